This is an optimization exercise on Yosys and OpenROAD, whose aim is small area, a short achievable clock period and few clock cycles, not a production implementation. RTL that was checked went through simulation tests only; none was proved equivalent to the original. Runs are listed by start time; runs that overlapped did not see each other's results, and the first one shown may already differ from the original design. Some runs may be left out. An edit can pass the tests and still lose a function that they never use. The RTL of runs 2 and 6 was laid out without a check of its function.

[flow/design.v]
`timescale 1ns / 1ps
module queens(
	input clk,
	input reset,
	input [4:0] n,
	output reg [31:0] result,
	input [4:0] row_query,
	output [4:0] row_result
    );
	parameter N = 31;
	parameter N2 = 63;
	parameter logN = 4;
	parameter logN2 = 5;
	reg [logN:0] column;  
	reg [logN:0] row [N:0];  
	reg [N:0] Rused;  
	reg [N2:0] D1used;  
	reg [N2:0] D2used;  
	reg finished;
	reg [logN:0] first_solution [N:0];  
	reg first_solution_found;
	wire [logN:0] currow = row[column];
	wire backward_needed = (currow == n) || (column == n);  
	wire [logN2:0] D1_check = currow + column;
	wire [logN2:0] D2_check = n+column-currow;
	wire forward_possible = (~(Rused[currow] || D1used[D1_check] || D2used[D2_check])) && ~backward_needed;
	wire solution_found = (column == n);
	wire [31:0] next_result = solution_found ? result+1 : result;
	wire [logN:0] next_currow = (currow == n) ? 0 : currow + 1;
	wire [logN:0] next_column = forward_possible ? column+1 : (backward_needed ? column-1 : column);
	wire next_finished = backward_needed && (column == 0);  
	wire edit_needed = forward_possible || backward_needed;
	wire [logN:0] edit_column = forward_possible ? column : next_column;  
	wire [logN:0] edit_row = forward_possible ? currow : row[next_column]-1;  
	wire edit_value = forward_possible ? 1 : 0;
	wire [logN:0] R_index = edit_needed ? edit_row : n;  
	wire [logN2:0] D1_index = edit_needed ? (edit_row + edit_column) : N2;  
	wire [logN2:0] D2_index = edit_needed ? (n + edit_column - edit_row) : N2;  
	always @ (posedge clk, posedge reset)
	begin
		if(reset)
		begin
			result <= 0;
			Rused <= 0;
			D1used <= 0;
			D2used <= 0;
			row[0] <= 0; row[1] <= 0; row[2] <= 0; row[3] <= 0; row[4] <= 0; row[5] <= 0; row[6] <= 0; row[7] <= 0;
			row[8] <= 0; row[9] <= 0; row[10] <= 0; row[11] <= 0; row[12] <= 0; row[13] <= 0; row[14] <= 0; row[15] <= 0;
			row[16] <= 0; row[17] <= 0; row[18] <= 0; row[19] <= 0; row[20] <= 0; row[21] <= 0; row[22] <= 0; row[23] <= 0;
			row[24] <= 0; row[25] <= 0; row[26] <= 0; row[27] <= 0; row[28] <= 0; row[29] <= 0; row[30] <= 0; row[31] <= 0;
			first_solution[0] <= 0; first_solution[1] <= 0; first_solution[2] <= 0; first_solution[3] <= 0; first_solution[4] <= 0; first_solution[5] <= 0; first_solution[6] <= 0; first_solution[7] <= 0;
			first_solution[8] <= 0; first_solution[9] <= 0; first_solution[10] <= 0; first_solution[11] <= 0; first_solution[12] <= 0; first_solution[13] <= 0; first_solution[14] <= 0; first_solution[15] <= 0;
			first_solution[16] <= 0; first_solution[17] <= 0; first_solution[18] <= 0; first_solution[19] <= 0; first_solution[20] <= 0; first_solution[21] <= 0; first_solution[22] <= 0; first_solution[23] <= 0;
			first_solution[24] <= 0; first_solution[25] <= 0; first_solution[26] <= 0; first_solution[27] <= 0; first_solution[28] <= 0; first_solution[29] <= 0; first_solution[30] <= 0; first_solution[31] <= 0;
			first_solution_found <= 0;
			column <= 0;
			finished <= 0;
		end
		else
		begin
			if(~finished)
			begin
				result <= next_result;
				row[column] <= next_currow;
				column <= next_column;
				Rused[R_index] <= edit_value;
				D1used[D1_index] <= edit_value;
				D2used[D2_index] <= edit_value;
				finished <= next_finished;
				if(solution_found && ~first_solution_found)
				begin
					first_solution[0] <= row[0]; first_solution[1] <= row[1]; first_solution[2] <= row[2]; first_solution[3] <= row[3];
					first_solution[4] <= row[4]; first_solution[5] <= row[5]; first_solution[6] <= row[6]; first_solution[7] <= row[7];
					first_solution[8] <= row[8]; first_solution[9] <= row[9]; first_solution[10] <= row[10]; first_solution[11] <= row[11];
					first_solution[12] <= row[12]; first_solution[13] <= row[13]; first_solution[14] <= row[14]; first_solution[15] <= row[15];
					first_solution[16] <= row[16]; first_solution[17] <= row[17]; first_solution[18] <= row[18]; first_solution[19] <= row[19];
					first_solution[20] <= row[20]; first_solution[21] <= row[21]; first_solution[22] <= row[22]; first_solution[23] <= row[23];
					first_solution[24] <= row[24]; first_solution[25] <= row[25]; first_solution[26] <= row[26]; first_solution[27] <= row[27];
					first_solution[28] <= row[28]; first_solution[29] <= row[29]; first_solution[30] <= row[30]; first_solution[31] <= row[31];
					first_solution_found <= 1;
				end
			end
		end
	end
	assign row_result = finished ? first_solution[row_query] : row[row_query];
endmodule
`timescale 1ns / 1ps
module queenController(
    input [4:0] n,
    input [1:0] outSel,
    input reset,
    output [7:0] outNum,
    input sysClk,
	 output [31:0] result,
	 input [4:0] row_query,
	 output [4:0] row_result
    );
	wire calcClk = sysClk;
	queens queenSolver(.clk(calcClk), .reset(reset), .n(n), .result(result), .row_query(row_query), .row_result(row_result));
	assign outNum = outSel[1] ? (outSel[0] ? result[31:24] : result[23:16]) : (outSel[0] ? result[15:8] : result[7:0]);
endmodule
[flow/constraint.sdc]
create_clock -name core_clock -period 12.0 [get_ports {sysClk}]
set_input_delay 2.4000 -clock core_clock [delete_from_list [all_inputs] [get_ports {sysClk}]]
set_output_delay 2.4000 -clock core_clock [all_outputs]
set_load 0.01 [all_outputs]
[flow/run.sh]
#!/bin/bash
# synth_recipe.tcl (not shown) runs the flow's synth.tcl, then flattens the netlist and writes it again
# the make line also repeats each setting of config.mk as NAME=value (left out here)
make -C /OpenROAD-flow-scripts/flow DESIGN_CONFIG=/design/flow/config.mk WORK_HOME=/design/flow/orfs CLKGATE_MAP_FILE= SYNTH_SCRIPT=/design/flow/synth_recipe.tcl finish
[flow/config.mk]
export PLATFORM = sky130hd
export DESIGN_NAME = queenController
export DESIGN_NICKNAME = queenController
export VERILOG_FILES = /design/flow/design.v
export SDC_FILE = /design/flow/constraint.sdc
export NUM_CORES = 4
export LEC_CHECK = 0
export CAP_MARGIN = 20
export CORE_MARGIN = 2
export CORE_UTILIZATION = 40
export SLEW_MARGIN = 20
==> metrics.csv, run 1 <==
stage,metric,value,unit
worst_setup_path,CP Class,flip-flop to flip-flop,
worst_setup_path,Arrival @ worst endpoint,12.22,ns
worst_setup_path,R2R Path End,queenSolver.D2used[1]$_DFFE_PP0N_,
sta,Sum Neg Setup Slack,0,ns
global_route,global-route wire length before repair,191,mm
worst_setup_path,"CP delay by family, top",simple AND/OR/NAND/NOR gates,
clocking,root buffer cell,clkbuf_16,
worst_setup_path,Startpoint Class,flip-flop,
global_route,vias in the first global route,26900,
placed_design,Post-DP Area,0.0333,mm2
routing,first-pass detailed-route iteration total,6,
routing,DR vias,27500,
logic_synthesis,register area share after synthesis,43.6,%
routing,aggregate routed wire length,132,mm
hold_path,Min-Delay Endpoint,queenSolver.D2used[27]$_DFFE_PP0N_,
worst_setup_path,Worst EP required,12.50,ns
routing,WL/cell,31.0,um
placed_design,Port Buffers,58,
hold_path,worst hold path cell count,2,
logic_synthesis,commonest cells in the netlist,"519 x dfrtp_1, 516 x nand2_1, 286 x o21ai_0, 206 x mux2_2, 130 x clkbuf_1",
placed_design,post-DP HPWL,93.5,mm
floorplanning,Core Box Area,0.0741,mm2
worst_setup_path,R2R Path Start,queenSolver.column[0]$_DFFE_PP0N_,
logic_synthesis,ranking of synthesized cells by area,"dfrtp_1 44%, mux2_2 7.8%, nand2_1 6.5%, o21ai_0 4.8%, mux4_2 4.3%",
sta,final setup vio count,0,
cells_and_area,area delta synth->final,18.8,%
global_route,M2 GR Usage,49.2,%
cells_and_area,final instance area,0.0354,mm2
cells_and_area,Post-Route Utilization,47.8,%
logic_synthesis,top cell type by total area after synthesis,dfrtp_1,
floorplanning,die width,277,um
logic_synthesis,Synth top area share,43.6,%
logic_synthesis,most common cell in the netlist,dfrtp_1,
logic_synthesis,synthesized area,0.0298,mm2
placed_design,DP Cell Count,4143,
routing,DR DRC count,0,
logic_synthesis,ys async rst share,100,%
sta,RSZ-0062 raised after global routing,no,
cells_and_area,Nets,3310,
cells_and_area,Fill cells,6870,
clocking,"Clk Latency, worst-skew pair",0.63,ns
worst_setup_path,Crit path largest cell delay,0.63,ns
clocking,clock tree sinks,519,
hold_path,hold wc startpoint,queenSolver.D2used[27]$_DFFE_PP0N_,
sta,final hold viol count,0,
clocking,htree depth,2,
routing,vias per inst,6.46,
worst_setup_path,CP max FO,9,
routing,Initial DRC Count,3545,
logic_synthesis,syn_area_per_cell,9.89,um2
worst_setup_path,critical path endpoint category,flip-flop,
logic_synthesis,Synth Register Bits,519,
global_route,grt met1 use,46.6,%
routing,Antenna Violating Nets Remaining,0,
floorplanning,starting density of the core,40.2,%
sta,Peak Freq,85.3,MHz
clocking,CTS Hold Bufs,0,
cells_and_area,non-filler instance count after layout,4257,
worst_setup_path,CP bufs+invs,8,
sta,Final min period,11.72,ns
floorplanning,Die Height,277,um
global_route,global-route usage over all layers,33.9,%
sta,"Slew Viols, Final",0,
cells_and_area,FF+latch area,0.0130,mm2
sta,Worst-Margin Slew,1.34,ns
cells_and_area,Multi-input gate area,0.0159,mm2
hold_path,worst hold path type,flip-flop to flip-flop,
logic_synthesis,ys flop type,dfrtp_1,
logic_synthesis,YS warnings,3,
clocking,Num CTS Buffers,59,
floorplanning,die area,0.0767,mm2
logic_synthesis,"Distinct cells, synth",101,
sta,Slew headroom,11.0,%
global_route,grt peak-use layer,met2,
global_route,initial antenna violation count,6,
worst_setup_path,"setup slack, reg-to-reg",0.28,ns
outcome,status,"complete, no violations",
floorplanning,Boundary Pins,59,
clocking,TritonCTS clock tree,done,
global_route,GR Overflow Total,0,
global_route,pin count of the biggest net entering global routing,161,
cells_and_area,share of layout cells above drive strength 1,23.1,%
logic_synthesis,Post-synth EDFFs,0,
flow_run,Max Cap Violations,0,
worst_setup_path,R2R cell count,45,
global_route,met3 Use GR,10.1,%
logic_synthesis,Synth Instances,3010,
worst_setup_path,"most used cell, CP",ha_1,
worst_setup_path,CP max-delay cell,or4_4,
sta,Final Skew,0.0368,ns
sta,crit share post-route,97.7,%
clocking,CTS Buffer Depth,3,
placed_design,gpl congestion,1.09,
clocking,Clock transition at path regs,0.07,ns
floorplanning,row count,100,
==> logic make-up (layout without fill, tap and decap cells) <==
logic type / count (synthesis) / in the layout / share of synthesized area, %
and+or+nand+nor: 1008 / 1008 / 15.9
AOI/OAI and AO/OA: 759 / 759 / 17.5
DFF: 519 / 519 / 43.6
muxes: 324 / 324 / 14.2
buffers and inverters: 267 / 544 / 3.79
xor gates and xnor gates: 77 / 77 / 2.29
adders and majority gates: 56 / 56 / 2.66
other: 0 / 1 / 0
==> stage by stage <==
| step | setup WS (ns) | hold WS [ns] |
|---|---|---|
| detailed placement | 0.0149 | 0.467 |
| global placement | 0.154 | 0.456 |
| CTS | 0.102 | 0.481 |
| finish | 0.276 | 0.476 |
| global route | 0.000528 | 0.501 |
| floorplan | 0.00107 | 0.441 |
==> worst max path at each step <==
stage | startpoint | endpoint | slack, ns | depth (start not counted)
after floorplan | queenSolver.column[2]$_DFFE_PP0N_ | queenSolver.D2used[38]$_DFFE_PP0N_ | 0.001 | 56
after global placement | queenSolver.column[1]$_DFFE_PP0N_ | queenSolver.D2used[50]$_DFFE_PP0N_ | 0.15 | 50
after detailed placement | n[1] | queenSolver.D2used[50]$_DFFE_PP0N_ | 0.01 | 38
after CTS | queenSolver.column[0]$_DFFE_PP0N_ | queenSolver.D2used[50]$_DFFE_PP0N_ | 0.10 | 47
after global routing | queenSolver.column[0]$_DFFE_PP0N_ | queenSolver.D2used[1]$_DFFE_PP0N_ | 0.0005 | 48
final | queenSolver.column[0]$_DFFE_PP0N_ | queenSolver.D2used[1]$_DFFE_PP0N_ | 0.28 | 45
==> final cells by class <==
type                            instances  area share, %
Multi-Input combinational cell       2224           44.9
Timing Repair Buffer                  358           8.44
Clock inverter                         35           1.13
Antenna cell                            1        0.00707
Tap cell                              969           3.43
Clock buffer                           73           4.55
Inverter                               78          0.848
Sequential cell                       519           36.7
==> cells in the final DEF, fill, tap and decap left out, types with 35 or more instances in the layout <==
cell / instances
mux4_2: 57
xnor2_1: 58
a21oi_1: 57
inv_1: 75
clkdlybuf4s50_1: 58
ha_1: 39
nand4_1: 65
a221oi_1: 77
clkbuf_16: 59
a22o_1: 80
nand2_1: 515
o21ai_0: 285
mux2i_1: 52
dfrtp_1: 515
nor2_1: 88
and2_1: 35
a22oi_1: 49
nor3_1: 40
mux2_2: 205
nand3_1: 68
buf_4: 287
==> metal layers <==
| metal | part of all wire [%] | wire length (um) |
|---|---|---|
| met3 | 12 | 15300 |
| met5 | 0.0099 | 13 |
| met1 | 41 | 54200 |
| met4 | 5.4 | 7120 |
| met2 | 42 | 55100 |
==> timing repair <==
item / 4_1_cts / 5_1_grt
setup endpoints to repair: 0 / 127
gates resized for setup: 0 / 21
buffers inserted: 0 / 5
==> worst min-delay path, delay by kind of cell (launching register included) <==
family	cells	cell delay [ns]
compound gates	1	0.05
simple gates	1	0.04
flops	1	0.34
==> flip-flops by register name (all words and copies together), names as in the netlist <==
register,flops
queenSolver.first_solution,160
queenSolver.D1used,64
queenSolver.first_solution_found,1
queenSolver.row,160
queenSolver.column,5
queenSolver.result,32
queenSolver.Rused,32
queenSolver.finished,1
queenSolver.D2used,64
Testbench counts, summed over its fixed seeds: cycles 3,905,824.
Power of run 1 is left out: the tool's default activity adds up to more than one toggle a clock period on the data nets, which glitch-free logic cannot reach.
==> run 2, diff against run 1 <==
==> flow/design.v (replaced) <==
`timescale 1ns / 1ps
module queens(
	input clk,
	input reset,
	input [4:0] n,
	output reg [31:0] result,
	input [4:0] row_query,
	output [4:0] row_result
    );
	reg [4:0] column;
	reg [4:0] cur;
	reg [4:0] rn;
	reg [4:0] Q [0:30];
	reg [4:0] FS [0:30];
	reg [30:0] Rused;    
	reg [60:0] D1used;   
	reg [61:0] D2used;   
	reg finished;
	reg found;
	integer i;
	wire [4:0] cm1 = column - 5'd1;
	wire [4:0] qa [0:31];
	wire [4:0] fa [0:31];
	genvar g;
	generate for (g = 0; g < 31; g = g + 1) begin : rd
		assign qa[g] = Q[g];
		assign fa[g] = FS[g];
	end endgenerate
	assign qa[31] = 5'd0;
	assign fa[31] = 5'd0;
	wire [4:0] prev = qa[cm1];
	wire sol = (column == n);
	wire exh = (cur == n);
	wire back = sol | exh;
	wire [4:0] er = back ? prev - 5'd1 : cur;
	wire [4:0] ec = back ? cm1 : column;
	wire [5:0] e1 = er + ec;
	wire [5:0] e2 = n + ec - er;
	wire [31:0] r_vec = {1'b0, Rused};
	wire [63:0] d1_vec = {3'b0, D1used};
	wire [63:0] d2_vec = {2'b0, D2used[61:1], 1'b0};
	wire r_bit = r_vec[er];
	wire d1_bit = d1_vec[e1];
	wire d2_bit = d2_vec[e2];
	wire blocked = r_bit | d1_bit | d2_bit;
	wire fwd = ~back & ~blocked;
	wire edit = back | ~blocked;
	always @(posedge clk, posedge reset)
	begin
		if (reset) begin
			result <= 0;
			Rused <= 0;
			D1used <= 0;
			D2used <= 0;
			column <= 0;
			cur <= 0;
			rn <= 0;
			finished <= 0;
			found <= 0;
		end else if (~finished) begin
			if (sol) begin
				result <= result + 1;
				rn <= (rn == n) ? 5'd0 : rn + 5'd1;
				found <= 1'b1;
			end
			if (fwd) begin
				column <= column + 5'd1;
				cur <= 5'd0;
			end else if (back) begin
				column <= cm1;
				cur <= prev;
			end else
				cur <= cur + 5'd1;
			finished <= back & (column == 0);
			for (i = 0; i < 31; i = i + 1) if (edit && er == i) Rused[i] <= ~back;
			for (i = 0; i < 61; i = i + 1) if (edit && e1 == i) D1used[i] <= ~back;
			for (i = 1; i < 62; i = i + 1) if (edit && e2 == i) D2used[i] <= ~back;
		end
	end
	always @(posedge clk)
	begin
		if (~finished) begin
			for (i = 0; i < 31; i = i + 1) begin
				if (fwd && column == i) Q[i] <= cur + 5'd1;
				if (sol && ~found) FS[i] <= Q[i];
			end
		end
	end
	wire [4:0] q_rd = qa[row_query];
	wire [4:0] fs_rd = fa[row_query];
	wire [4:0] live = (row_query < column) ? q_rd :
	                  (row_query == column && ~sol) ? cur :
	                  (row_query == n) ? rn : 5'd0;
	wire [4:0] done = (found && row_query < n) ? fs_rd : 5'd0;
	assign row_result = finished ? done : live;
endmodule
`timescale 1ns / 1ps
module queenController(
    input [4:0] n,
    input [1:0] outSel,
    input reset,
    output [7:0] outNum,
    input sysClk,
    output [31:0] result,
    input [4:0] row_query,
    output [4:0] row_result
    );
	queens queenSolver(.clk(sysClk), .reset(reset), .n(n), .result(result), .row_query(row_query), .row_result(row_result));
	assign outNum = outSel[1] ? (outSel[0] ? result[31:24] : result[23:16]) : (outSel[0] ? result[15:8] : result[7:0]);
endmodule
==> run 2 against run 1 <==
  * Sequential cell count is 7 lower
  * Final cell count down 26%
  * Routed wire length is 27% lower
  * Non-clock buffer count down 235
  * Largest cell class is now sequential cells
==> metrics.csv, run 2 <==
stage,metric,value,unit,change
sta,Worst-Margin Slew,1.05,ns,-0.282 ns
floorplanning,Die Height,258,um,-6.7%
placed_design,post-DP HPWL,67.3,mm,-28%
logic_synthesis,Synth Instances,2220,,-26%
floorplanning,Core Box Area,0.0642,mm2,-13%
logic_synthesis,syn_area_per_cell,11.6,um2,+18%
worst_setup_path,"setup slack, reg-to-reg",1.38,ns,+1.10 ns
cells_and_area,area delta synth->final,13.9,%,
placed_design,gpl congestion,0.981,,-9.5%
logic_synthesis,Synth top area share,36.0,%,-7.6 points
logic_synthesis,synthesized area,0.0259,mm2,-13%
clocking,Clock transition at path regs,0.07,ns,about the same
routing,M1 WL,37.8,mm,-30%
global_route,vias in the first global route,20200,,-25%
sta,final hold viol count,0,,unchanged
clocking,Resized cells post-CTS,0,,unchanged
flow_run,Max Cap Violations,0,,unchanged
worst_setup_path,"most used cell, CP",inv_1,,
placed_design,Port Buffers,58,,unchanged
worst_setup_path,CP bufs+invs,6,,-2
routing,WL/cell,30.6,um,-1.1%
routing,metal3 WL,9.81,mm,-36%
logic_synthesis,Compound-Gate Fraction of Synth Area,19.4,%,+1.9 points
cells_and_area,n_diodes,0,,-1
global_route,global-route usage over all layers,28.6,%,-5.3 points
hold_path,Min-Delay Endpoint,queenSolver.FS[0][4]$_DFFE_PP_,,
global_route,initial antenna violation count,2,,-4
clocking,root buffer cell,clkbuf_16,,
sta,final setup vio count,0,,unchanged
cells_and_area,share of layout cells above drive strength 1,11.8,%,-11 points
global_route,GR Overflow Total,0,,unchanged
sta,"Slew Viols, Final",0,,unchanged
worst_setup_path,CP max FO,30,,+21
routing,Antenna Violating Nets Remaining,0,,unchanged
logic_synthesis,ys flop type,edfxtp_1,,
logic_synthesis,adder-cell share of the synthesized area,1.98,%,-0.68 points
routing,aggregate routed wire length,96.7,mm,-27%
clocking,CTS Buffer Depth,3,,unchanged
sta,Slew headroom,29.7,%,+19 points
logic_synthesis,top cell type by total area after synthesis,edfxtp_1,,
routing,highest routed layer,met5,,
cells_and_area,most frequent cells in the layout,"310 x edfxtp_1, 202 x a31oi_1, 201 x dfrtp_1",,
logic_synthesis,ys async rst share,39.5,%,-61 points
worst_setup_path,CP max-delay cell,fa_1,,
clocking,TritonCTS clock tree,done,,
worst_setup_path,critical path endpoint category,flip-flop,,
logic_synthesis,Post-Synth Simple-Gate Area,10.9,%,-5.0 points
clocking,clock tree sinks,512,,-1.3%
worst_setup_path,Startpoint Class,flip-flop,,
floorplanning,row count,93,,-7.0%
worst_setup_path,Crit path largest cell delay,1.22,ns,+0.59 ns
cells_and_area,Largest regs,"queenSolver.FS x155, queenSolver.Q x155",,
logic_synthesis,"Distinct cells, synth",99,,-2.0%
logic_synthesis,register area share after synthesis,55.5,%,+12 points
logic_synthesis,ranking of synthesized cells by area,"edfxtp_1 36%, dfrtp_1 20%, a31oi_1 4.9%, mux4_2 3.7%, a21oi_1 2.9%",,
clocking,"Clk Latency, worst-skew pair",0.63,ns,about the same
routing,DR vias,21200,,-23%
worst_setup_path,Worst EP required,12.25,ns,-0.25 ns
cells_and_area,Nets,2305,,-30%
sta,Sum Neg Setup Slack,0,ns,unchanged
logic_synthesis,commonest cells in the netlist,"310 x edfxtp_1, 202 x a31oi_1, 202 x dfrtp_1, 152 x nor2_1, 149 x a21oi_1",,
hold_path,worst hold path cell count,0,,-2
logic_synthesis,XOR/XNOR Fraction of Synth Area,2.39,%,+0.10 points
worst_setup_path,R2R Path Start,queenSolver.column[1]$_DFFE_PP0N_,,
worst_setup_path,CP Class,flip-flop to flip-flop,,
floorplanning,starting density of the core,40.3,%,+0.053 points
hold_path,worst hold path type,flip-flop to flip-flop,,
global_route,pin count of the biggest net entering global routing,164,,+1.9%
routing,DR DRC count,0,,unchanged
clocking,Num CTS Buffers,56,,-5.1%
floorplanning,Boundary Pins,59,,unchanged
worst_setup_path,R2R cell count,28,,-38%
routing,vias per inst,6.73,,+4.2%
clocking,htree depth,2,,unchanged
global_route,global-route wire length before repair,141,mm,-26%
hold_path,hold wc startpoint,queenSolver.Q[0][4]$_DFFE_PP_,,
logic_synthesis,post-synthesis mux area share,6.36,%,-7.8 points
sta,RSZ-0062 raised after global routing,no,,
logic_synthesis,Post-synth EDFFs,310,,+310
outcome,status,"complete, no violations",,
worst_setup_path,Arrival @ worst endpoint,10.87,ns,-1.35 ns
sta,Final Skew,0.0360,ns,-0.000819 ns
logic_synthesis,YS warnings,3,,unchanged
sta,Peak Freq,94.1,MHz,+10%
sta,crit share post-route,88.5,%,-9.2 points
routing,Initial DRC Count,3010,,-15%
worst_setup_path,R2R Path End,queenSolver.Q[25][3]$_DFFE_PP_,,
logic_synthesis,Synth Register Bits,512,,-1.3%
sta,Final min period,10.62,ns,-1.10 ns
cells_and_area,"most common cell after layout, fill and taps aside",edfxtp_1,,
worst_setup_path,"CP delay by family, top",adder cells,,
routing,wire length on met2,43.9,mm,-20%
logic_synthesis,most common cell in the netlist,edfxtp_1,,
floorplanning,die width,258,um,-6.7%
clocking,post-CTS setup buffers,0,,unchanged
routing,first-pass detailed-route iteration total,8,,+2
logic_synthesis,largest family of logic cells by synthesized area,compound AO/OA/AOI/OAI gates,,
floorplanning,die area,0.0667,mm2,-13%
clocking,CTS Hold Bufs,0,,unchanged
## run 2: area by class of cell
type                            instances  area (um2)
Clock buffer                           71        1580
Clock inverter                         34         403
Fill cell                            5855       34800
Inverter                               49         191
Multi-Input combinational cell       1512       10800
Sequential cell                       512       14400
Tap cell                              855        1070
Timing Repair Buffer                  123        1090
## run 2: worst max path at each step
stage                                      start                             end  slack (ns)  cells after the start
5_1_grt        queenSolver.column[1]$_DFFE_PP0N_  queenSolver.Q[25][3]$_DFFE_PP_        0.72                     31
3_3_place_gp   queenSolver.column[0]$_DFFE_PP0N_  queenSolver.Q[25][3]$_DFFE_PP_        1.75                     27
2_1_floorplan                               n[3]  queenSolver.FS[0][0]$_DFFE_PP_        2.30                      5
3_5_place_dp   queenSolver.column[1]$_DFFE_PP0N_  queenSolver.Q[25][3]$_DFFE_PP_        1.52                     27
6_report       queenSolver.column[1]$_DFFE_PP0N_  queenSolver.Q[25][3]$_DFFE_PP_        1.38                     28
4_1_cts        queenSolver.column[0]$_DFFE_PP0N_  queenSolver.Q[25][3]$_DFFE_PP_        1.53                     27
## run 2: per-stage QoR
stage / utilization (%) / instance area, um2 / setup WS, ns / hold WS [ns] / std cells
after floorplan: - / 25900 / 2.30 / 0.441 / 2220
after global placement: 42.7 / 27400 / 1.75 / 0.494 / 3051
after detailed placement: 42.7 / 27500 / 1.52 / 0.501 / 3051
after CTS: 45.8 / 29400 / 1.53 / 0.517 / 3156
after global routing: 45.9 / 29500 / 0.716 / 0.524 / 3156
final: 45.9 / 29500 / 1.38 / 0.505 / 3156
## run 2: layer usage
metal,up-vias,GRT usage [%]
met2,1403,44.7
met4,2,13.2
met3,273,5.07
li1,8921,-
met5,-,0
met1,10600,38.9
## run 2: cell families (layout without fill, tap and decap cells)
| family | count (synthesis) | count (layout) |
|---|---|---|
| and+or+nand+nor | 573 | 573 |
| AOI/OAI and AO/OA | 723 | 723 |
| muxes | 109 | 109 |
| DFF | 512 | 512 |
| xor gates and xnor gates | 69 | 69 |
| adders and majority gates | 38 | 38 |
| buffers and inverters | 196 | 277 |
Power of run 2 is not shown: the default activity estimate is doubtful for this run.
==> run 3, diff against run 2 <==
--- a/flow/design.v
+++ b/flow/design.v
@@ -13,7 +13,7 @@
 	reg [4:0] Q [0:30];
 	reg [4:0] FS [0:30];
-	reg [30:0] Rused;    
-	reg [60:0] D1used;   
-	reg [61:0] D2used;   
+	reg [30:0] Rused;
+	reg [60:0] A;
+	reg [60:0] B;
 	reg finished;
 	reg found;
@@ -33,17 +33,16 @@
 	wire exh = (cur == n);
 	wire back = sol | exh;
-	wire [4:0] er = back ? prev - 5'd1 : cur;
-	wire [4:0] ec = back ? cm1 : column;
-	wire [5:0] e1 = er + ec;
-	wire [5:0] e2 = n + ec - er;
-	wire [31:0] r_vec = {1'b0, Rused};
-	wire [63:0] d1_vec = {3'b0, D1used};
-	wire [63:0] d2_vec = {2'b0, D2used[61:1], 1'b0};
-	wire r_bit = r_vec[er];
-	wire d1_bit = d1_vec[e1];
-	wire d2_bit = d2_vec[e2];
-	wire blocked = r_bit | d1_bit | d2_bit;
+	wire [30:0] occ = Rused | {1'b0, A[60:31]} | {B[29:0], 1'b0};
+	wire [31:0] occ_vec = {1'b0, occ};
+	wire [4:0] pr = prev - 5'd1;
+	reg [30:0] S, C;
+	always @* begin
+		for (i = 0; i < 31; i = i + 1) begin
+			S[i] = (cur == i);
+			C[i] = (pr == i);
+		end
+	end
+	wire blocked = occ_vec[cur];
 	wire fwd = ~back & ~blocked;
-	wire edit = back | ~blocked;
 	always @(posedge clk, posedge reset)
 	begin
@@ -51,6 +50,6 @@
 			result <= 0;
 			Rused <= 0;
-			D1used <= 0;
-			D2used <= 0;
+			A <= 0;
+			B <= 0;
 			column <= 0;
 			cur <= 0;
@@ -73,7 +72,13 @@
 				cur <= cur + 5'd1;
 			finished <= back & (column == 0);
-			for (i = 0; i < 31; i = i + 1) if (edit && er == i) Rused[i] <= ~back;
-			for (i = 0; i < 61; i = i + 1) if (edit && e1 == i) D1used[i] <= ~back;
-			for (i = 1; i < 62; i = i + 1) if (edit && e2 == i) D2used[i] <= ~back;
+			if (fwd) begin
+				Rused <= Rused | S;
+				A <= {1'b0, A[60:1]} | {S, 30'd0};
+				B <= {B[59:0], 1'b0} | {30'd0, S};
+			end else if (back) begin
+				Rused <= Rused & ~C;
+				A <= {A[59:0], 1'b0} & ~{C[29:0], 31'd0};
+				B <= {1'b0, B[60:1]} & ~{31'd0, C[30:1]};
+			end
 		end
 	end
--- a/flow/config.mk
+++ b/flow/config.mk
@@ -9,3 +9,4 @@
 export CORE_MARGIN = 2
 export CORE_UTILIZATION = 40
+export SETUP_SLACK_MARGIN = 5
 export SLEW_MARGIN = 20
==> run 3 against run 2 <==
  * Critical path depth down 17
  * Maximum frequency up 51%
  * First-iteration DRC count down 20%
  * Final cell count down 7.4%
  * Worst setup slack better by 3.6 ns
==> metrics.csv, run 3 <==
stage,metric,value,unit,change
outcome,status,"complete, no violations",,
cells_and_area,"most common cell after layout, fill and taps aside",edfxtp_1,,
logic_synthesis,commonest cells in the netlist,"310 x edfxtp_1, 202 x dfrtp_1, 166 x nand2_1, 142 x a22oi_1, 138 x nor2_1",,
logic_synthesis,ys flop type,edfxtp_1,,
clocking,root buffer cell,clkbuf_16,,
clocking,clock tree sinks,512,,unchanged
logic_synthesis,most common cell in the netlist,edfxtp_1,,
global_route,global-route wire length before repair,130,mm,-8.1%
hold_path,worst hold path cell count,0,,unchanged
clocking,Clock transition at path regs,0.06,ns,about the same
clocking,htree depth,2,,unchanged
sta,hold slack,0.455,ns,-0.0498 ns
routing,WL/cell,30.6,um,-0.17%
worst_setup_path,CP Class,input pin to output port,,
placed_design,Port Buffers,58,,unchanged
cells_and_area,n_diodes,0,,unchanged
logic_synthesis,ys async rst share,39.5,%,unchanged
routing,first-pass detailed-route iteration total,8,,unchanged
worst_setup_path,"CP delay by family, top",simple AND/OR/NAND/NOR gates,,
logic_synthesis,XOR/XNOR Fraction of Synth Area,2.10,%,-0.29 points
worst_setup_path,"setup slack, reg-to-reg",6.18,ns,+4.80 ns
worst_setup_path,Worst EP required,9.60,ns,-2.65 ns
floorplanning,starting density of the core,40.4,%,+0.17 points
worst_setup_path,CP max FO,6,,-80%
floorplanning,die width,248,um,-4.0%
logic_synthesis,Synth Instances,2016,,-9.2%
logic_synthesis,YS warnings,3,,unchanged
cells_and_area,Largest regs,"queenSolver.FS x155, queenSolver.Q x155",,
sta,Slew headroom,29.3,%,-0.44 points
logic_synthesis,synthesized area,0.0238,mm2,-7.9%
worst_setup_path,CP Cell Sequence,"clkbuf_4, inv_2, or3_4, nor2_1, buf_6, buf_4, a222oi_1, nand3_1, nor4_4, o22ai_4, buf_2",,
placed_design,gpl congestion,0.973,,-0.87%
worst_setup_path,Crit path largest cell delay,0.53,ns,-0.69 ns
routing,Antenna Violating Nets Remaining,0,,unchanged
sta,final setup vio count,0,,unchanged
floorplanning,die area,0.0615,mm2,-7.8%
logic_synthesis,post-synthesis mux area share,2.46,%,-3.9 points
worst_setup_path,critical path endpoint category,output port,,
worst_setup_path,CP bufs+invs,5,,-1
global_route,pin count of the biggest net entering global routing,161,,-1.8%
hold_path,hold wc startpoint,queenSolver.Q[8][4]$_DFFE_PP_,,
sta,crit share post-route,58.6,%,-30 points
logic_synthesis,Post-Synth Simple-Gate Area,10.9,%,-0.045 points
worst_setup_path,R2R cell count,13,,-54%
sta,RSZ-0062 raised after global routing,yes,,
logic_synthesis,Synth top area share,39.1,%,+3.1 points
routing,Initial DRC Count,2423,,-20%
sta,Sum Neg Setup Slack,0,ns,unchanged
floorplanning,Boundary Pins,59,,unchanged
logic_synthesis,adder-cell share of the synthesized area,1.26,%,-0.72 points
routing,DR DRC count,0,,unchanged
global_route,global-route usage over all layers,29.1,%,+0.55 points
placed_design,Post-DP Area,0.0255,mm2,-7.3%
logic_synthesis,Synth Register Bits,512,,unchanged
worst_setup_path,CP max-delay cell,nor4_4,,
cells_and_area,final instance area,0.0278,mm2,-5.6%
hold_path,Min-Delay Endpoint,queenSolver.FS[8][4]$_DFFE_PP_,,
global_route,initial antenna violation count,1,,-1
worst_setup_path,Arrival @ worst endpoint,4.63,ns,-6.24 ns
clocking,CTS Hold Bufs,0,,unchanged
sta,Peak Freq,142,MHz,+51%
worst_setup_path,R2R Path End,queenSolver.Rused[18]$_DFFE_PP0P_,,
cells_and_area,area delta synth->final,16.8,%,
hold_path,worst hold path type,flip-flop to flip-flop,,
worst_setup_path,Startpoint Class,input pin,,
logic_synthesis,"Distinct cells, synth",83,,-16%
routing,DR vias,19200,,-9.8%
floorplanning,Core Box Area,0.0589,mm2,-8.3%
logic_synthesis,Post-synth EDFFs,310,,unchanged
floorplanning,Die Height,248,um,-4.0%
cells_and_area,share of layout cells above drive strength 1,14.1,%,+2.3 points
cells_and_area,most frequent cells in the layout,"310 x edfxtp_1, 201 x dfrtp_1, 165 x nand2_1",,
cells_and_area,Post-Route Utilization,47.2,%,+1.3 points
global_route,GR Overflow Total,0,,unchanged
flow_run,Max Cap Violations,0,,unchanged
routing,aggregate routed wire length,89.3,mm,-7.6%
logic_synthesis,largest family of logic cells by synthesized area,compound AO/OA/AOI/OAI gates,,
logic_synthesis,top cell type by total area after synthesis,edfxtp_1,,
clocking,CTS Buffer Depth,3,,unchanged
clocking,Num CTS Buffers,57,,+1.8%
cells_and_area,Nets,2138,,-7.2%
sta,Final Skew,0.0408,ns,+0.00483 ns
clocking,"Clk Latency, worst-skew pair",0.63,ns,about the same
sta,final hold viol count,0,,unchanged
logic_synthesis,ranking of synthesized cells by area,"edfxtp_1 39%, dfrtp_1 21%, a22oi_1 4.5%, o21ai_0 2.8%, nand2_1 2.6%",,
logic_synthesis,syn_area_per_cell,11.8,um2,+1.4%
worst_setup_path,R2R Path Start,queenSolver.column[1]$_DFFE_PP0P_,,
routing,vias per inst,6.56,,-2.5%
sta,Worst-Margin Slew,1.06,ns,+0.00389 ns
clocking,TritonCTS clock tree,done,,
logic_synthesis,register area share after synthesis,60.3,%,+4.8 points
floorplanning,row count,89,,-4.3%
placed_design,post-DP HPWL,60.8,mm,-9.6%
global_route,vias in the first global route,18500,,-8.7%
sta,Final min period,7.03,ns,-3.59 ns
logic_synthesis,Compound-Gate Fraction of Synth Area,20.6,%,+1.2 points
sta,"Slew Viols, Final",0,,unchanged
run 3: cell types whose count changed in the layout (fill, tap and decap cells not counted), moves of 32 or more:
cell	before	now
a221o_1	3	37
mux4_2	43	11
nand2_1	105	165
o21ai_0	39	133
a21oi_1	149	117
a31oi_1	202	22
a22oi_1	77	142
mux2i_1	54	19
run 3: area by class of cell:
class                   count  area [um2]
inverters                  28         109
fillers                  5278       31100
clock inverters            31         263
well taps                 773         967
repair buffers            139        1250
multi-input cells        1362        9250
flip-flops and latches    512       14400
clock buffers              76        1610
run 3: kinds of logic (layout without fill, tap and decap cells):
group	Yosys count	after routing
adders and majority gates	24	24
DFF	512	512
muxes	43	43
xor gates and xnor gates	55	55
buffers and inverters	142	274
AOI/OAI and AO/OA	691	691
and+or+nand+nor	549	549
run 3: how the worst max path moves through the flow:
stage          cells past startpoint          from       endpoint
2_1_floorplan                     10  row_query[1]  row_result[3]
3_3_place_gp                      10  row_query[1]  row_result[0]
3_5_place_dp                       9  row_query[3]  row_result[1]
4_1_cts                           12  row_query[3]  row_result[0]
5_1_grt                           10          n[2]  row_result[1]
6_report                          11  row_query[0]  row_result[4]
run 3: stage by stage:
step | std cells | setup WS [ns]
after floorplan | 2016 | 5.36
after global placement | 2795 | 3.85
after detailed placement | 2795 | 3.78
after CTS | 2918 | 5.03
after global routing | 2921 | 4.95
final | 2921 | 4.97
run 3: worst reg2reg max path: stages, from the launching register on:
cell,delay (ns)
dfrtp_1,0.60
inv_1,0.27
ha_1,0.18
buf_4,0.34
or3b_1,0.57
xnor2_4,0.18
buf_4,0.33
a32oi_1,0.43
o2111ai_2,0.26
nor3_1,0.90
a2111o_1,0.50
nor3_2,0.20
nor3_1,0.69
a31oi_1,0.19
run 3: per-layer routing:
metal  share of wire [%]  track usage, %  up-vias
li1                    -               -     8106
met1                  42            41.1     9775
met2                  45            44.2     1092
met3                 9.7            6.25      190
met4                 4.1            10.5        0
met5                   0               0        -
run 3: timing repair:
action	4_1_cts	5_1_grt
gates resized for setup	115	17
buffers inserted	15	3
pin swaps	18	17
setup endpoints to repair	5	5
hold endpoints to repair	0	0
cloned	1	0
Testbench counts for the RTL of run 3, summed over its fixed seeds: cycles 3,905,824.
Power of run 3 is not shown: the default activity estimate is doubtful for this run.
==> run 4, diff against run 3 <==
--- a/flow/config.mk
+++ b/flow/config.mk
@@ -9,4 +9,6 @@
 export CORE_MARGIN = 2
 export CORE_UTILIZATION = 40
+export CTS_CLUSTER_DIAMETER = 80
+export CTS_CLUSTER_SIZE = 35
 export SETUP_SLACK_MARGIN = 5
 export SLEW_MARGIN = 20
==> run 4 against run 3 <==
  * Register-to-register slack better by 0.08 ns
  * Sequential cell count unchanged
  * Utilization down 1.0 points
  * Count of clock-buffer cells in the layout down 39
  * Area after synthesis unchanged
  * Maximum frequency up 0.85%
  * Still clean on timing, DRC and antenna
  * Routed wire length down 0.59%
  * First-iteration DRC count up 6.7%
  * Hold slack better by 0.024 ns
  * Non-clock buffer count unchanged
==> metrics.csv, run 4 <==
stage,metric,value,unit,change
logic_synthesis,adder-cell share of the synthesized area,1.26,%,unchanged
hold_path,worst hold path cell count,0,,unchanged
clocking,Clock transition at path regs,0.10,ns,+0.04 ns
sta,RSZ-0062 raised after global routing,yes,,
logic_synthesis,XOR/XNOR Fraction of Synth Area,2.10,%,unchanged
cells_and_area,"most common cell after layout, fill and taps aside",edfxtp_1,,
worst_setup_path,R2R Path End,queenSolver.Rused[18]$_DFFE_PP0P_,,
worst_setup_path,CP Class,input pin to output port,,
worst_setup_path,"setup slack, reg-to-reg",6.26,ns,+0.08 ns
logic_synthesis,post-synthesis mux area share,2.46,%,unchanged
worst_setup_path,critical path endpoint category,output port,,
global_route,initial antenna violation count,2,,+1
floorplanning,Die Height,248,um,unchanged
clocking,Num CTS Buffers,34,,-40%
worst_setup_path,CP max FO,6,,unchanged
routing,aggregate routed wire length,88.8,mm,-0.59%
sta,fin worst setup slack,5.02,ns,+0.0592 ns
logic_synthesis,Synth top area share,39.1,%,unchanged
cells_and_area,share of layout cells above drive strength 1,12.9,%,-1.2 points
routing,DR vias,19000,,-0.96%
sta,Peak Freq,143,MHz,+0.85%
flow_run,Max Cap Violations,0,,unchanged
logic_synthesis,commonest cells in the netlist,"310 x edfxtp_1, 202 x dfrtp_1, 166 x nand2_1, 142 x a22oi_1, 138 x nor2_1",,
sta,final hold viol count,0,,unchanged
clocking,clock tree sinks,512,,unchanged
logic_synthesis,Post-synth EDFFs,310,,unchanged
placed_design,gpl congestion,0.973,,unchanged
logic_synthesis,ys async rst share,39.5,%,unchanged
cells_and_area,most frequent cells in the layout,"310 x edfxtp_1, 201 x dfrtp_1, 165 x nand2_1",,
logic_synthesis,ranking of synthesized cells by area,"edfxtp_1 39%, dfrtp_1 21%, a22oi_1 4.5%, o21ai_0 2.8%, nand2_1 2.6%",,
placed_design,Port Buffers,58,,unchanged
worst_setup_path,Startpoint Class,input pin,,
logic_synthesis,register area share after synthesis,60.3,%,unchanged
routing,Initial DRC Count,2585,,+6.7%
logic_synthesis,Compound-Gate Fraction of Synth Area,20.6,%,unchanged
outcome,status,"complete, no violations",,
clocking,htree depth,2,,unchanged
sta,Slew headroom,30.8,%,+1.5 points
routing,first-pass detailed-route iteration total,6,,-2
sta,Sum Neg Setup Slack,0,ns,unchanged
clocking,"Clk Latency, worst-skew pair",0.62,ns,about the same
worst_setup_path,Worst EP required,9.60,ns,about the same
worst_setup_path,R2R cell count,13,,unchanged
global_route,GR Overflow Total,0,,unchanged
global_route,vias in the first global route,18300,,-1.2%
hold_path,hold wc startpoint,queenSolver.Q[8][4]$_DFFE_PP_,,
sta,"Slew Viols, Final",0,,unchanged
sta,final setup vio count,0,,unchanged
clocking,CTS Buffer Depth,3,,unchanged
cells_and_area,area delta synth->final,14.3,%,
logic_synthesis,Synth Register Bits,512,,unchanged
worst_setup_path,Arrival @ worst endpoint,4.58,ns,-0.05 ns
global_route,global-route wire length before repair,129,mm,-0.62%
sta,Final min period,6.98,ns,-0.0592 ns
logic_synthesis,YS warnings,3,,unchanged
floorplanning,die width,248,um,unchanged
routing,WL/cell,30.9,um,+0.97%
logic_synthesis,ys flop type,edfxtp_1,,
logic_synthesis,largest family of logic cells by synthesized area,compound AO/OA/AOI/OAI gates,,
global_route,pin count of the biggest net entering global routing,161,,unchanged
clocking,TritonCTS clock tree,done,,
cells_and_area,n_diodes,0,,unchanged
routing,Antenna Violating Nets Remaining,0,,unchanged
sta,Worst-Margin Slew,1.03,ns,-0.0232 ns
cells_and_area,Largest regs,"queenSolver.FS x155, queenSolver.Q x155",,
logic_synthesis,syn_area_per_cell,11.8,um2,unchanged
hold_path,worst hold path type,flip-flop to flip-flop,,
floorplanning,row count,89,,unchanged
routing,DR DRC count,0,,unchanged
clocking,root buffer cell,clkbuf_16,,
floorplanning,Boundary Pins,59,,unchanged
hold_path,Min-Delay Endpoint,queenSolver.FS[8][4]$_DFFE_PP_,,
floorplanning,starting density of the core,40.4,%,unchanged
routing,vias per inst,6.60,,+0.59%
floorplanning,Core Box Area,0.0589,mm2,unchanged
placed_design,dpl ws,3.78,ns,unchanged
logic_synthesis,"Distinct cells, synth",83,,unchanged
worst_setup_path,R2R Path Start,queenSolver.column[1]$_DFFE_PP0P_,,
global_route,global-route usage over all layers,29.0,%,-0.16 points
sta,Final Skew,0.0659,ns,+0.0251 ns
logic_synthesis,most common cell in the netlist,edfxtp_1,,
cells_and_area,Nets,2115,,-1.1%
floorplanning,die area,0.0615,mm2,unchanged
logic_synthesis,Post-Synth Simple-Gate Area,10.9,%,unchanged
placed_design,post-DP HPWL,60.8,mm,unchanged
logic_synthesis,top cell type by total area after synthesis,edfxtp_1,,
sta,crit share post-route,58.1,%,-0.49 points
logic_synthesis,Synth Instances,2016,,unchanged
logic_synthesis,synthesized area,0.0238,mm2,unchanged
run 4: kinds of logic after synthesis:
group / after synthesis
simple gates: 549
mux: 43
flops: 512
compound gates: 691
buf+inv: 142
fa+ha+maj: 24
xor+xnor: 55
run 4: repair_timing:
item                                    CTS  global route
setup buffers                             9             9
resized for setup                       114            24
endpoints found under the hold margin     0             0
endpoints found under the setup margin    5             5
pin swaps                                16            19
gates cloned                              1             0
hold buffers                              0             0
run 4: final cells by class:
| class | count | area [um2] |
|---|---|---|
| tap | 773 | 967 |
| fill | 5308 | 31700 |
| inverter | 28 | 111 |
| multi-input combinational | 1362 | 9260 |
| clock buffer | 37 | 893 |
| timing repair buffer | 139 | 1250 |
| clock inverter | 25 | 373 |
| sequential | 512 | 14400 |
run 4: per-stage QoR:
step	hold slack (ns)	util (%)	instances	instance area [um2]
floorplan	0.442	-	2016	23800
detailed placement	0.474	43.2	2795	25500
global placement	0.472	43.2	2795	25500
finish	0.479	46.2	2876	27200
CTS	0.478	45.9	2867	27000
global route	0.487	46.2	2876	27200
run 4: worst max path at each step:
| stage | cells after the start | startpoint | endpoint |
|---|---|---|---|
| 6_report | 12 | row_query[0] | row_result[1] |
| 3_5_place_dp | 9 | row_query[3] | row_result[1] |
| 3_3_place_gp | 10 | row_query[1] | row_result[0] |
| 2_1_floorplan | 10 | row_query[1] | row_result[3] |
| 4_1_cts | 10 | n[2] | row_result[1] |
| 5_1_grt | 12 | row_query[2] | row_result[4] |
run 4: per-layer routing:
metal / wire (um) / global-route usage [%] / share of wire (%)
met2: 40000 / 44.3 / 45
met1: 36900 / 41.1 / 42
met5: 9 / 0 / 0.010
met4: 3150 / 9.67 / 3.5
met3: 8670 / 5.90 / 9.8
run 4: worst max-delay path, stage by stage:
cell,delay [ns]
buf_4,0.13
inv_4,0.06
or3_4,0.42
nor2_4,0.17
buf_6,0.19
a22o_1,0.17
a221oi_2,0.05
nand4_1,0.17
nor3_4,0.07
o31a_1,0.32
o22ai_4,0.22
buf_2,0.19
Power of run 4 is not shown: the default activity estimate is doubtful for this run.
==> run 5, diff against run 4 <==
--- a/flow/design.v
+++ b/flow/design.v
@@ -19,29 +19,26 @@
 	reg found;
 	integer i;
+	genvar g;
+	wire [154:0] q_flat, fs_flat;
+	generate for (g = 0; g < 31; g = g + 1) begin : fl
+		assign q_flat[5*g +: 5] = Q[g];
+		assign fs_flat[5*g +: 5] = FS[g];
+	end endgenerate
+	wire [31:0] col_oh, cur_oh, rq_oh, prev_oh;
+	queens_dec dec_col(.s(column), .oh(col_oh));
+	queens_dec dec_cur(.s(cur), .oh(cur_oh));
+	queens_dec dec_rq(.s(row_query), .oh(rq_oh));
 	wire [4:0] cm1 = column - 5'd1;
-	wire [4:0] qa [0:31];
-	wire [4:0] fa [0:31];
-	genvar g;
-	generate for (g = 0; g < 31; g = g + 1) begin : rd
-		assign qa[g] = Q[g];
-		assign fa[g] = FS[g];
-	end endgenerate
-	assign qa[31] = 5'd0;
-	assign fa[31] = 5'd0;
-	wire [4:0] prev = qa[cm1];
+	wire [4:0] prev;
+	queens_sel5 sel_prev(.oh(col_oh[31:1]), .d(q_flat), .y(prev));
+	queens_dec dec_prev(.s(prev), .oh(prev_oh));
 	wire sol = (column == n);
 	wire exh = (cur == n);
 	wire back = sol | exh;
 	wire [30:0] occ = Rused | {1'b0, A[60:31]} | {B[29:0], 1'b0};
-	wire [31:0] occ_vec = {1'b0, occ};
-	wire [4:0] pr = prev - 5'd1;
-	reg [30:0] S, C;
-	always @* begin
-		for (i = 0; i < 31; i = i + 1) begin
-			S[i] = (cur == i);
-			C[i] = (pr == i);
-		end
-	end
-	wire blocked = occ_vec[cur];
+	wire [30:0] S = cur_oh[30:0];
+	wire [30:0] C = prev_oh[31:1];    
+	wire blocked;
+	queens_sel1 sel_occ(.oh(S), .d(occ), .y(blocked));
 	wire fwd = ~back & ~blocked;
 	always @(posedge clk, posedge reset)
@@ -87,11 +84,12 @@
 		if (~finished) begin
 			for (i = 0; i < 31; i = i + 1) begin
-				if (fwd && column == i) Q[i] <= cur + 5'd1;
+				if (fwd && col_oh[i]) Q[i] <= cur + 5'd1;
 				if (sol && ~found) FS[i] <= Q[i];
 			end
 		end
 	end
-	wire [4:0] q_rd = qa[row_query];
-	wire [4:0] fs_rd = fa[row_query];
+	wire [4:0] q_rd, fs_rd;
+	queens_sel5 sel_q(.oh(rq_oh[30:0]), .d(q_flat), .y(q_rd));
+	queens_sel5 sel_fs(.oh(rq_oh[30:0]), .d(fs_flat), .y(fs_rd));
 	wire [4:0] live = (row_query < column) ? q_rd :
 	                  (row_query == column && ~sol) ? cur :
@@ -99,4 +97,31 @@
 	wire [4:0] done = (found && row_query < n) ? fs_rd : 5'd0;
 	assign row_result = finished ? done : live;
+endmodule
+module queens_dec(
+	input [4:0] s,
+	output [31:0] oh
+    );
+	genvar g;
+	generate for (g = 0; g < 32; g = g + 1) begin : d
+		assign oh[g] = (s == g);
+	end endgenerate
+endmodule
+module queens_sel5(
+	input [30:0] oh,
+	input [154:0] d,
+	output reg [4:0] y
+    );
+	integer i;
+	always @* begin
+		y = 5'd0;
+		for (i = 0; i < 31; i = i + 1) y = y | ({5{oh[i]}} & d[5*i +: 5]);
+	end
+endmodule
+module queens_sel1(
+	input [30:0] oh,
+	input [30:0] d,
+	output y
+    );
+	assign y = |(oh & d);
 endmodule
 `timescale 1ns / 1ps
--- a/flow/config.mk
+++ b/flow/config.mk
@@ -13,2 +13,3 @@
 export SETUP_SLACK_MARGIN = 5
 export SLEW_MARGIN = 20
+export SYNTH_HIERARCHICAL = 1
==> run 5 against run 4 <==
  * Final cell count is 1.4% lower
  * Area after synthesis is 2.7% lower
  * Count of clock-buffer cells in the layout down 6
  * Still clean
==> metrics.csv, run 5 <==
stage,metric,value,unit,change
outcome,status,"complete, no violations",,
global_route,global-route usage over all layers,22.3,%,-6.6 points
clocking,CTS Hold Bufs,0,,unchanged
worst_setup_path,R2R Path Start,queenSolver.cur[4]$_DFFE_PP0N_,,
flow_run,Max Cap Violations,0,,unchanged
cells_and_area,FF+latch area,0.0144,mm2,about the same
routing,first-pass detailed-route iteration total,8,,+2
routing,WL/cell,23.9,um,-23%
placed_design,gpl congestion,0.942,,-3.2%
global_route,vias in the first global route,16400,,-10%
sta,Worst-Margin Slew,1.09,ns,+0.0554 ns
worst_setup_path,Worst EP required,9.60,ns,about the same
logic_synthesis,synthesized area,0.0232,mm2,-2.7%
worst_setup_path,CP Class,input pin to output port,,
floorplanning,starting density of the core,40.3,%,-0.12 points
worst_setup_path,"setup slack, reg-to-reg",7.15,ns,+0.89 ns
sta,final hold viol count,0,,unchanged
sta,Final Skew,0.0472,ns,-0.0188 ns
logic_synthesis,Synth Instances,2001,,-0.74%
routing,DR vias,17300,,-8.7%
sta,Peak Freq,143,MHz,-0.30%
routing,aggregate routed wire length,67.7,mm,-24%
global_route,pin count of the biggest net entering global routing,99,,-39%
cells_and_area,most frequent cells in the layout,"310 x edfxtp_1, 217 x nand2_1, 202 x dfrtp_1",,
worst_setup_path,critical path endpoint category,output port,,
sta,final setup vio count,0,,unchanged
floorplanning,Boundary Pins,59,,unchanged
clocking,Clock transition at path regs,0.11,ns,about the same
routing,vias per inst,6.11,,-7.4%
worst_setup_path,CP max FO,9,,+3
hold_path,Min-Delay Endpoint,queenSolver.FS[23][3]$_DFFE_PP_,,
cells_and_area,Nets,2076,,-1.8%
logic_synthesis,YS warnings,10,,+7
clocking,CTS Buffer Depth,3,,unchanged
floorplanning,row count,88,,-1.1%
cells_and_area,"most common cell after layout, fill and taps aside",edfxtp_1,,
sta,Slew headroom,27.4,%,-3.4 points
worst_setup_path,R2R cell count,10,,-3
routing,Antenna Violating Nets Remaining,0,,unchanged
worst_setup_path,Startpoint Class,input pin,,
sta,crit share post-route,58.3,%,+0.17 points
floorplanning,Die Height,245,um,-1.3%
routing,DR DRC count,0,,unchanged
clocking,TritonCTS clock tree,done,,
floorplanning,die width,245,um,-1.3%
sta,"Slew Viols, Final",0,,unchanged
placed_design,post-DP HPWL,47.5,mm,-22%
routing,Initial DRC Count,2303,,-11%
hold_path,worst hold path type,flip-flop to flip-flop,,
floorplanning,die area,0.0599,mm2,-2.7%
hold_path,hold wc startpoint,queenSolver.Q[23][3]$_DFFE_PP_,,
clocking,Num CTS Buffers,30,,-12%
hold_path,worst hold path cell count,0,,unchanged
floorplanning,Core Box Area,0.0575,mm2,-2.4%
sta,Sum Neg Setup Slack,0,ns,unchanged
cells_and_area,share of layout cells above drive strength 1,10.3,%,-2.6 points
clocking,htree depth,1,,-1
global_route,global-route wire length before repair,103,mm,-20%
logic_synthesis,syn_area_per_cell,11.6,um2,-2.0%
placed_design,Port Buffers,58,,unchanged
clocking,clock tree sinks,512,,unchanged
cells_and_area,area delta synth->final,13.4,%,
cells_and_area,Multi-input gate area,0.00860,mm2,-7.2%
cells_and_area,Post-Route Utilization,45.7,%,-0.51 points
clocking,"Clk Latency, worst-skew pair",0.64,ns,+0.02 ns
global_route,initial antenna violation count,4,,+2
global_route,GR Overflow Total,0,,unchanged
worst_setup_path,R2R Path End,queenSolver.A[7]$_DFFE_PP0P_,,
sta,fin worst setup slack,5.00,ns,-0.0208 ns
sta,Final min period,7.00,ns,+0.0208 ns
placed_design,dpl ws,3.75,ns,-0.0289 ns
cells_and_area,Fill cells,5227,,-1.5%
cells_and_area,Largest regs,"queenSolver.FS x155, queenSolver.Q x155",,
clocking,root buffer cell,clkbuf_16,,
sta,RSZ-0062 raised after global routing,no,,
placed_design,Post-DP Area,0.0245,mm2,-3.9%
cells_and_area,final instance area,0.0263,mm2,-3.5%
worst_setup_path,Arrival @ worst endpoint,4.60,ns,+0.02 ns
==> run 5: through the flow <==
step / cells / hold WS [ns]
final: 2837 / 0.483
after global routing: 2836 / 0.488
after CTS: 2830 / 0.481
after detailed placement: 2757 / 0.465
after global placement: 2757 / 0.460
after floorplan: 2001 / 0.448
==> run 5: how the worst max path moves through the flow <==
stage / from / endpoint / slack, ns
final: row_query[0] / row_result[0] / 5.00
after global routing: row_query[1] / row_result[0] / 5.00
after CTS: row_query[3] / row_result[2] / 5.00
after detailed placement: row_query[3] / row_result[1] / 3.75
after global placement: row_query[3] / row_result[0] / 3.80
after floorplan: row_query[4] / row_result[2] / 5.45
==> run 5: worst max-delay path: stages <==
cell and delay, ns:
buf_8 0.11, or3b_4 0.29, nor2_4 0.07, a222oi_1 0.47, nand3_1 0.24, or4_4 0.57, mux2i_1 0.16, o21ai_1 0.11
buf_2 0.16
==> run 5: final cells by class <==
cell class | count | area share, %
Inverter | 52 | 0.762
Antenna cell | 1 | 0.00952
Tap cell | 765 | 3.64
Multi-Input combinational cell | 1352 | 32.7
Clock buffer | 31 | 2.95
Clock inverter | 25 | 1.78
Timing Repair Buffer | 99 | 3.45
Sequential cell | 512 | 54.7
==> run 5: routing by layer <==
layer	global-route usage (%)	vias to the layer above	routed length, um
met5	0	-	27
met2	33.8	765	30200
li1	-	7704	-
met4	5.06	4	1300
met3	3.63	93	5380
met1	33.7	8761	30800
==> run 5: what timing repair did <==
action / in CTS / in global routing
pin swaps: 13 / 14
gates resized for setup: 121 / 30
cloned: 1 / 1
setup buffers: 16 / 4
setup endpoints to repair: 5 / 5
Testbench counts for the RTL of run 5, summed over its fixed seeds: cycles 3,905,824.
Power of run 5 is not shown: the default activity estimate is doubtful for this run.
==> run 6, diff against run 5 <==
--- a/flow/design.v
+++ b/flow/design.v
@@ -90,11 +90,16 @@
 	end
 	wire [4:0] q_rd, fs_rd;
-	queens_sel5 sel_q(.oh(rq_oh[30:0]), .d(q_flat), .y(q_rd));
-	queens_sel5 sel_fs(.oh(rq_oh[30:0]), .d(fs_flat), .y(fs_rd));
-	wire [4:0] live = (row_query < column) ? q_rd :
-	                  (row_query == column && ~sol) ? cur :
-	                  (row_query == n) ? rn : 5'd0;
-	wire [4:0] done = (found && row_query < n) ? fs_rd : 5'd0;
-	assign row_result = finished ? done : live;
+	queens_rd31 rd_q(.oh(rq_oh[30:0]), .d(q_flat), .y(q_rd));
+	queens_rd31 rd_fs(.oh(rq_oh[30:0]), .d(fs_flat), .y(fs_rd));
+	wire g_q = ~finished & (row_query < column);
+	wire g_f = finished & found & (row_query < n);
+	wire g_c = ~finished & ~sol & (row_query == column);
+	wire g_r = ~finished & (row_query == n);
+	generate for (g = 0; g < 5; g = g + 1) begin : ob
+		wire x0, x1;
+		queens_a22oi o0(.a0(g_q), .b0(q_rd[g]), .a1(g_f), .b1(fs_rd[g]), .y(x0));
+		queens_a22oi o1(.a0(g_c), .b0(cur[g]), .a1(g_r), .b1(rn[g]), .y(x1));
+		queens_nand2 o2(.a(x0), .b(x1), .y(row_result[g]));
+	end endgenerate
 endmodule
 module queens_dec(
@@ -106,4 +111,47 @@
 		assign oh[g] = (s == g);
 	end endgenerate
+endmodule
+module queens_rd31(
+	input [30:0] oh,
+	input [154:0] d,
+	output [4:0] y
+    );
+	genvar b, k, j;
+	wire [31:0] ohx = {1'b0, oh};
+	wire [159:0] dx = {5'd0, d};
+	generate for (b = 0; b < 5; b = b + 1) begin : bt
+		wire [3:0] l2;
+		wire [1:0] l3;
+		for (k = 0; k < 4; k = k + 1) begin : q
+			wire [7:0] dk;
+			for (j = 0; j < 8; j = j + 1) begin : e
+				assign dk[j] = dx[5*(8*k+j) + b];
+			end
+			queens_sel8n u(.oh(ohx[8*k +: 8]), .d(dk), .yn(l2[k]));
+		end
+		queens_nor2 u3a(.a(l2[0]), .b(l2[1]), .y(l3[0]));
+		queens_nor2 u3b(.a(l2[2]), .b(l2[3]), .y(l3[1]));
+		queens_nand2 u4(.a(l3[0]), .b(l3[1]), .y(y[b]));
+	end endgenerate
+endmodule
+module queens_sel8n(input [7:0] oh, input [7:0] d, output yn);
+	wire [3:0] p;
+	assign p[0] = ~((oh[0] & d[0]) | (oh[1] & d[1]));
+	assign p[1] = ~((oh[2] & d[2]) | (oh[3] & d[3]));
+	assign p[2] = ~((oh[4] & d[4]) | (oh[5] & d[5]));
+	assign p[3] = ~((oh[6] & d[6]) | (oh[7] & d[7]));
+	assign yn = ~(p[0] & p[1] & p[2] & p[3]);
+endmodule
+module queens_a22oi(input a0, input b0, input a1, input b1, output y);
+	assign y = ~((a0 & b0) | (a1 & b1));
+endmodule
+module queens_nand4(input a, input b, input c, input d, output y);
+	assign y = ~(a & b & c & d);
+endmodule
+module queens_nand2(input a, input b, output y);
+	assign y = ~(a & b);
+endmodule
+module queens_nor2(input a, input b, output y);
+	assign y = ~(a | b);
 endmodule
 module queens_sel5(
==> flow/flow/run.sh (new file) <==
#!/bin/bash
set -euo pipefail
cd "$(dirname "${BASH_SOURCE[0]}")/.."
bash standard.sh SETUP_SLACK_MARGIN=6 finish > standard_flow.log 2>&1
==> flow/standard.sh (new file) <==
#!/bin/bash
# synth_recipe.tcl (not shown) runs the flow's synth.tcl, then flattens the netlist and writes it again
# the make line also repeats each setting of config.mk as NAME=value (left out here)
make -C /OpenROAD-flow-scripts/flow DESIGN_CONFIG=/design/flow/config.mk WORK_HOME=/design/flow/orfs CLKGATE_MAP_FILE= SYNTH_SCRIPT=/design/flow/synth_recipe.tcl "${@:-finish}"
--- a/flow/config.mk
+++ b/flow/config.mk
@@ -9,7 +9,6 @@
 export CORE_MARGIN = 2
 export CORE_UTILIZATION = 40
-export CTS_CLUSTER_DIAMETER = 80
-export CTS_CLUSTER_SIZE = 35
-export SETUP_SLACK_MARGIN = 5
+export CTS_CLUSTER_DIAMETER = 70
+export CTS_CLUSTER_SIZE = 30
 export SLEW_MARGIN = 20
 export SYNTH_HIERARCHICAL = 1
removed: flow/run.sh
==> run 6 against run 5 <==
  * Still clean
  * Cell area up 2.9%
  * First-iteration DRC count down 13%
  * Routed wire length up 9.5%
==> metrics.csv, run 6 <==
stage,metric,value,unit,change
outcome,status,"complete, no violations",,
routing,first-pass detailed-route iteration total,7,,-1
routing,WL/cell,25.7,um,+7.6%
logic_synthesis,YS warnings,10,,unchanged
placed_design,Post-DP Area,0.0248,mm2,+1.3%
cells_and_area,most frequent cells in the layout,"310 x edfxtp_1, 231 x nor2_1, 202 x dfrtp_1",,
cells_and_area,Post-Route Utilization,46.9,%,+1.2 points
floorplanning,row count,88,,unchanged
logic_synthesis,synthesized area,0.0232,mm2,+0.29%
global_route,GR Overflow Total,0,,unchanged
clocking,Num CTS Buffers,34,,+13%
worst_setup_path,Arrival @ worst endpoint,4.33,ns,-0.27 ns
routing,vias per inst,6.12,,+0.23%
clocking,root buffer cell,clkbuf_16,,
clocking,clock tree sinks,512,,unchanged
logic_synthesis,Synth Instances,1982,,-0.95%
global_route,pin count of the biggest net entering global routing,240,,+140%
cells_and_area,FF+latch area,0.0144,mm2,unchanged
sta,final setup vio count,0,,unchanged
floorplanning,starting density of the core,40.4,%,about the same
routing,aggregate routed wire length,74.1,mm,+9.5%
floorplanning,Core Box Area,0.0576,mm2,+0.19%
routing,DR vias,17700,,+1.9%
worst_setup_path,critical path endpoint category,output port,,
global_route,global-route usage over all layers,24.6,%,+2.3 points
global_route,initial antenna violation count,0,,-4
placed_design,Port Buffers,58,,unchanged
worst_setup_path,CP Class,input pin to output port,,
cells_and_area,Largest regs,"queenSolver.FS x155, queenSolver.Q x155",,
clocking,CTS Hold Bufs,0,,unchanged
flow_run,Max Cap Violations,0,,unchanged
sta,Final Skew,0.0371,ns,-0.0101 ns
placed_design,gpl congestion,0.992,,+5.4%
placed_design,post-DP HPWL,50.6,mm,+6.5%
global_route,global-route wire length before repair,111,mm,+7.5%
sta,Slew headroom,31.4,%,+4.0 points
routing,DR DRC count,0,,unchanged
cells_and_area,n_diodes,0,,-1
floorplanning,Boundary Pins,59,,unchanged
floorplanning,die width,245,um,+0.14%
sta,Worst-Margin Slew,1.03,ns,-0.0601 ns
routing,Antenna Violating Nets Remaining,0,,unchanged
cells_and_area,Fill cells,5176,,-0.98%
clocking,"Clk Latency, worst-skew pair",0.59,ns,-0.05 ns
placed_design,DP Cell Count,2757,,unchanged
cells_and_area,area delta synth->final,16.3,%,
clocking,TritonCTS clock tree,done,,
cells_and_area,"most common cell after layout, fill and taps aside",edfxtp_1,,
cells_and_area,non-filler instance count after layout,2885,,+1.7%
clocking,htree depth,2,,+1
hold_path,worst hold path cell count,0,,unchanged
logic_synthesis,syn_area_per_cell,11.7,um2,+1.3%
sta,final hold viol count,0,,unchanged
clocking,CTS Buffer Depth,3,,unchanged
worst_setup_path,CP max FO,8,,-1
cells_and_area,share of layout cells above drive strength 1,15.8,%,+5.5 points
sta,Peak Freq,149,MHz,+4.0%
floorplanning,Die Height,245,um,+0.14%
floorplanning,die area,0.0600,mm2,+0.29%
sta,Final min period,6.73,ns,-0.270 ns
sta,Sum Neg Setup Slack,0,ns,unchanged
hold_path,worst hold path type,flip-flop to flip-flop,,
sta,crit share post-route,56.1,%,-2.2 points
routing,Initial DRC Count,2001,,-13%
worst_setup_path,Startpoint Class,input pin,,
global_route,vias in the first global route,17000,,+3.6%
cells_and_area,Nets,2124,,+2.3%
worst_setup_path,Worst EP required,9.60,ns,about the same
clocking,Clock transition at path regs,0.09,ns,-0.02 ns
cells_and_area,Multi-input gate area,0.00913,mm2,+6.1%
cells_and_area,final instance area,0.0270,mm2,+2.9%
worst_setup_path,R2R cell count,9,,-1
sta,"Slew Viols, Final",0,,unchanged
sta,RSZ-0062 raised after global routing,yes,,
## run 6: worst max-delay path, cell delays in order
cell and delay [ns]:
buf_12 0.11, or3b_4 0.31, buf_6 0.17, nor2_4 0.05
buf_4 0.16, a22oi_2 0.16, nand4_1 0.12, nor2_2 0.26
nand2_1 0.10, a22oi_2 0.22, nand2_1 0.10, buf_2 0.15
## run 6: path summary, 6_finish.rpt
| kind | start | slack (ns) | end |
|---|---|---|---|
| setup / recovery | row_query[1] | 5.27 | row_result[2] |
| hold / removal | queenSolver.Q[1][0]$_DFFE_PP_ | 0.50 | queenSolver.FS[1][0]$_DFFE_PP_ |
| setup reg to reg | queenSolver.cur[4]$_DFFE_PP0N_ | 7.59 | queenSolver.Q[14][2]$_DFFE_PP_ |
| hold reg to reg | queenSolver.Q[1][0]$_DFFE_PP_ | 0.50 | queenSolver.FS[1][0]$_DFFE_PP_ |
| max in group asynchronous | reset | 8.23 | queenSolver.A[19]$_DFFE_PP0P_ |
| min in group asynchronous | reset | 2.40 | queenSolver.B[33]$_DFFE_PP0P_ |
## run 6: layout make-up
cell class                 instances  area share, %
clock buffer                      39           3.33
clock inverter                    22           1.12
tap                              765           3.54
sequential                       512           53.1
inverter                          19          0.287
multi-input combinational       1396           33.8
timing repair buffer             132           4.80
## run 6: layer usage
| layer | GRT usage [%] | routed length [um] | vias to the layer above |
|---|---|---|---|
| li1 | - | - | 7799 |
| met1 | 34.2 | 31000 | 8938 |
| met2 | 39.0 | 34700 | 779 |
| met3 | 4.07 | 5770 | 145 |
| met4 | 8.72 | 2620 | 0 |
| met5 | 0 | 0 | - |
## run 6: repair_timing
item / CTS / global route
setup endpoints to repair: 13 / 61
buffers inserted: 47 / 12
gates cloned: 8 / 0
pin swaps: 71 / 52
resized for setup: 148 / 51
## run 6: metrics by stage
stage               hold slack [ns]  worst slack [ns]
floorplan                     0.449              6.00
global placement              0.474              3.80
detailed placement            0.475              3.83
CTS                           0.495              5.31
global route                  0.510              5.24
finish                        0.499              5.27
Power of run 6 is not shown: the default activity estimate is doubtful for this run.
==> run 7, diff against run 6 <==
--- a/flow/design.v
+++ b/flow/design.v
@@ -25,8 +25,15 @@
 		assign fs_flat[5*g +: 5] = FS[g];
 	end endgenerate
-	wire [31:0] col_oh, cur_oh, rq_oh, prev_oh;
+	wire [31:0] col_oh, cur_oh, prev_oh;
 	queens_dec dec_col(.s(column), .oh(col_oh));
 	queens_dec dec_cur(.s(cur), .oh(cur_oh));
-	queens_dec dec_rq(.s(row_query), .oh(rq_oh));
+	wire [3:0] rq_lo;
+	wire [7:0] rq_hi;
+	generate for (g = 0; g < 4; g = g + 1) begin : plo
+		assign rq_lo[g] = (row_query[1:0] == g);
+	end endgenerate
+	generate for (g = 0; g < 8; g = g + 1) begin : phi
+		assign rq_hi[g] = (row_query[4:2] == g);
+	end endgenerate
 	wire [4:0] cm1 = column - 5'd1;
 	wire [4:0] prev;
@@ -90,6 +97,6 @@
 	end
 	wire [4:0] q_rd, fs_rd;
-	queens_rd31 rd_q(.oh(rq_oh[30:0]), .d(q_flat), .y(q_rd));
-	queens_rd31 rd_fs(.oh(rq_oh[30:0]), .d(fs_flat), .y(fs_rd));
+	queens_rd31 rd_q(.lo(rq_lo), .hi(rq_hi), .d(q_flat), .y(q_rd));
+	queens_rd31 rd_fs(.lo(rq_lo), .hi(rq_hi), .d(fs_flat), .y(fs_rd));
 	wire g_q = ~finished & (row_query < column);
 	wire g_f = finished & found & (row_query < n);
@@ -113,27 +120,29 @@
 endmodule
 module queens_rd31(
-	input [30:0] oh,
+	input [3:0] lo,
+	input [7:0] hi,
 	input [154:0] d,
 	output [4:0] y
     );
 	genvar b, k, j;
-	wire [31:0] ohx = {1'b0, oh};
 	wire [159:0] dx = {5'd0, d};
 	generate for (b = 0; b < 5; b = b + 1) begin : bt
-		wire [3:0] l2;
-		wire [1:0] l3;
+		wire [3:0] grp;
 		for (k = 0; k < 4; k = k + 1) begin : q
 			wire [7:0] dk;
 			for (j = 0; j < 8; j = j + 1) begin : e
-				assign dk[j] = dx[5*(8*k+j) + b];
+				assign dk[j] = dx[5*(4*j+k) + b];
 			end
-			queens_sel8n u(.oh(ohx[8*k +: 8]), .d(dk), .yn(l2[k]));
+			queens_sel8 u(.oh(hi), .d(dk), .y(grp[k]));
 		end
-		queens_nor2 u3a(.a(l2[0]), .b(l2[1]), .y(l3[0]));
-		queens_nor2 u3b(.a(l2[2]), .b(l2[3]), .y(l3[1]));
-		queens_nand2 u4(.a(l3[0]), .b(l3[1]), .y(y[b]));
+		queens_sel4 u4(.oh(lo), .d(grp), .y(y[b]));
 	end endgenerate
 endmodule
-module queens_sel8n(input [7:0] oh, input [7:0] d, output yn);
+module queens_sel4(input [3:0] oh, input [3:0] d, output y);
+	wire p0 = ~((oh[0] & d[0]) | (oh[1] & d[1]));
+	wire p1 = ~((oh[2] & d[2]) | (oh[3] & d[3]));
+	assign y = ~(p0 & p1);
+endmodule
+module queens_sel8(input [7:0] oh, input [7:0] d, output y);
 	wire [3:0] p;
 	assign p[0] = ~((oh[0] & d[0]) | (oh[1] & d[1]));
@@ -141,5 +150,5 @@
 	assign p[2] = ~((oh[4] & d[4]) | (oh[5] & d[5]));
 	assign p[3] = ~((oh[6] & d[6]) | (oh[7] & d[7]));
-	assign yn = ~(p[0] & p[1] & p[2] & p[3]);
+	assign y = ~(p[0] & p[1] & p[2] & p[3]);
 endmodule
 module queens_a22oi(input a0, input b0, input a1, input b1, output y);
==> flow/run.sh (new file) <==
#!/bin/bash
# synth_recipe.tcl (not shown) runs the flow's synth.tcl, then flattens the netlist and writes it again
# the make line also repeats each setting of config.mk as NAME=value (left out here)
make -C /OpenROAD-flow-scripts/flow DESIGN_CONFIG=/design/flow/config.mk WORK_HOME=/design/flow/orfs CLKGATE_MAP_FILE= SYNTH_SCRIPT=/design/flow/synth_recipe.tcl finish
--- a/flow/config.mk
+++ b/flow/config.mk
@@ -11,4 +11,5 @@
 export CTS_CLUSTER_DIAMETER = 70
 export CTS_CLUSTER_SIZE = 30
+export SETUP_SLACK_MARGIN = 5
 export SLEW_MARGIN = 20
 export SYNTH_HIERARCHICAL = 1
removed: flow/flow/run.sh
removed: flow/standard.sh
==> run 7 against run 6 <==
  * First-iteration DRC count is 4.9% higher
  * Critical endpoint is now row_result[3]
  * Worst setup slack worse by 0.25 ns
  * Area after synthesis down 0.95%
  * Non-clock buffer count decreased by 36
  * Critical path type unchanged
  * Hold slack got worse by 0.011 ns
  * Final cell count down 5.6%
  * Die area down 0.94%
  * Highest routed layer unchanged
  * Count of clock-buffer cells in the layout down 1
  * Global-route usage is 0.80 points lower
==> metrics.csv, run 7 <==
stage,metric,value,unit,change
worst_setup_path,Crit path largest cell delay,0.82,ns,+0.51 ns
sta,Worst-Margin Slew,1.07,ns,+0.0451 ns
floorplanning,starting density of the core,40.7,%,+0.31 points
logic_synthesis,synthesized area,0.0230,mm2,-0.95%
clocking,clock tree sinks,512,,unchanged
floorplanning,row count,87,,-1.1%
cells_and_area,FF+latch area,0.0144,mm2,unchanged
worst_setup_path,CP max FO,10,,+2
routing,Initial DRC Count,2100,,+4.9%
clocking,CTS Hold Bufs,0,,unchanged
routing,aggregate routed wire length,72.6,mm,-2.1%
routing,first-pass detailed-route iteration total,6,,-1
placed_design,gpl congestion,0.966,,-2.7%
cells_and_area,Nets,1973,,-7.1%
clocking,CTS Buffer Depth,3,,unchanged
worst_setup_path,CP Cell Sequence,"clkdlybuf4s15_1, nor2b_2, a22oi_1, nand2_1, a22oi_2, nand2_1, clkdlybuf4s15_1",,
routing,DR DRC count,0,,unchanged
hold_path,worst hold path type,flip-flop to flip-flop,,
global_route,initial antenna violation count,0,,unchanged
clocking,Num CTS Buffers,34,,unchanged
flow_run,Max Cap Violations,0,,unchanged
logic_synthesis,syn_area_per_cell,12.2,um2,+4.3%
clocking,htree depth,2,,unchanged
outcome,status,"complete, no violations",,
cells_and_area,n_diodes,0,,unchanged
worst_setup_path,CP Class,input pin to output port,,
global_route,global-route usage over all layers,23.8,%,-0.80 points
logic_synthesis,YS warnings,10,,unchanged
sta,Peak Freq,143,MHz,-3.6%
cells_and_area,area delta synth->final,12.5,%,
hold_path,hold wc startpoint,queenSolver.Q[23][1]$_DFFE_PP_,,
worst_setup_path,Arrival @ worst endpoint,4.58,ns,+0.25 ns
floorplanning,Die Height,244,um,-0.47%
floorplanning,die width,244,um,-0.47%
cells_and_area,"most common cell after layout, fill and taps aside",edfxtp_1,,
sta,"Slew Viols, Final",0,,unchanged
sta,final setup vio count,0,,unchanged
hold_path,Min-Delay Endpoint,queenSolver.FS[23][1]$_DFFE_PP_,,
clocking,TritonCTS clock tree,done,,
worst_setup_path,R2R Path Start,queenSolver.cur[3]$_DFFE_PP0N_,,
logic_synthesis,Synth Instances,1883,,-5.0%
cells_and_area,Largest regs,"queenSolver.FS x155, queenSolver.Q x155",,
global_route,vias in the first global route,16800,,-0.74%
clocking,Clock transition at path regs,0.11,ns,+0.02 ns
cells_and_area,most frequent cells in the layout,"310 x edfxtp_1, 243 x a22oi_1, 225 x nor2_1",,
sta,RSZ-0062 raised after global routing,no,,
placed_design,post-DP HPWL,48.2,mm,-4.8%
clocking,root buffer cell,clkbuf_16,,
cells_and_area,Fill cells,5175,,-0.019%
global_route,pin count of the biggest net entering global routing,179,,-25%
sta,Sum Neg Setup Slack,0,ns,unchanged
worst_setup_path,Worst EP required,9.60,ns,about the same
routing,vias per inst,6.41,,+4.7%
global_route,GR Overflow Total,0,,unchanged
sta,Final Skew,0.0289,ns,-0.00820 ns
routing,WL/cell,26.6,um,+3.7%
worst_setup_path,CP max-delay cell,nor2b_2,,
placed_design,Port Buffers,58,,unchanged
worst_setup_path,Startpoint Class,input pin,,
clocking,"Clk Latency, worst-skew pair",0.57,ns,-0.02 ns
worst_setup_path,R2R Path End,queenSolver.A[53]$_DFFE_PP0P_,,
worst_setup_path,critical path endpoint category,output port,,
floorplanning,Boundary Pins,59,,unchanged
sta,crit share post-route,58.1,%,+2.1 points
worst_setup_path,R2R cell count,10,,+1
cells_and_area,Multi-input gate area,0.00840,mm2,-8.0%
hold_path,worst hold path cell count,0,,unchanged
worst_setup_path,"setup slack, reg-to-reg",7.23,ns,-0.36 ns
routing,DR vias,17500,,-1.1%
cells_and_area,share of layout cells above drive strength 1,9.30,%,-6.5 points
sta,Slew headroom,28.4,%,-3.0 points
global_route,global-route wire length before repair,108,mm,-2.5%
sta,Final min period,6.98,ns,+0.250 ns
floorplanning,Core Box Area,0.0566,mm2,-1.7%
floorplanning,die area,0.0595,mm2,-0.94%
routing,Antenna Violating Nets Remaining,0,,unchanged
sta,final hold viol count,0,,unchanged
==> run 7: cell type report <==
type                    count  area share, %
clock buffers              38           3.43
multi-input cells        1282           32.4
well taps                 756           3.65
flip-flops and latches    512           55.5
inverters                  18          0.285
clock inverters            22           1.13
repair buffers             96           3.61
==> run 7: through the flow <==
step	area (um2)	hold slack [ns]	util, %	setup WS [ns]	instances
after floorplan	23100	0.449	-	5.05	1891
after global placement	24400	0.476	43.1	3.75	2650
after detailed placement	24400	0.475	43.2	3.69	2651
after CTS	25800	0.485	45.5	4.84	2716
after global routing	25900	0.491	45.8	5.00	2724
final	25900	0.489	45.8	5.02	2724
==> run 7: per-layer routing <==
layer	track usage, %	up-vias	part of all wire [%]
li1	-	7514	-
met1	32.8	8811	40
met2	38.4	934	47
met3	3.13	199	8.6
met4	9.09	0	4.2
met5	0	-	0
==> run 7: how the worst max path moves through the flow <==
| stage | start | slack (ns) | to | depth (start not counted) |
|---|---|---|---|---|
| 2_1_floorplan | n[2] | 5.05 | row_result[0] | 7 |
| 3_3_place_gp | row_query[3] | 3.75 | row_result[0] | 10 |
| 3_5_place_dp | row_query[3] | 3.69 | row_result[2] | 10 |
| 4_1_cts | row_query[3] | 4.84 | row_result[2] | 10 |
| 5_1_grt | n[2] | 5.00 | row_result[3] | 11 |
| 6_report | row_query[0] | 5.02 | row_result[3] | 7 |
==> run 7: what timing repair did <==
| item | 4_1_cts | 5_1_grt |
|---|---|---|
| endpoints found under the setup margin | 5 | 5 |
| pin swaps | 2 | 3 |
| resized for setup | 55 | 16 |
| cloned | 2 | 1 |
| buffers inserted | 3 | 7 |
==> run 7: worst max-delay path, delay by kind of cell <==
family | cells | cell delay (ns)
AOI/OAI and AO/OA | 2 | 0.42
buffers and inverters | 2 | 0.65
and+or+nand+nor | 3 | 1.09
Testbench counts for the RTL of run 7, summed over its fixed seeds: cycles 3,905,824.
Power of run 7 is not shown: the default activity estimate is doubtful for this run.
==> run 8, diff against run 7 <==
==> flow/flow/run.sh (new file) <==
#!/bin/bash
set -euo pipefail
cd "$(dirname "${BASH_SOURCE[0]}")/.."
bash standard.sh SETUP_SLACK_MARGIN=6 finish > standard_flow.log 2>&1
==> flow/standard.sh (new file) <==
#!/bin/bash
# synth_recipe.tcl (not shown) runs the flow's synth.tcl, then flattens the netlist and writes it again
# the make line also repeats each setting of config.mk as NAME=value (left out here)
make -C /OpenROAD-flow-scripts/flow DESIGN_CONFIG=/design/flow/config.mk WORK_HOME=/design/flow/orfs CLKGATE_MAP_FILE= SYNTH_SCRIPT=/design/flow/synth_recipe.tcl "${@:-finish}"
--- a/flow/config.mk
+++ b/flow/config.mk
@@ -11,5 +11,4 @@
 export CTS_CLUSTER_DIAMETER = 70
 export CTS_CLUSTER_SIZE = 30
-export SETUP_SLACK_MARGIN = 5
 export SLEW_MARGIN = 20
 export SYNTH_HIERARCHICAL = 1
removed: flow/run.sh
==> run 8 against run 7 <==
  * Via count is 3.5% higher
  * Clock skew is 0.0085 ns lower
  * Die area stayed put
  * Maximum frequency is 6.0% higher
  * Count of clock-buffer cells in the layout is 2 lower
  * Area after synthesis stayed put
  * Register-to-register slack better by 0.09 ns
  * Routed wire length is 9.1% higher
  * Critical path depth is 4 higher
  * Sequential cell count stayed put
  * Cell area is 4.1% higher
==> metrics.csv, run 8 <==
stage,metric,value,unit,change
sta,final hold viol count,0,,unchanged
worst_setup_path,R2R cell count,8,,-2
sta,Sum Neg Setup Slack,0,ns,unchanged
worst_setup_path,CP max FO,6,,-4
sta,Slew headroom,20.2,%,-8.1 points
placed_design,post-DP HPWL,48.8,mm,+1.3%
sta,final setup vio count,0,,unchanged
routing,DR DRC count,0,,unchanged
flow_run,Max Cap Violations,0,,unchanged
hold_path,worst hold path type,flip-flop to flip-flop,,
cells_and_area,"most common cell after layout, fill and taps aside",edfxtp_1,,
worst_setup_path,R2R Path Start,queenSolver.cur[2]$_DFFE_PP0N_,,
sta,Final min period,6.58,ns,-0.392 ns
worst_setup_path,critical path endpoint category,output port,,
logic_synthesis,YS warnings,10,,unchanged
clocking,Num CTS Buffers,34,,unchanged
placed_design,gpl congestion,0.928,,-3.9%
floorplanning,Boundary Pins,59,,unchanged
sta,crit share post-route,54.9,%,-3.3 points
global_route,initial antenna violation count,1,,+1
routing,WL/cell,28.7,um,+7.9%
global_route,vias in the first global route,17300,,+3.0%
worst_setup_path,critical path capture point,row_result[1],,
sta,Worst-Margin Slew,1.19,ns,+0.118 ns
worst_setup_path,CP Class,input pin to output port,,
clocking,Clock transition at path regs,0.09,ns,-0.02 ns
floorplanning,Core Box Area,0.0566,mm2,unchanged
routing,Initial DRC Count,2593,,+23%
floorplanning,Die Height,244,um,unchanged
global_route,global-route usage over all layers,26.0,%,+2.2 points
clocking,CTS Buffer Depth,3,,unchanged
global_route,global-route wire length before repair,115,mm,+6.6%
cells_and_area,Fill cells,5042,,-2.6%
floorplanning,row count,87,,unchanged
worst_setup_path,Setup crit start,row_query[2],,
global_route,GR Overflow Total,0,,unchanged
floorplanning,starting density of the core,40.7,%,unchanged
cells_and_area,FF+latch area,0.0144,mm2,unchanged
placed_design,Port Buffers,58,,unchanged
routing,aggregate routed wire length,79.2,mm,+9.1%
logic_synthesis,syn_area_per_cell,12.2,um2,unchanged
clocking,CTS Hold Bufs,0,,unchanged
routing,first-pass detailed-route iteration total,8,,+2
cells_and_area,Post-Route Utilization,47.6,%,+1.9 points
outcome,status,"complete, no violations",,
sta,hold slack,0.494,ns,+0.00557 ns
worst_setup_path,Startpoint Class,input pin,,
sta,Peak Freq,152,MHz,+6.0%
logic_synthesis,Synth Instances,1883,,unchanged
cells_and_area,Largest regs,"queenSolver.FS x155, queenSolver.Q x155",,
cells_and_area,Nets,2003,,+1.5%
worst_setup_path,"setup slack, reg-to-reg",7.32,ns,+0.09 ns
worst_setup_path,Worst EP required,9.60,ns,about the same
sta,RSZ-0062 raised after global routing,yes,,
clocking,TritonCTS clock tree,done,,
cells_and_area,most frequent cells in the layout,"310 x edfxtp_1, 225 x nor2_1, 202 x dfrtp_1",,
clocking,"Clk Latency, worst-skew pair",0.59,ns,+0.02 ns
clocking,root buffer cell,clkbuf_16,,
worst_setup_path,R2R Path End,queenSolver.Q[14][0]$_DFFE_PP_,,
logic_synthesis,synthesized area,0.0230,mm2,unchanged
routing,DR vias,18100,,+3.5%
clocking,clock tree sinks,512,,unchanged
cells_and_area,share of layout cells above drive strength 1,13.6,%,+4.3 points
floorplanning,die width,244,um,unchanged
worst_setup_path,Arrival @ worst endpoint,4.18,ns,-0.40 ns
floorplanning,die area,0.0595,mm2,unchanged
cells_and_area,Multi-input gate area,0.00866,mm2,+3.2%
sta,Final Skew,0.0204,ns,-0.00848 ns
cells_and_area,area delta synth->final,17.1,%,
clocking,htree depth,2,,unchanged
routing,Antenna Violating Nets Remaining,0,,unchanged
global_route,pin count of the biggest net entering global routing,105,,-41%
sta,"Slew Viols, Final",0,,unchanged
routing,vias per inst,6.56,,+2.3%
==> run 8: repair_timing <==
action | CTS | global route
gates cloned | 17 | 4
endpoints found under the hold margin | 0 | 0
endpoints found under the setup margin | 89 | 6
setup buffers | 20 | 3
pin swaps | 32 | 35
gates resized for setup | 193 | 22
==> run 8: metal layers <==
layer	track usage, %	part of all wire [%]
met1	34.7	39
met2	40.1	45
met3	6.33	10
met4	11.6	5.3
met5	0	0.059
==> run 8: worst min path at each step <==
stage	startpoint	endpoint	depth (start not counted)	slack [ns]
after floorplan	queenSolver.Q[13][3]$_DFFE_PP_	queenSolver.FS[13][3]$_DFFE_PP_	0	0.45
after global placement	queenSolver.Q[13][2]$_DFFE_PP_	queenSolver.FS[13][2]$_DFFE_PP_	0	0.47
after detailed placement	queenSolver.Q[12][0]$_DFFE_PP_	queenSolver.FS[12][0]$_DFFE_PP_	0	0.47
after CTS	queenSolver.Q[12][0]$_DFFE_PP_	queenSolver.FS[12][0]$_DFFE_PP_	0	0.49
after global routing	queenSolver.Q[12][0]$_DFFE_PP_	queenSolver.FS[12][0]$_DFFE_PP_	0	0.50
final	queenSolver.Q[12][0]$_DFFE_PP_	queenSolver.FS[12][0]$_DFFE_PP_	0	0.49
==> run 8: final cells by class <==
class | count | share of cell area, %
antenna | 1 | 0.00928
clock buffer | 36 | 3.26
clock inverter | 25 | 1.34
inverter | 18 | 0.274
multi-input combinational | 1282 | 32.1
sequential | 512 | 53.3
tap | 756 | 3.51
timing repair buffer | 126 | 6.19
==> run 8: stage by stage <==
step | instance area (um2) | setup slack [ns] | cells
after CTS | 26700 | 5.46 | 2747
after detailed placement | 24400 | 3.97 | 2649
after global placement | 24400 | 4.00 | 2649
after global routing | 27000 | 5.39 | 2755
after floorplan | 23200 | 5.70 | 1891
final | 27000 | 5.42 | 2756
==> run 8: worst max-delay path, cell delays in order <==
cell and delay (ns):
buf_16 0.12, nor3b_4 0.19, buf_12 0.15, buf_16 0.14, a22oi_2 0.16, nand4_1 0.13
a22oi_2 0.30, nand2_1 0.12, a22oi_2 0.23, nand2_1 0.10, buf_6 0.13
Power of run 8 is not shown: the default activity estimate is doubtful for this run.
==> run 9, diff against run 8 <==
--- a/flow/design.v
+++ b/flow/design.v
@@ -96,16 +96,16 @@
 		end
 	end
-	wire [4:0] q_rd, fs_rd;
-	queens_rd31 rd_q(.lo(rq_lo), .hi(rq_hi), .d(q_flat), .y(q_rd));
-	queens_rd31 rd_fs(.lo(rq_lo), .hi(rq_hi), .d(fs_flat), .y(fs_rd));
 	wire g_q = ~finished & (row_query < column);
 	wire g_f = finished & found & (row_query < n);
 	wire g_c = ~finished & ~sol & (row_query == column);
 	wire g_r = ~finished & (row_query == n);
+	wire [3:0] lo_q = rq_lo & {4{g_q}};
+	wire [3:0] lo_f = rq_lo & {4{g_f}};
+	wire [9:0] q_pn, f_pn;
+	queens_rd31 rd_q(.lo(lo_q), .hi(rq_hi), .d(q_flat), .pn(q_pn));
+	queens_rd31 rd_fs(.lo(lo_f), .hi(rq_hi), .d(fs_flat), .pn(f_pn));
+	wire [4:0] cr = ({5{g_c}} & cur) | ({5{g_r}} & rn);
 	generate for (g = 0; g < 5; g = g + 1) begin : ob
-		wire x0, x1;
-		queens_a22oi o0(.a0(g_q), .b0(q_rd[g]), .a1(g_f), .b1(fs_rd[g]), .y(x0));
-		queens_a22oi o1(.a0(g_c), .b0(cur[g]), .a1(g_r), .b1(rn[g]), .y(x1));
-		queens_nand2 o2(.a(x0), .b(x1), .y(row_result[g]));
+		queens_rdout o(.pn({q_pn[2*g +: 2], f_pn[2*g +: 2]}), .cr(cr[g]), .y(row_result[g]));
 	end endgenerate
 endmodule
@@ -123,5 +123,5 @@
 	input [7:0] hi,
 	input [154:0] d,
-	output [4:0] y
+	output [9:0] pn
     );
 	genvar b, k, j;
@@ -136,6 +136,10 @@
 			queens_sel8 u(.oh(hi), .d(dk), .y(grp[k]));
 		end
-		queens_sel4 u4(.oh(lo), .d(grp), .y(y[b]));
-	end endgenerate
+		queens_a22oi u0(.a0(lo[0]), .b0(grp[0]), .a1(lo[1]), .b1(grp[1]), .y(pn[2*b]));
+		queens_a22oi u1(.a0(lo[2]), .b0(grp[2]), .a1(lo[3]), .b1(grp[3]), .y(pn[2*b+1]));
+	end endgenerate
+endmodule
+module queens_rdout(input [3:0] pn, input cr, output y);
+	assign y = ~(&pn) | cr;
 endmodule
 module queens_sel4(input [3:0] oh, input [3:0] d, output y);
==> run 9 against run 8 <==
  * Maximum frequency down 1.5%
  * Cell area down 2.3%
  * Hold slack better by 0.013 ns
  * First-iteration DRC count is 1.0% higher
  * Critical endpoint is now row_result[0]
  * Largest cell class unchanged
  * Still clean on timing, DRC and antenna
  * Routed wire length fell by 6.9%
  * Utilization is 1.8 points lower
  * Sequential share of layout area grew 1.3 points
  * Register-to-register slack got worse by 0.27 ns
  * Area after synthesis grew 0.59%
  * Via count shrank 1.9%
  * Critical path type unchanged
  * Final cell count down 0.18%
==> metrics.csv, run 9 <==
stage,metric,value,unit,change
routing,highest routed layer,met4,,
sta,final setup vio count,0,,unchanged
sta,Peak Freq,150,MHz,-1.5%
clocking,Clock transition at path regs,0.10,ns,about the same
clocking,TritonCTS clock tree,done,,
routing,Initial DRC Count,2620,,+1.0%
clocking,root buffer cell,clkbuf_16,,
floorplanning,Boundary Pins,59,,unchanged
logic_synthesis,YS warnings,10,,unchanged
worst_setup_path,Worst EP required,9.60,ns,about the same
routing,first-pass detailed-route iteration total,6,,-2
sta,crit share post-route,55.7,%,+0.83 points
clocking,clock tree sinks,512,,unchanged
sta,fin worst setup slack,5.32,ns,-0.100 ns
floorplanning,Core Box Area,0.0575,mm2,+1.5%
worst_setup_path,Startpoint Class,input pin,,
clocking,"Clk Latency, worst-skew pair",0.63,ns,+0.04 ns
sta,Worst-Margin Slew,1.09,ns,-0.0989 ns
global_route,global-route usage over all layers,24.4,%,-1.6 points
hold_path,hold wc startpoint,queenSolver.Q[22][4]$_DFFE_PP_,,
global_route,GR Overflow Total,0,,unchanged
cells_and_area,Largest regs,"queenSolver.FS x155, queenSolver.Q x155",,
worst_setup_path,CP Cell Sequence,"buf_8, ha_2, nand4_1, o211ai_1, buf_4, buf_4, nor2_4, a22oi_2, nand4_1, buf_2",,
sta,Slew headroom,27.1,%,+6.9 points
worst_setup_path,Setup crit start,row_query[1],,
worst_setup_path,CP max-delay cell,ha_2,,
routing,aggregate routed wire length,73.7,mm,-6.9%
outcome,status,"complete, no violations",,
routing,metal3 WL,7.65,mm,-7.2%
routing,WL/cell,26.8,um,-6.8%
cells_and_area,n_diodes,0,,-1
hold_path,worst hold path type,flip-flop to flip-flop,,
sta,Final Skew,0.0206,ns,+0.000172 ns
cells_and_area,most frequent cells in the layout,"310 x edfxtp_1, 231 x nor2_1, 227 x a22oi_1",,
global_route,initial antenna violation count,3,,+2
routing,vias per inst,6.44,,-1.8%
clocking,CTS Buffer Depth,3,,unchanged
placed_design,post-DP HPWL,48.2,mm,-1.2%
clocking,Num CTS Buffers,31,,-8.8%
clocking,CTS Hold Bufs,0,,unchanged
logic_synthesis,Synth Instances,1901,,+0.96%
floorplanning,die width,245,um,+0.29%
floorplanning,Die Height,245,um,+0.29%
routing,M1 WL,30.0,mm,-3.1%
cells_and_area,share of layout cells above drive strength 1,11.3,%,-2.3 points
worst_setup_path,CP Class,input pin to output port,,
placed_design,gpl congestion,0.993,,+6.9%
placed_design,Port Buffers,58,,unchanged
clocking,htree depth,1,,-1
flow_run,Max Cap Violations,0,,unchanged
sta,final hold viol count,0,,unchanged
routing,DR vias,17700,,-1.9%
logic_synthesis,syn_area_per_cell,12.2,um2,-0.37%
routing,wire length on met2,33.5,mm,-6.5%
routing,Antenna Violating Nets Remaining,0,,unchanged
logic_synthesis,synthesized area,0.0232,mm2,+0.59%
global_route,pin count of the biggest net entering global routing,174,,+66%
floorplanning,die area,0.0598,mm2,+0.57%
global_route,vias in the first global route,17200,,-0.52%
sta,Final min period,6.68,ns,+0.100 ns
cells_and_area,Nets,1991,,-0.60%
sta,"Slew Viols, Final",0,,unchanged
sta,Sum Neg Setup Slack,0,ns,unchanged
routing,DR DRC count,0,,unchanged
cells_and_area,area delta synth->final,13.8,%,
worst_setup_path,CP max FO,7,,+1
floorplanning,row count,88,,+1.1%
worst_setup_path,R2R Path Start,queenSolver.cur[4]$_DFFE_PP0N_,,
sta,RSZ-0062 raised after global routing,yes,,
global_route,global-route wire length before repair,111,mm,-3.4%
floorplanning,starting density of the core,40.3,%,-0.38 points
worst_setup_path,critical path endpoint category,output port,,
worst_setup_path,Crit path largest cell delay,0.31,ns,about the same
placed_design,dpl ws,3.79,ns,-0.187 ns
cells_and_area,"most common cell after layout, fill and taps aside",edfxtp_1,,
worst_setup_path,Arrival @ worst endpoint,4.28,ns,+0.10 ns
[run 9: critical path, delay by kind of cell]
family	cells	cell delay (ns)
buffers and inverters	4	0.71
AOI/OAI and AO/OA	2	0.43
and+or+nand+nor	3	0.42
adders and majority gates	1	0.31
[run 9: worst paths after layout]
path | to | slack [ns] | depth (start not counted)
setup / recovery | row_result[0] | 5.32 | 10
hold / removal | queenSolver.FS[22][4]$_DFFE_PP_ | 0.51 | 0
setup reg to reg | queenSolver.Q[0][3]$_DFFE_PP_ | 7.05 | 11
hold reg to reg | queenSolver.FS[22][4]$_DFFE_PP_ | 0.51 | 0
max in group asynchronous | queenSolver.B[6]$_DFFE_PP0P_ | 8.41 | 3
min in group asynchronous | queenSolver.result[3]$_DFFE_PP0P_ | 2.23 | 2
[run 9: cell type report]
class	count	area (um2)
Fill cell	5229	31100
Sequential cell	512	14400
Multi-Input combinational cell	1298	8780
Timing Repair Buffer	101	1060
Tap cell	765	957
Clock buffer	32	779
Clock inverter	25	325
Inverter	18	71.3
[run 9: per-layer routing]
layer  global-route usage [%]  vias up
met2                     37.8      985
met5                        0        -
met4                     7.55        0
li1                         -     7628
met1                     34.0     8913
met3                     5.76      192
[run 9: timing repair]
item                       CTS  global route
resized for setup          163            11
setup endpoints to repair   13            11
hold endpoints to repair     0             0
cloned                       5             0
buffers inserted            16             1
pin swaps                   26            18
[run 9: metrics by stage]
stage                     hold WS (ns)  cell area [um2]  utilization (%)  cells
final                            0.507            26300             45.8   2751
after global placement           0.470            24700             43.0   2672
after floorplan                  0.449            23300                -   1909
after CTS                        0.504            26300             45.8   2750
after detailed placement         0.480            24700             43.0   2672
after global routing             0.519            26300             45.8   2751
Testbench counts for the RTL of run 9, summed over its fixed seeds: cycles 3,905,824.
Power of run 9 is not shown: the default activity estimate is doubtful for this run.
==> run 10, diff against run 9 <==
--- a/flow/config.mk
+++ b/flow/config.mk
@@ -8,5 +8,5 @@
 export CAP_MARGIN = 20
 export CORE_MARGIN = 2
-export CORE_UTILIZATION = 40
+export CORE_UTILIZATION = 65
 export CTS_CLUSTER_DIAMETER = 70
 export CTS_CLUSTER_SIZE = 30
==> run 10 against run 9 <==
  * Global-route usage increased by 12 points
  * Count of clock-buffer cells in the layout fell by 1
  * Routed wire length shrank 8.9%
  * Cell area fell by 2.0%
  * Sequential cell count unchanged
  * Maximum frequency fell by 1.9%
  * Die area down 38%
  * Sequential share of layout area increased by 1.1 points
  * Worst setup slack got worse by 0.13 ns
  * Clock skew increased by 0.0083 ns
  * Register-to-register slack improved by 0.43 ns
  * Final cell count down 11%
  * Critical path type unchanged
  * Critical endpoint is now row_result[3]
  * Largest cell class unchanged
==> metrics.csv, run 10 <==
stage,metric,value,unit,change
sta,final setup vio count,0,,unchanged
cells_and_area,Fill cells,2373,,-55%
worst_setup_path,"setup slack, reg-to-reg",7.48,ns,+0.43 ns
cells_and_area,Multi-input gate area,0.00870,mm2,-0.88%
routing,first-pass detailed-route iteration total,7,,+1
sta,crit share post-route,56.8,%,+1.1 points
worst_setup_path,R2R cell count,11,,unchanged
routing,highest routed layer,met5,,
worst_setup_path,"most used cell, CP",nand4_1,,
routing,Antenna Violating Nets Remaining,0,,unchanged
flow_run,Max Cap Violations,0,,unchanged
global_route,global-route usage over all layers,36.2,%,+12 points
routing,Initial DRC Count,2526,,-3.6%
sta,Final min period,6.81,ns,+0.131 ns
floorplanning,Boundary Pins,59,,unchanged
cells_and_area,"most common cell after layout, fill and taps aside",edfxtp_1,,
floorplanning,die width,193,um,-21%
worst_setup_path,critical path endpoint category,output port,,
clocking,root buffer cell,clkbuf_16,,
logic_synthesis,synthesized area,0.0232,mm2,unchanged
worst_setup_path,CP max FO,7,,unchanged
worst_setup_path,Startpoint Class,input pin,,
clocking,CTS Buffer Depth,3,,unchanged
cells_and_area,Largest regs,"queenSolver.FS x155, queenSolver.Q x155",,
clocking,Num CTS Buffers,27,,-13%
sta,final hold viol count,0,,unchanged
global_route,initial antenna violation count,2,,-1
global_route,pin count of the biggest net entering global routing,93,,-47%
hold_path,worst hold path type,flip-flop to flip-flop,,
clocking,TritonCTS clock tree,done,,
placed_design,post-DP HPWL,44.6,mm,-7.5%
placed_design,Port Buffers,58,,unchanged
placed_design,gpl congestion,0.962,,-3.1%
global_route,global-route wire length before repair,101,mm,-9.6%
floorplanning,Die Height,193,um,-21%
cells_and_area,n_diodes,0,,unchanged
cells_and_area,share of layout cells above drive strength 1,10.2,%,-1.1 points
cells_and_area,most frequent cells in the layout,"310 x edfxtp_1, 232 x a22oi_1, 231 x nor2_1",,
floorplanning,Core Box Area,0.0353,mm2,-39%
sta,Final Skew,0.0289,ns,+0.00830 ns
worst_setup_path,R2R Path Start,queenSolver.cur[3]$_DFFE_PP0N_,,
cells_and_area,Nets,1984,,-0.35%
sta,Worst-Margin Slew,1.13,ns,+0.0384 ns
worst_setup_path,R2R Path End,queenSolver.Q[16][2]$_DFFE_PP_,,
logic_synthesis,Synth Instances,1901,,unchanged
worst_setup_path,Worst EP required,9.60,ns,about the same
routing,vias per inst,7.25,,+13%
clocking,"Clk Latency, worst-skew pair",0.60,ns,-0.03 ns
logic_synthesis,syn_area_per_cell,12.2,um2,unchanged
logic_synthesis,YS warnings,10,,unchanged
global_route,vias in the first global route,16900,,-2.3%
sta,Slew headroom,24.3,%,-2.8 points
floorplanning,starting density of the core,65.6,%,+25 points
worst_setup_path,Arrival @ worst endpoint,4.41,ns,+0.13 ns
routing,DR vias,17700,,-0.27%
floorplanning,row count,69,,-22%
cells_and_area,Post-Route Utilization,73.1,%,+27 points
outcome,status,"complete, no violations",,
sta,Peak Freq,147,MHz,-1.9%
worst_setup_path,CP Class,input pin to output port,,
clocking,Clock transition at path regs,0.10,ns,about the same
sta,"Slew Viols, Final",0,,unchanged
cells_and_area,FF+latch area,0.0144,mm2,unchanged
worst_setup_path,CP max-delay cell,o211ai_1,,
routing,M1 WL,24.6,mm,-18%
routing,aggregate routed wire length,67.2,mm,-8.9%
worst_setup_path,Crit path largest cell delay,0.32,ns,about the same
routing,metal3 WL,5.92,mm,-23%
routing,WL/cell,27.6,um,+2.9%
clocking,clock tree sinks,512,,unchanged
sta,Sum Neg Setup Slack,0,ns,unchanged
floorplanning,die area,0.0371,mm2,-38%
cells_and_area,area delta synth->final,11.4,%,
routing,DR DRC count,0,,unchanged
clocking,htree depth,1,,unchanged
worst_setup_path,CP Cell Sequence,"buf_8, ha_4, nand4_1, o211ai_1, buf_4, nor3_4, buf_12, a22oi_2, nor2b_1, nand4_1, buf_2",,
hold_path,Min-Delay Endpoint,queenSolver.FS[11][1]$_DFFE_PP_,,
hold_path,hold wc startpoint,queenSolver.Q[11][1]$_DFFE_PP_,,
sta,RSZ-0062 raised after global routing,yes,,
global_route,GR Overflow Total,0,,unchanged
hold_path,worst hold path cell count,0,,unchanged
routing,wire length on met2,32.6,mm,-2.5%
[run 10: changes by cell type in the layout (fill, tap and decap cells not counted), moves of 3 or more]
cell / before / now
inv_12: 5 / 2
ha_1: 7 / 10
inv_6: 6 / 1
a22oi_2: 26 / 21
inv_4: 0 / 5
dlygate4sd2_1: 2 / 5
nor2_2: 4 / 1
buf_6: 9 / 5
buf_12: 3 / 7
inv_2: 5 / 1
bufinv_16: 0 / 3
a22oi_1: 227 / 232
[run 10: stage by stage]
step	worst slack [ns]	cells	hold WS, ns	area [um2]
after floorplan	5.72	1909	0.449	23300
after global placement	3.77	2366	0.460	24300
after detailed placement	3.71	2367	0.465	24300
after CTS	5.44	2429	0.478	25700
after global routing	5.12	2436	0.489	25800
final	5.19	2436	0.486	25800
[run 10: worst max-delay path by stage]
stage | startpoint | endpoint | slack (ns) | cells past startpoint
after CTS | row_query[2] | row_result[3] | 5.44 | 13
after detailed placement | row_query[2] | row_result[3] | 3.71 | 10
after floorplan | row_query[4] | row_result[0] | 5.72 | 6
final | row_query[1] | row_result[3] | 5.19 | 11
after global placement | row_query[2] | row_result[3] | 3.77 | 10
after global routing | n[4] | row_result[0] | 5.12 | 12
[run 10: timing repair]
action / 4_1_cts / 5_1_grt
buffers inserted: 13 / 5
hold buffers: 0 / 0
resized for setup: 146 / 16
hold endpoints to repair: 0 / 0
endpoints found under the setup margin: 13 / 8
pin swaps: 16 / 8
cloned: 0 / 2
[run 10: area by class of cell]
cell class	instances	area share (%)
sequential	512	55.7
multi-input combinational	1294	33.7
clock buffer	31	2.84
clock inverter	18	1.13
timing repair buffer	102	4.07
inverter	18	0.315
tap	461	2.24
[run 10: layer usage]
metal  up-vias  GRT usage, %
met5         -             0
met4         2          17.9
met1      8693          46.7
met3       254          5.18
li1       7623             -
met2      1099          60.5
[run 10: critical path, delay by kind of cell]
kind,cells,cell delay [ns]
buffers and inverters,4,0.71
adder cells (fa/ha/maj),1,0.26
AND/OR/NAND/NOR,4,0.55
AO/OA/AOI/OAI,2,0.48
Power of run 10 is not shown: the default activity estimate is doubtful for this run.
==> run 11, diff against run 10 <==
==> flow/flow/run.sh (replaced) <==
#!/bin/bash
# Layout flow: the standard layout (standard.sh, all ORFS steps from the
# standard synthesis to the final DEF) with two settings changed:
#  - every port still gets its buffer, but placement inserts buf_1 there
#    (repair upsizes it where timing needs it).
# The clock, the constraints and every step are the standard flow's.
set -euo pipefail
cd "$(dirname "${BASH_SOURCE[0]}")/.."
bash standard.sh SETUP_SLACK_MARGIN=6 "BUFFER_PORTS_ARGS=-buffer_cell sky130_fd_sc_hd__buf_1" finish > standard_flow.log 2>&1
--- a/flow/config.mk
+++ b/flow/config.mk
@@ -8,5 +8,5 @@
 export CAP_MARGIN = 20
 export CORE_MARGIN = 2
-export CORE_UTILIZATION = 65
+export CORE_UTILIZATION = 40
 export CTS_CLUSTER_DIAMETER = 70
 export CTS_CLUSTER_SIZE = 30
==> run 11 against run 10 <==
  * Worst setup slack improved by 0.16 ns
  * Count of clock-buffer cells in the layout unchanged
  * Final cell count increased by 13%
  * Largest cell class unchanged
  * Critical path depth rose by 1
  * Clock skew increased by 0.0025 ns
  * Global-route usage is 13 points lower
  * Cell area is 1.1% higher
==> metrics.csv, run 11 <==
stage,metric,value,unit,change
cells_and_area,final instance area,0.0261,mm2,+1.1%
sta,RSZ-0062 raised after global routing,yes,,
global_route,grt met1 use,33.0,%,-14 points
sta,Sum Neg Setup Slack,0,ns,unchanged
logic_synthesis,YS warnings,10,,unchanged
floorplanning,Core Box Area,0.0575,mm2,+63%
worst_setup_path,CP Class,input pin to output port,,
cells_and_area,share of layout cells above drive strength 1,11.3,%,+1.1 points
logic_synthesis,Synth Instances,1901,,unchanged
cells_and_area,Nets,1993,,+0.45%
sta,crit share post-route,55.5,%,-1.3 points
cells_and_area,Largest regs,"queenSolver.FS x155, queenSolver.Q x155",,
sta,Worst-Margin Slew,1.09,ns,-0.0397 ns
clocking,htree depth,1,,unchanged
worst_setup_path,R2R Path Start,queenSolver.cur[3]$_DFFE_PP0N_,,
global_route,vias in the first global route,17000,,+0.73%
routing,WL/cell,26.5,um,-4.0%
clocking,CTS Buffer Depth,3,,unchanged
clocking,"Clk Latency, worst-skew pair",0.64,ns,+0.04 ns
floorplanning,Boundary Pins,59,,unchanged
routing,first-pass detailed-route iteration total,7,,unchanged
sta,Final min period,6.66,ns,-0.157 ns
logic_synthesis,syn_area_per_cell,12.2,um2,unchanged
cells_and_area,non-filler instance count after layout,2752,,+13%
hold_path,hold wc startpoint,queenSolver.Q[21][1]$_DFFE_PP_,,
cells_and_area,most frequent cells in the layout,"310 x edfxtp_1, 231 x nor2_1, 224 x a22oi_1",,
clocking,CTS Hold Bufs,0,,unchanged
placed_design,gpl congestion,0.980,,+1.8%
clocking,clock tree sinks,512,,unchanged
global_route,pin count of the biggest net entering global routing,189,,+100%
clocking,TritonCTS clock tree,done,,
hold_path,Min-Delay Endpoint,queenSolver.FS[21][1]$_DFFE_PP_,,
routing,Antenna Violating Nets Remaining,0,,unchanged
sta,Final Skew,0.0314,ns,+0.00248 ns
placed_design,DP Cell Count,2671,,+13%
worst_setup_path,R2R cell count,10,,-1
routing,vias per inst,6.48,,-11%
worst_setup_path,Arrival @ worst endpoint,4.26,ns,-0.15 ns
logic_synthesis,synthesized area,0.0232,mm2,unchanged
floorplanning,Die Height,245,um,+27%
placed_design,post-DP HPWL,47.3,mm,+6.2%
clocking,root buffer cell,clkbuf_16,,
global_route,M2 GR Usage,36.9,%,-24 points
floorplanning,starting density of the core,40.3,%,-25 points
global_route,GR Overflow Total,0,,unchanged
floorplanning,die width,245,um,+27%
worst_setup_path,Startpoint Class,input pin,,
global_route,initial antenna violation count,2,,unchanged
worst_setup_path,CP max FO,7,,unchanged
worst_setup_path,"setup slack, reg-to-reg",7.07,ns,-0.41 ns
global_route,grt peak-use layer,met2,,
cells_and_area,area delta synth->final,12.7,%,
floorplanning,die area,0.0598,mm2,+61%
outcome,status,"complete, no violations",,
cells_and_area,"most common cell after layout, fill and taps aside",edfxtp_1,,
sta,"Slew Viols, Final",0,,unchanged
worst_setup_path,critical path endpoint category,output port,,
global_route,global-route usage over all layers,23.7,%,-13 points
placed_design,Port Buffers,58,,unchanged
sta,final hold viol count,0,,unchanged
sta,Slew headroom,27.2,%,+2.9 points
worst_setup_path,Worst EP required,9.60,ns,about the same
clocking,Num CTS Buffers,30,,+11%
hold_path,worst hold path cell count,0,,unchanged
routing,aggregate routed wire length,72.8,mm,+8.4%
flow_run,Max Cap Violations,0,,unchanged
global_route,met3 Use GR,5.39,%,+0.21 points
sta,Peak Freq,150,MHz,+2.4%
sta,final setup vio count,0,,unchanged
global_route,global-route wire length before repair,108,mm,+7.6%
placed_design,Post-DP Area,0.0243,mm2,about the same
hold_path,worst hold path type,flip-flop to flip-flop,,
routing,DR vias,17800,,+0.97%
floorplanning,row count,88,,+28%
clocking,Clock transition at path regs,0.10,ns,about the same
cells_and_area,n_diodes,0,,unchanged
routing,DR DRC count,0,,unchanged
worst_setup_path,R2R Path End,queenSolver.A[43]$_DFFE_PP0P_,,
routing,Initial DRC Count,2656,,+5.1%
run 11: worst max-delay path by stage:
stage	from	end	cells past startpoint
global route	row_query[2]	row_result[0]	11
global placement	row_query[2]	row_result[0]	10
floorplan	row_query[4]	row_result[0]	6
detailed placement	row_query[2]	row_result[0]	10
finish	row_query[1]	row_result[4]	12
CTS	row_query[2]	row_result[4]	13
run 11: per-stage QoR:
stage               utilization, %  setup WS, ns  hold WS (ns)
finish                        45.4          5.34         0.498
global route                  45.4          5.28         0.501
CTS                           45.3          5.42         0.490
detailed placement            42.3          4.45         0.469
global placement              42.3          4.48         0.463
floorplan                        -          5.72         0.449
run 11: layer usage:
layer | vias to the layer above | share of wire (%)
met3 | 222 | 11
met1 | 8878 | 40
met4 | 2 | 3.7
met5 | - | 0.018
li1 | 7629 | -
met2 | 1111 | 46
run 11: repair_timing:
item | CTS | global route
resized for setup | 106 | 1
cloned | 4 | 0
setup endpoints to repair | 13 | 5
setup buffers | 21 | 0
pin swaps | 24 | 7
run 11: worst max-delay path: stages:
cell,delay [ns]
buf_6,0.14
ha_1,0.22
a21oi_2,0.14
nor2b_1,0.07
o21ai_0,0.15
o211ai_1,0.12
buf_4,0.19
buf_4,0.15
nor2_4,0.22
a22oi_2,0.12
nand4_1,0.17
buf_2,0.16
run 11: area by class of cell:
type,instances,area (um2)
fillers,5219,31400
flip-flops and latches,512,14400
multi-input cells,1297,8780
well taps,765,957
repair buffers,105,817
clock buffers,31,764
clock inverters,24,332
inverters,18,73.8
Power of run 11 is not shown: the default activity estimate is doubtful for this run.
==> run 12, diff against run 11 <==
--- a/flow/config.mk
+++ b/flow/config.mk
@@ -8,5 +8,5 @@
 export CAP_MARGIN = 20
 export CORE_MARGIN = 2
-export CORE_UTILIZATION = 40
+export CORE_UTILIZATION = 65
 export CTS_CLUSTER_DIAMETER = 70
 export CTS_CLUSTER_SIZE = 30
==> run 12 against run 11 <==
  * Sequential cell count unchanged
  * Final cell count down 11%
  * Synthesized cell count unchanged
  * Via count down 0.80%
  * Global-route usage up 13 points
  * Routed wire length down 8.0%
  * Still clean on timing, DRC and antenna
  * Area after synthesis unchanged
==> metrics.csv, run 12 <==
stage,metric,value,unit,change
outcome,status,"complete, no violations",,
worst_setup_path,Startpoint Class,input pin,,
routing,DR vias,17700,,-0.80%
global_route,pin count of the biggest net entering global routing,97,,-49%
sta,"Slew Viols, Final",0,,unchanged
cells_and_area,"most common cell after layout, fill and taps aside",edfxtp_1,,
floorplanning,die area,0.0371,mm2,-38%
sta,Worst-Margin Slew,1.09,ns,-0.00464 ns
cells_and_area,Largest regs,"queenSolver.FS x155, queenSolver.Q x155",,
global_route,initial antenna violation count,1,,-1
worst_setup_path,Worst EP required,9.60,ns,about the same
routing,vias per inst,7.27,,+12%
logic_synthesis,syn_area_per_cell,12.2,um2,unchanged
floorplanning,Die Height,193,um,-21%
clocking,CTS Buffer Depth,3,,unchanged
floorplanning,Core Box Area,0.0353,mm2,-39%
worst_setup_path,CP max FO,4,,-3
clocking,TritonCTS clock tree,done,,
sta,Slew headroom,27.4,%,+0.14 points
routing,DR DRC count,0,,unchanged
routing,aggregate routed wire length,67.0,mm,-8.0%
sta,Peak Freq,149,MHz,-0.66%
sta,Final Skew,0.0310,ns,-0.000332 ns
placed_design,dpl ws,4.39,ns,-0.0588 ns
cells_and_area,most frequent cells in the layout,"310 x edfxtp_1, 233 x a22oi_1, 231 x nor2_1",,
placed_design,post-DP HPWL,44.3,mm,-6.3%
global_route,global-route usage over all layers,36.3,%,+13 points
cells_and_area,area delta synth->final,9.71,%,
sta,RSZ-0062 raised after global routing,yes,,
hold_path,hold wc startpoint,queenSolver.Q[24][3]$_DFFE_PP_,,
floorplanning,die width,193,um,-21%
flow_run,Max Cap Violations,0,,unchanged
sta,hold slack,0.476,ns,-0.0228 ns
floorplanning,Boundary Pins,59,,unchanged
cells_and_area,Fill cells,2451,,-53%
sta,final setup vio count,0,,unchanged
hold_path,Min-Delay Endpoint,queenSolver.FS[24][3]$_DFFE_PP_,,
floorplanning,starting density of the core,65.6,%,+25 points
logic_synthesis,synthesized area,0.0232,mm2,unchanged
global_route,vias in the first global route,16900,,-0.54%
logic_synthesis,Synth Instances,1901,,unchanged
sta,crit share post-route,55.8,%,+0.37 points
worst_setup_path,R2R Path End,queenSolver.A[50]$_DFFE_PP0P_,,
clocking,clock tree sinks,512,,unchanged
worst_setup_path,CP Class,input pin to output port,,
worst_setup_path,R2R cell count,8,,-2
global_route,GR Overflow Total,0,,unchanged
worst_setup_path,R2R Path Start,queenSolver.cur[2]$_DFFE_PP0N_,,
logic_synthesis,YS warnings,10,,unchanged
sta,final hold viol count,0,,unchanged
clocking,root buffer cell,clkbuf_16,,
sta,Sum Neg Setup Slack,0,ns,unchanged
routing,first-pass detailed-route iteration total,7,,unchanged
placed_design,gpl congestion,0.960,,-2.1%
placed_design,Post-DP Area,0.0239,mm2,-1.5%
cells_and_area,share of layout cells above drive strength 1,10.1,%,-1.2 points
hold_path,worst hold path type,flip-flop to flip-flop,,
worst_setup_path,Arrival @ worst endpoint,4.30,ns,+0.04 ns
sta,Final min period,6.70,ns,+0.0440 ns
routing,WL/cell,27.5,um,+4.0%
worst_setup_path,critical path endpoint category,output port,,
routing,Antenna Violating Nets Remaining,0,,unchanged
clocking,Clock transition at path regs,0.12,ns,+0.02 ns
floorplanning,row count,69,,-22%
sta,fin worst setup slack,5.30,ns,-0.0440 ns
cells_and_area,final instance area,0.0254,mm2,-2.6%
hold_path,worst hold path cell count,0,,unchanged
global_route,global-route wire length before repair,101,mm,-6.7%
worst_setup_path,"setup slack, reg-to-reg",7.23,ns,+0.16 ns
placed_design,Port Buffers,58,,unchanged
clocking,"Clk Latency, worst-skew pair",0.61,ns,-0.03 ns
clocking,CTS Hold Bufs,0,,unchanged
clocking,htree depth,1,,unchanged
cells_and_area,Nets,1981,,-0.60%
clocking,Num CTS Buffers,29,,-3.3%
routing,Initial DRC Count,2279,,-14%
run 12: worst max path at each step:
stage	from	to	slack, ns	depth (start not counted)
global route	n[2]	row_result[0]	5.22	14
floorplan	row_query[4]	row_result[0]	5.72	6
detailed placement	row_query[2]	row_result[3]	4.39	10
CTS	n[2]	row_result[0]	5.39	14
global placement	row_query[2]	row_result[3]	4.45	10
finish	n[2]	row_result[0]	5.30	14
run 12: through the flow:
stage	instances	util [%]
after floorplan	1909	-
after global placement	2368	67.8
after detailed placement	2368	67.8
after CTS	2431	71.7
after global routing	2436	71.9
final	2436	71.9
run 12: timing repair:
action	4_1_cts	5_1_grt
setup endpoints to repair	6	5
gates resized for setup	59	9
buffers inserted	10	2
pin swaps	11	9
run 12: layout make-up:
type                    instances  area, um2  area share, %
well taps                     461        577           2.27
multi-input cells            1294       8660           34.1
clock inverters                21        315           1.24
inverters                      18       73.8          0.291
repair buffers                 97        636           2.50
diodes                          1       2.50        0.00985
clock buffers                  32        768           3.02
flip-flops and latches        512      14400           56.6
run 12: worst max-delay path, stage by stage:
cell and delay, ns:
buf_8 0.10, inv_4 0.05, ha_4 0.20, a21oi_2 0.14, nor2b_1 0.06, o21ai_1 0.12
o211ai_1 0.12, buf_4 0.19, nor3_4 0.24, buf_4 0.16, a22oi_2 0.06, nor2b_2 0.16
nand4_1 0.14, buf_2 0.16
run 12: per-layer routing:
metal  global-route usage [%]  vias to the layer above  routed length (um)
met5                        0                        -                   0
met4                     20.1                        0                4290
met3                     5.67                      274                6570
met2                     57.4                     1080               31400
met1                     48.4                     8741               24800
li1                         -                     7604                   -
Power of run 12 is not shown: the default activity estimate is doubtful for this run.
==> run 13, diff against run 12 <==
--- a/flow/design.v
+++ b/flow/design.v
@@ -143,9 +143,4 @@
 	assign y = ~(&pn) | cr;
 endmodule
-module queens_sel4(input [3:0] oh, input [3:0] d, output y);
-	wire p0 = ~((oh[0] & d[0]) | (oh[1] & d[1]));
-	wire p1 = ~((oh[2] & d[2]) | (oh[3] & d[3]));
-	assign y = ~(p0 & p1);
-endmodule
 module queens_sel8(input [7:0] oh, input [7:0] d, output y);
 	wire [3:0] p;
@@ -158,13 +153,4 @@
 module queens_a22oi(input a0, input b0, input a1, input b1, output y);
 	assign y = ~((a0 & b0) | (a1 & b1));
-endmodule
-module queens_nand4(input a, input b, input c, input d, output y);
-	assign y = ~(a & b & c & d);
-endmodule
-module queens_nand2(input a, input b, output y);
-	assign y = ~(a & b);
-endmodule
-module queens_nor2(input a, input b, output y);
-	assign y = ~(a | b);
 endmodule
 module queens_sel5(
==> run 13 against run 12 <==
  * First-iteration DRC count did not move
  * Count of clock-buffer cells in the layout did not move
  * Die area did not move
  * Sequential share of layout area did not move
  * Sequential cell count did not move
  * Clock skew did not move
  * Hold slack did not move
  * Critical path type unchanged
  * Largest cell class unchanged
==> metrics.csv, run 13 <==
stage,metric,value,unit,change
sta,fin worst setup slack,5.30,ns,unchanged
worst_setup_path,"setup slack, reg-to-reg",7.23,ns,about the same
cells_and_area,non-filler instance count after layout,2436,,unchanged
global_route,vias in the first global route,16900,,unchanged
clocking,Clock transition at path regs,0.12,ns,about the same
worst_setup_path,Worst EP required,9.60,ns,about the same
floorplanning,Boundary Pins,59,,unchanged
routing,DR vias,17700,,unchanged
logic_synthesis,syn_area_per_cell,12.2,um2,unchanged
cells_and_area,Nets,1981,,unchanged
worst_setup_path,R2R Path End,queenSolver.A[50]$_DFFE_PP0P_,,
sta,Final min period,6.70,ns,unchanged
cells_and_area,most frequent cells in the layout,"310 x edfxtp_1, 233 x a22oi_1, 231 x nor2_1",,
clocking,TritonCTS clock tree,done,,
routing,Antenna Violating Nets Remaining,0,,unchanged
worst_setup_path,Startpoint Class,input pin,,
floorplanning,starting density of the core,65.6,%,unchanged
clocking,root buffer cell,clkbuf_16,,
placed_design,Post-DP Area,0.0239,mm2,unchanged
sta,final hold viol count,0,,unchanged
placed_design,Port Buffers,58,,unchanged
cells_and_area,area delta synth->final,9.71,%,unchanged
outcome,status,"complete, no violations",,
logic_synthesis,synthesized area,0.0232,mm2,unchanged
routing,WL/cell,27.5,um,unchanged
floorplanning,row count,69,,unchanged
global_route,global-route wire length before repair,101,mm,unchanged
routing,aggregate routed wire length,67.0,mm,unchanged
clocking,htree depth,1,,unchanged
hold_path,worst hold path type,flip-flop to flip-flop,,
sta,"Slew Viols, Final",0,,unchanged
sta,RSZ-0062 raised after global routing,yes,,
floorplanning,Core Box Area,0.0353,mm2,unchanged
global_route,global-route usage over all layers,36.3,%,unchanged
global_route,GR Overflow Total,0,,unchanged
worst_setup_path,R2R cell count,8,,unchanged
flow_run,Max Cap Violations,0,,unchanged
sta,Final Skew,0.0310,ns,unchanged
floorplanning,die area,0.0371,mm2,unchanged
routing,DR DRC count,0,,unchanged
cells_and_area,final instance area,0.0254,mm2,unchanged
floorplanning,Die Height,193,um,unchanged
global_route,pin count of the biggest net entering global routing,97,,unchanged
clocking,"Clk Latency, worst-skew pair",0.61,ns,about the same
clocking,clock tree sinks,512,,unchanged
cells_and_area,"most common cell after layout, fill and taps aside",edfxtp_1,,
logic_synthesis,Synth Instances,1901,,unchanged
routing,Initial DRC Count,2279,,unchanged
global_route,initial antenna violation count,1,,unchanged
placed_design,gpl congestion,0.960,,unchanged
hold_path,worst hold path cell count,0,,unchanged
clocking,Num CTS Buffers,29,,unchanged
sta,Worst-Margin Slew,1.09,ns,unchanged
logic_synthesis,YS warnings,10,,unchanged
placed_design,dpl ws,4.39,ns,unchanged
placed_design,post-DP HPWL,44.3,mm,unchanged
sta,Sum Neg Setup Slack,0,ns,unchanged
worst_setup_path,R2R Path Start,queenSolver.cur[2]$_DFFE_PP0N_,,
clocking,CTS Buffer Depth,3,,unchanged
clocking,CTS Hold Bufs,0,,unchanged
worst_setup_path,Arrival @ worst endpoint,4.30,ns,about the same
hold_path,Min-Delay Endpoint,queenSolver.FS[24][3]$_DFFE_PP_,,
cells_and_area,share of layout cells above drive strength 1,10.1,%,unchanged
placed_design,DP Cell Count,2368,,unchanged
floorplanning,die width,193,um,unchanged
sta,Slew headroom,27.4,%,unchanged
sta,crit share post-route,55.8,%,unchanged
routing,vias per inst,7.27,,unchanged
cells_and_area,Largest regs,"queenSolver.FS x155, queenSolver.Q x155",,
sta,final setup vio count,0,,unchanged
worst_setup_path,CP Class,input pin to output port,,
hold_path,hold wc startpoint,queenSolver.Q[24][3]$_DFFE_PP_,,
routing,first-pass detailed-route iteration total,7,,unchanged
sta,Peak Freq,149,MHz,unchanged
worst_setup_path,critical path endpoint category,output port,,
worst_setup_path,CP max FO,4,,unchanged
==> run 13: final cells by class <==
cell class	instances	area [um2]
clock buffer	32	768
fill	2451	9910
sequential	512	14400
multi-input combinational	1294	8660
inverter	18	73.8
tap	461	577
antenna	1	2.50
clock inverter	21	315
timing repair buffer	97	636
==> run 13: how the worst max path moves through the flow <==
| stage | from | end | slack, ns | depth (start not counted) |
|---|---|---|---|---|
| after floorplan | row_query[4] | row_result[0] | 5.72 | 6 |
| final | n[2] | row_result[0] | 5.30 | 14 |
| after CTS | n[2] | row_result[0] | 5.39 | 14 |
| after global routing | n[2] | row_result[0] | 5.22 | 14 |
| after detailed placement | row_query[2] | row_result[3] | 4.39 | 10 |
| after global placement | row_query[2] | row_result[3] | 4.45 | 10 |
==> run 13: layer usage <==
layer / vias to the layer above / routed length (um) / GRT usage [%]
li1: 7604 / - / -
met1: 8741 / 24800 / 48.4
met2: 1080 / 31400 / 57.4
met3: 274 / 6570 / 5.67
met4: 0 / 4290 / 20.1
met5: - / 0 / 0
==> run 13: stage by stage <==
stage                     utilization [%]  hold WS, ns
final                                71.9        0.476
after global routing                 71.9        0.495
after CTS                            71.7        0.482
after detailed placement             67.8        0.469
after global placement               67.8        0.459
after floorplan                         -        0.449
==> run 13: worst max-delay path, stage by stage <==
cell	delay (ns)
buf_8	0.10
inv_4	0.05
ha_4	0.20
a21oi_2	0.14
nor2b_1	0.06
o21ai_1	0.12
o211ai_1	0.12
buf_4	0.19
nor3_4	0.24
buf_4	0.16
a22oi_2	0.06
nor2b_2	0.16
nand4_1	0.14
buf_2	0.16
==> run 13: what timing repair did <==
| item | 4_1_cts | 5_1_grt |
|---|---|---|
| buffers inserted | 10 | 2 |
| resized for setup | 59 | 9 |
| pin swaps | 11 | 9 |
| endpoints found under the setup margin | 6 | 5 |
Testbench counts for the RTL of run 13, summed over its fixed seeds: cycles 3,905,824.
Power of run 13 is not shown: the default activity estimate is doubtful for this run.

-- static timing again, ports no longer ideal --
In the flow no input, the clock included, has a driving cell. The finished layouts below were timed again as built, in two steps.
Step 1 (the two cells are an assumption about what drives the block):
set clk [get_ports {sysClk}]
set_driving_cell -lib_cell sky130_fd_sc_hd__clkbuf_16 $clk
set_driving_cell -lib_cell sky130_fd_sc_hd__buf_2 [delete_from_list [all_inputs] $clk]
Step 2 moves the port delays by t, midway between the first and last clock arrival at a register: inputs arrive t later, outputs are due t later. That takes back most of the time a late clock gives input paths.
Three values: ideal ports, drivers, drivers and shift; two values: the first two.
| run | shift t [ns] | setup slack, ns | clock arrival spread, ns | slew at the worst register clock pin (ns) |
|---|---|---|---|---|
| run 1 | 0.682 | 0.276 / 0.276 / 0.012 | 0.037 / 0.037 | 0.07 / 0.07 |
| run 2 | 0.676 | 1.377 / 1.377 / 1.377 | 0.036 / 0.036 | 0.07 / 0.07 |
| run 3 | 0.675 | 4.966 / 4.946 / 4.946 | 0.047 / 0.047 | 0.07 / 0.07 |
| run 4 | 0.647 | 5.025 / 5.000 / 5.000 | 0.066 / 0.066 | 0.11 / 0.11 |
| run 5 | 0.679 | 5.004 / 4.908 / 4.908 | 0.047 / 0.047 | 0.12 / 0.12 |
| run 6 | 0.632 | 5.274 / 5.148 / 5.148 | 0.039 / 0.040 | 0.10 / 0.10 |
| run 7 | 0.615 | 5.024 / 4.998 / 4.998 | 0.029 / 0.030 | 0.11 / 0.11 |
| run 8 | 0.641 | 5.417 / 5.255 / 5.255 | 0.022 / 0.021 | 0.10 / 0.10 |
| run 9 | 0.683 | 5.317 / 5.176 / 5.176 | 0.021 / 0.021 | 0.11 / 0.11 |
| run 10 | 0.645 | 5.186 / 5.104 / 5.104 | 0.030 / 0.029 | 0.11 / 0.11 |
| run 11 | 0.679 | 5.342 / 5.212 / 5.212 | 0.035 / 0.035 | 0.10 / 0.10 |
| run 12 | 0.653 | 5.299 / 5.230 / 5.230 | 0.031 / 0.031 | 0.12 / 0.12 |
| run 13 | 0.653 | 5.299 / 5.230 / 5.230 | 0.031 / 0.031 | 0.12 / 0.12 |
After both steps setup and hold are still met in every run listed. For run 1, which loses most, drivers alone change the setup slack by 0.000 ns; drivers and shift together by -0.264 ns.
